From an optimization exercise on the open Yosys and OpenROAD flow, aimed at small area; shortcuts taken in it are not production practice. Where RTL was checked, it was by simulation tests only, not by an equivalence proof against the original. Runs are listed by start time; runs that overlapped did not see each other's results, and the first one shown may already differ from the original design. Not every run is shown, and edits may drop behaviour that the tests do not exercise. Function not checked in runs 2 to 4: the RTL went through the layout flow alone. No driver is modelled on the clock port, so clock power and skew are understated where the tree is cut down; a real chip needs a root buffer or a tree. Power figures rest on the tool's default switching activity, not on a simulated workload.

<file path="flow/design.v">
module usart (
    input clk,               
    input rst_n,             
    input usart_rxp,
    output[5:0] led
);
    parameter BaudRateDiv = 234;     
    reg[$clog2(BaudRateDiv+1)-1:0] BaudRateCnt;      
    reg rx_r, rx_rr;
    always @(posedge clk) begin
        if(!rst_n) begin
            rx_r <= 1'b1;
            rx_rr <= 1'b1;
        end
        else begin
            rx_r <= usart_rxp;
            rx_rr <= rx_r;
        end
    end
    reg [5:0] led_reg;
    localparam RX_STATE_IDLE = 0;
    localparam RX_STATE_START = 1;
    localparam RX_STATE_READ = 2;
    localparam RX_STATE_STOP = 3;
    reg [1:0] status;
    reg [7:0] rx_data;
    reg [2:0] rx_cur_index;
    reg rx_data_valid;
    always @(posedge clk) begin
        if(!rst_n) begin
            BaudRateCnt <= 0;
            status <= RX_STATE_IDLE;
            rx_data <= 8'b11000000;
            rx_cur_index <= 0;
            rx_data_valid <= 1'b0;
        end
        else
        case (status)
            RX_STATE_IDLE:begin
                if(rx_rr==0) begin
                    status <= RX_STATE_START;
                    BaudRateCnt <= 0;
                    rx_data_valid <= 1'b0;
                end
            end
            RX_STATE_START:begin
                BaudRateCnt <= BaudRateCnt+1'b1;
                if(BaudRateCnt == BaudRateDiv/2 - 1) begin   
                    status <= RX_STATE_READ;
                    BaudRateCnt <= 0;    
                    rx_cur_index <= 0;
                end
            end
            RX_STATE_READ:begin
                BaudRateCnt <= BaudRateCnt+1'b1;
                if(BaudRateCnt == BaudRateDiv - 1) begin
                    rx_data <= {rx_rr, rx_data[7:1]};
                    BaudRateCnt <= 0;
                    rx_cur_index <= rx_cur_index+1'b1;
                    if(rx_cur_index == 7) begin
                        status <= RX_STATE_STOP;    
                    end
                end
            end
            RX_STATE_STOP:begin
                BaudRateCnt <= BaudRateCnt+1'b1;
                if(BaudRateCnt == BaudRateDiv-1) begin
                    status <= RX_STATE_IDLE;
                    if(rx_rr == 1'b1) begin
                        rx_data_valid <= 1'b1;
                    end
                end
            end
        endcase
    end
    always @(posedge clk ) begin
        if(!rst_n)
            led_reg <= 6'b111111;
        else if(rx_data_valid == 1) begin
            led_reg <= rx_data[5:0];
        end
    end
    assign led = ~led_reg;
endmodule
module top (
    input clk,               
    input rst_n,
    input usart_rxp,
    output[5:0] led
);
    usart usart_instance(.clk(clk), .rst_n(rst_n), .usart_rxp(usart_rxp), .led(led));
endmodule
</file>
<file path="flow/run.sh">
#!/bin/bash
# synth_recipe.tcl (not shown) runs the flow's synth.tcl, then flattens the netlist and writes it again
# the make line also repeats each setting of config.mk as NAME=value (left out here)
make -C /OpenROAD-flow-scripts/flow DESIGN_CONFIG=/design/flow/config.mk WORK_HOME=/design/flow/orfs CLKGATE_MAP_FILE= SYNTH_SCRIPT=/design/flow/synth_recipe.tcl finish
</file>
<file path="flow/config.mk">
export PLATFORM = sky130hd
export DESIGN_NAME = top
export DESIGN_NICKNAME = top
export VERILOG_FILES = /design/flow/design.v
export SDC_FILE = /design/flow/constraint.sdc
export NUM_CORES = 4
export LEC_CHECK = 0
export CAP_MARGIN = 20
export CORE_MARGIN = 2
export CORE_UTILIZATION = 40
export SLEW_MARGIN = 20
</file>
<file path="flow/constraint.sdc">
create_clock -name core_clock -period 10.0 [get_ports {clk}]
set_input_delay 2.0000 -clock core_clock [delete_from_list [all_inputs] [get_ports {clk}]]
set_output_delay 2.0000 -clock core_clock [all_outputs]
set_load 0.01 [all_outputs]
</file>
==> impl_metrics.py, run 1 <==
metrics = {
    "layout": {
        "layout_commonest_cell": "dfxtp_1",
        "syn_to_final_growth_pct": 11.0,
        "utilization": 0.463,
        "antenna_cells": 0,
        "design_area_mm2": 0.00170,
        "nets": 187,
        "layout.cells.non_filler": 224,
        "drive_gt1_frac": 0.0682,
        "final_cell_mix": "dfxtp_1 (30), nand2_1 (28), inv_1 (13), o211ai_1 (13)",
    },
    "power": {
        "switchingPower_mw": 0.0900,
        "power_density_mw_per_mm2": 169,
        "p_int_mw": 0.196,
        "combinationalPowerShare": 0.201,
        "power.total_mw": 0.286,
        "peakVddDrop_mv": 0.116,
        "p_leak_nw": 0.674,
        "pwr-share-seq": 0.444,
        "swShare": 0.314,
        "clockPowerShare": 0.355,
    },
    "floorplanning": {
        "dieHeight_um": 65.8,
        "dieWidth_um": 65.8,
        "row_count": 22,
        "core-area_mm2": 0.00366,
        "initial_utilization": 0.418,
        "io_pins": 9,
        "fp.dieArea_mm2": 0.00433,
    },
    "synthesis": {
        "ys_ff_latch": 30,
        "synthSimpleGateAreaFrac": 0.212,
        "syn_inst": 172,
        "synth-compound-area-share": 0.190,
        "synth_area_leaders": "dfxtp_1 (39%), ha_1 (7.4%), nand2_1 (6.9%)",
        "yosysTopAreaCell": "dfxtp_1",
        "synth_nets": 184,
        "ys.flop_type": "dfxtp_1",
        "synth_edf_count": 0,
        "syn_avg_cell_area_um2": 8.89,
        "synth_top_family_by_area": "simple AND/OR/NAND/NOR gates",
        "ys_types": 43,
        "ys.warnings.count": 1,
        "synth_mux_area_frac": 0.0589,
        "async_reset_ff_frac": 0,
        "yosysSeqAreaShare": 0.393,
        "synthAdderAreaFrac": 0.0736,
        "synth_xor_area_frac": 0,
        "synth_top_cell_area_share": 0.393,
        "synth_area_mm2": 0.00153,
    },
    "clocking": {
        "h-tree-depth": 2,
        "cts_hold_buf": 0,
        "clock_sinks": 30,
        "cts_root_buffer": "clkbuf_8",
        "clockBufferDepth": 2,
        "cts_made_buffers": 5,
        "clk_pin_slew_ns": 0.07,
        "clk_latency_ns": 0.28,
        "cts_setup_buffers": 0,
        "tritoncts": "yes",
        "post_cts_resize_count": 0,
    },
    "timing": {
        "rsz0062_at_grt": "no",
        "slew_violations": 0,
        "hold_viol_final": 0,
        "maxSlewHeadroom": 0.469,
        "finClkSkew_ns": 0.00730,
        "max_freq_mhz": 316,
        "worst_pin_slew_ns": 0.796,
        "post-route-period-util": 0.316,
        "setup_viol_count_final": 0,
        "period_minus_slack_ns": 3.16,
        "setup_tns_ns": 0,
    },
    "critical_path": {
        "crit_family": "buffers and inverters",
        "cp.arrival_ns": 1.16,
        "crit_slowest_cell": "clkdlybuf4s50_1",
        "slowest_delay_ns": 0.53,
        "worstPathMaxFanout": 2,
        "worst_ep_required_time_ns": 8.00,
        "worstSetupEndpointType": "primary output",
        "path_class": "reg -> out",
        "critPathLaunchType": "flip-flop",
        "crit_chain": "inv_1, clkdlybuf4s50_1",
        "crit_buf_inv": 2,
    },
    "routing": {
        "remaining_drc_errors": 0,
        "num_vias": 1200,
        "drt-initial-drc-count": 67,
        "routed_wl_um": 2910,
        "ant_nets": 0,
        "via_per_inst": 5.36,
        "first_pass_iters": 4,
        "wl_per_cell_um": 13.0,
    },
    "grt": {
        "grt-busiest-layer": "met2",
        "grt_max_degree": 37,
        "antenna_found_initial": 0,
        "use_met3": 0.0562,
        "use_met1": 0.189,
        "grt_pass1_wl_um": 5250,
        "use_met2": 0.270,
        "grt_pass1_vias": 1205,
        "grt_overflow_total": 0,
        "track_usage": 0.159,
    },
    "place": {
        "portBuffers": 8,
        "placed_cell_area_mm2": 0.00161,
        "globalplace.congestion": 0.814,
        "dp_hpwl_um": 2000,
        "dp.cells": 216,
    },
    "flow_run": {
        "maxCapViolations": 0,
    },
    "hold_path": {
        "hp-class": "reg -> reg",
    },
    "run_status": {
        "outcome": "timing/DRC/antenna clean",
    },
}
-- per-stage QoR --
step	worst slack, ns	hold WS, ns
after CTS	6.30	0.425
final	6.84	0.424
after floorplan	6.98	0.386
after global routing	6.77	0.438
after detailed placement	6.00	0.408
after global placement	6.08	0.395
-- path summary, 6_finish.rpt --
| check | from | endpoint | slack (ns) | depth (start not counted) |
|---|---|---|---|---|
| setup / recovery | usart_instance.led_reg[3] | led[3] | 6.84 | 2 |
| hold / removal | usart_instance.rx_r | usart_instance.rx_rr | 0.42 | 1 |
| setup reg to reg | usart_instance.BaudRateCnt[1] | usart_instance.BaudRateCnt[5] | 7.77 | 6 |
| hold reg to reg | usart_instance.rx_r | usart_instance.rx_rr | 0.42 | 1 |
-- cells by family (layout without fill, tap and decap cells) --
logic type                 Yosys count  after routing
AOI/OAI and AO/OA                   39             39
adders and majority gates            9              9
buffers and inverters               25             29
DFF                                 30             30
muxes                                9              9
and+or+nand+nor                     60             60
-- synth_stat cells, types with 2 or more instances --
master and number:
nor4_1 2, inv_1 13, nand2_1 28, o2111a_1 2
clkbuf_1 7, nand2b_1 4, o22ai_1 2, nor2b_1 7
buf_4 2, nor4bb_1 2, o21bai_1 2, a21boi_0 2
ha_1 9, mux2i_1 9, a21oi_1 2, nor4b_1 2
or3_1 2, o21ai_0 5, o211ai_1 13, dfxtp_1 30
nand3_1 5
-- power groups by stage --
stage	registers [mW]	clock network (mW)	logic [mW]
2_1_floorplan	0.129	0	0.0456
4_1_cts	0.127	0.104	0.0587
3_5_place_dp	0.130	0	0.0587
3_3_place_gp	0.129	0	0.0571
5_1_grt	0.128	0.109	0.0663
6_report	0.127	0.102	0.0576
-- routing by layer --
metal	wire length [um]	part of all wire	vias up
li1	-	-	618
met1	1420	0.49	553
met2	1360	0.47	27
met3	114	0.039	2
met4	17	0.0058	0
met5	0	0	-
-- area by class of cell --
cell class | instances | area [um2]
clock buffers | 6 | 82.6
clock inverters | 2 | 12.5
fillers | 363 | 1960
inverters | 13 | 48.8
multi-input cells | 117 | 817
flip-flops and latches | 30 | 601
well taps | 48 | 60.1
repair buffers | 8 | 75.1
==> inputs of run 2 (changes only) <==
==> flow/design.v (replaced) <==
module usart (
    input clk,
    input rst_n,
    input usart_rxp,
    output [5:0] led
);
    reg rx1;                 
    reg [6:0] t;             
    reg [4:0] ph;            
    reg [5:0] sr;            
    reg pend;                
    reg [5:0] ledq;
    wire tend = (t[6:2] == 5'b01010);    
    wire idle = (ph == 5'd0);
    wire adv  = idle ? ~rx1 : tend;
    wire last = (ph == 5'd19);           
    wire shift = adv & ph[0] & ~ph[4] & ~(ph[3] & ph[2] & ph[1]);
    wire load = pend & (~idle | t[6]);
    always @(posedge clk)
        rx1 <= usart_rxp | ~rst_n;
    always @(posedge clk)
        t <= adv ? 7'd21 : {~t[5:0], t[0] ^ t[6]};
    always @(posedge clk) begin
        if (!rst_n || (adv && last)) ph <= 5'd0;
        else if (adv) ph <= ph + 5'd1;
    end
    always @(posedge clk)
        if (shift) sr <= {~rx1, sr[5:1]};
    always @(posedge clk)
        pend <= rst_n & ((adv & last & rx1) | (pend & ~load));
    always @(posedge clk) begin
        if (!rst_n) ledq <= 6'd0;
        else if (load) ledq <= sr;
    end
    assign led = ledq;
endmodule
module top (
    input clk,
    input rst_n,
    input usart_rxp,
    output [5:0] led
);
    usart usart_instance(.clk(clk), .rst_n(rst_n), .usart_rxp(usart_rxp), .led(led));
endmodule
--- a/flow/config.mk
+++ b/flow/config.mk
@@ -6,6 +6,10 @@
 export NUM_CORES = 4
 export LEC_CHECK = 0
+export ABC_CLOCK_PERIOD_IN_PS = 10000
 export CAP_MARGIN = 20
 export CORE_MARGIN = 2
 export CORE_UTILIZATION = 40
+export CTS_BUF_LIST = sky130_fd_sc_hd__clkbuf_8
+export CTS_CLUSTER_DIAMETER = 100
+export CTS_CLUSTER_SIZE = 30
 export SLEW_MARGIN = 20
==> run 2 against run 1 <==
Via count decreased by 45%. Power decreased by 20%. Core utilization increased by 2.6 points. Critical path depth decreased by 1. Area after synthesis decreased by 33%. Design area decreased by 29%. Non-clock buffer count increased by 1. Clock skew decreased by 0.0057 ns. Worst hold slack got worse by 0.038 ns. Synthesized cell count decreased by 46%. Register-to-register slack improved by 0.11 ns. Highest routed layer unchanged.
==> impl_metrics.py, run 2 <==
metrics = {
    "clocking": {
        "tritoncts": "yes",
        "cts_setup_buffers": 0,
        "clk_pin_slew_ns": 0.09,
        "cts_hold_buf": 0,
        "post_cts_resize_count": 0,
        "clock_sinks": 26,
        "cts_root_buffer": "clkbuf_8",
        "cts_made_buffers": 3,
        "clockBufferDepth": 2,
        "h-tree-depth": 1,
        "clk_latency_ns": 0.26,
    },
    "floorplanning": {
        "dieWidth_um": 54.8,
        "io_pins": 9,
        "initial_utilization": 0.420,
        "dieHeight_um": 54.8,
        "core-area_mm2": 0.00245,
        "fp.dieArea_mm2": 0.00300,
        "row_count": 18,
    },
    "grt": {
        "grt_pass1_wl_um": 2840,
        "grt_pass1_vias": 659,
        "grt_overflow_total": 0,
        "antenna_found_initial": 0,
        "track_usage": 0.136,
        "grt_max_degree": 16,
    },
    "synthesis": {
        "async_reset_ff_frac": 0,
        "synth_area_mm2": 0.00103,
        "ys_types": 29,
        "ys.warnings.count": 1,
        "yosysSeqAreaShare": 0.563,
        "ys_ff_latch": 26,
        "synth_top_cell_area_share": 0.388,
        "synth_edf_count": 6,
        "yosysTopAreaCell": "dfxtp_1",
        "yosysMostFrequentCell": "dfxtp_1",
        "ys.flop_type": "dfxtp_1",
        "synth_nets": 98,
        "syn_inst": 93,
        "yosys-top-cells-count": "dfxtp_1 (20), nor2_1 (8), nor2b_1 (8)",
        "synth_area_leaders": "dfxtp_1 (39%), edfxtp_1 (17%), mux2i_1 (5.8%)",
        "syn_avg_cell_area_um2": 11.1,
    },
    "timing": {
        "maxSlewHeadroom": 0.754,
        "setup_viol_count_final": 0,
        "post-route-period-util": 0.314,
        "finClkSkew_ns": 0.00160,
        "period_minus_slack_ns": 3.14,
        "rsz0062_at_grt": "no",
        "worst_pin_slew_ns": 0.367,
        "hold_viol_final": 0,
        "max_freq_mhz": 319,
        "slew_violations": 0,
        "hold-worst-slack_ns": 0.386,
        "setup_tns_ns": 0,
    },
    "power": {
        "peakVddDrop_mv": 0.112,
        "p_leak_nw": 0.492,
        "power_density_mw_per_mm2": 190,
    },
    "place": {
        "portBuffers": 8,
        "globalplace.congestion": 0.815,
        "dp_hpwl_um": 1240,
    },
    "layout": {
        "nets": 109,
        "antenna_cells": 0,
        "multi_input_area_um2": 409,
        "largest_register_ffs": 7,
        "seqCellArea_um2": 581,
        "drive_gt1_frac": 0.0874,
        "fill_cells": 220,
        "syn_to_final_growth_pct": 16.5,
        "top_register": "usart_instance.t",
        "layout_commonest_cell": "dfxtp_1",
        "final_cell_mix": "dfxtp_1 (20), nor2_1 (8), nor2b_1 (8), clkdlybuf4s50_1 (8)",
    },
    "critical_path": {
        "worstSetupEndpointType": "primary output",
        "worstPathMaxFanout": 2,
        "slowest_delay_ns": 0.53,
        "critPathLaunchType": "flip-flop",
        "crit_family": "buffers and inverters",
        "crit_slowest_cell": "clkdlybuf4s50_1",
        "crit_chain": "clkdlybuf4s50_1",
        "crit_buf_inv": 1,
        "cp.arrival_ns": 1.14,
        "worst_ep_required_time_ns": 8.00,
        "path_class": "reg -> out",
    },
    "run_status": {
        "outcome": "timing/DRC/antenna clean",
    },
    "routing": {
        "via_per_inst": 5.00,
        "ant_nets": 0,
        "wl_per_cell_um": 12.7,
        "first_pass_iters": 4,
        "routed_wl_um": 1690,
        "num_vias": 665,
        "remaining_drc_errors": 0,
        "drt-initial-drc-count": 11,
    },
    "hold_path": {
        "hp-class": "reg -> reg",
    },
    "flow_run": {
        "maxCapViolations": 0,
    },
}
==> run 2: kinds of logic (layout without fill, tap and decap cells) <==
logic type      after synthesis  after routing  share of synthesized area
flops                        26             26                      0.563
fa+ha+maj                     2              2                     0.0243
buf+inv                       7             17                     0.0400
simple gates                 38             38                      0.209
mux                           6              6                     0.0583
compound gates               12             12                     0.0886
xor+xnor                      2              2                     0.0170
==> run 2: layout make-up <==
| class | count | area share |
|---|---|---|
| clock inverters | 1 | 0.0250 |
| flip-flops and latches | 26 | 0.483 |
| inverters | 4 | 0.0125 |
| multi-input cells | 60 | 0.341 |
| clock buffers | 3 | 0.0344 |
| well taps | 30 | 0.0313 |
| repair buffers | 9 | 0.0729 |
==> run 2: layer usage <==
metal,wire length (um),up-vias,part of all wire,track usage
li1,-,340,-,-
met1,813,318,0.48,0.162
met2,824,5,0.49,0.228
met3,45,2,0.027,0.0246
met4,10,0,0.0059,0.0750
met5,0,-,0,0
==> run 2: worst paths after layout <==
kind,from,end,slack (ns),cells after the start
setup / recovery,usart_instance.ledq[4],led[4],6.86,1
hold / removal,usart_instance.t[1],usart_instance.t[2],0.39,1
setup reg to reg,usart_instance.ph[0],usart_instance.sr[1],7.88,7
hold reg to reg,usart_instance.t[1],usart_instance.t[2],0.39,1
==> run 2: through the flow <==
step	power [mW]	instance area, um2	cells	utilization	setup WS, ns
detailed placement	0.145	1130	129	0.460	6.77
global placement	0.144	1130	129	0.460	6.80
CTS	0.230	1200	133	0.489	6.85
floorplan	0.141	1030	93	-	7.54
finish	0.228	1200	133	0.489	6.86
global route	0.237	1200	133	0.489	6.80
==> run 2: report_power, final <==
part | internal (mW) | switching, mW | leakage, nW
Clock | 0.0535 | 0.0321 | 0.0357
Sequential | 0.118 | 0.00816 | 0.218
Combinational | 0.00803 | 0.00785 | 0.239
==> inputs of run 3 (changes only) <==
==> flow/flow/run.sh (new file) <==
#!/bin/bash
# Own layout flow: the standard flow with three changes.
#  - ports are buffered with the smallest buffer (buf_1);
#  - clock tree: one cluster of clkbuf_8, no dummy loads;
#  - after placement every combinational cell is swapped for the smallest
#    cell of the same function (the design has ample slack at 10 ns).
set -euo pipefail
export BUFFER_PORTS_ARGS="-buffer_cell sky130_fd_sc_hd__buf_1"
export CTS_ARGS="-sink_clustering_enable -repair_clock_nets -buf_list sky130_fd_sc_hd__clkbuf_8 -dont_use_dummy_load -sink_clustering_size 50 -sink_clustering_max_diameter 300"
bash standard.sh synth floorplan place > std_place.log 2>&1
R=orfs/results/sky130hd/top/base
ODB_IN=$R/3_place.odb SDC_IN=$R/3_place.sdc openroad -no_init -exit flow/downsize.tcl > downsize.log 2>&1
bash standard.sh > std_finish.log 2>&1
==> flow/flow/downsize.tcl (new file) <==
# Swap every combinational cell of the placed design for the smallest cell of
# the same function (same name but drive suffix), then legalise the placement.
set p $::env(FLOW_HOME)/platforms/sky130hd
read_lef $p/lef/sky130_fd_sc_hd.tlef
read_lef $p/lef/sky130_fd_sc_hd_merged.lef
read_liberty $p/lib/sky130_fd_sc_hd__tt_025C_1v80.lib
read_db $::env(ODB_IN)
read_sdc $::env(SDC_IN)
set db [ord::get_db]
set masters {}
foreach lib [$db getLibs] {
  foreach m [$lib getMasters] { dict set masters [$m getName] $m }
}
set n 0
foreach inst [[ord::get_db_block] getInsts] {
  set m [$inst getMaster]
  set name [$m getName]
  if {![regexp {^(sky130_fd_sc_hd__[a-z0-9]+)_([0-9]+)$} $name -> base drv]} continue
  if {[regexp {df|edf|sdf|dl|tap|fill|decap|conb|clkbuf|clkinv|dly} $base]} continue
  set best $name
  set ba [expr {[$m getWidth]*[$m getHeight]}]
  foreach d {0 1 2} {
    set c ${base}_$d
    if {![dict exists $masters $c]} continue
    set cm [dict get $masters $c]
    set a [expr {[$cm getWidth]*[$cm getHeight]}]
    if {$a < $ba} { set best $c; set ba $a }
  }
  if {$best ne $name} {
    puts "resize [$inst getName] $name -> $best"
    replace_cell [$inst getName] $best
    incr n
  }
}
puts "downsized $n cells"
detailed_placement
check_placement -verbose
write_db $::env(ODB_IN)
==> flow/standard.sh (new file) <==
#!/bin/bash
# synth_recipe.tcl (not shown) runs the flow's synth.tcl, then flattens the netlist and writes it again
# the make line also repeats each setting of config.mk as NAME=value (left out here)
make -C /OpenROAD-flow-scripts/flow DESIGN_CONFIG=/design/flow/config.mk WORK_HOME=/design/flow/orfs CLKGATE_MAP_FILE= SYNTH_SCRIPT=/design/flow/synth_recipe.tcl "${@:-finish}"
--- a/flow/config.mk
+++ b/flow/config.mk
@@ -10,6 +10,3 @@
 export CORE_MARGIN = 2
 export CORE_UTILIZATION = 40
-export CTS_BUF_LIST = sky130_fd_sc_hd__clkbuf_8
-export CTS_CLUSTER_DIAMETER = 100
-export CTS_CLUSTER_SIZE = 30
 export SLEW_MARGIN = 20
removed: flow/run.sh
==> run 3 against run 2 <==
Core utilization down 4.3 points. First-iteration DRC count is 27% higher. Final cell count is 0.75% lower. Highest routed layer unchanged. Non-clock buffer count unchanged. Critical endpoint unchanged. Largest cell class unchanged. Combinational power decreased by 12%. Sequential cell count is the same. Design area down 8.9%. Global-route usage about the same. Still clean.
==> impl_metrics.py, run 3 <==
metrics = {
    "critical_path": {
        "worstSetupEndpointType": "primary output",
        "cp.arrival_ns": 0.76,
        "crit_buf_inv": 1,
        "worstPathMaxFanout": 2,
        "path_class": "reg -> out",
        "crit_slowest_cell": "dfxtp_1",
        "crit_chain": "buf_1",
        "critPathLaunchType": "flip-flop",
        "crit_family": "flip-flops",
        "slowest_delay_ns": 0.34,
        "worst_ep_required_time_ns": 8.00,
    },
    "place": {
        "dp.cells": 129,
        "placed_cell_area_mm2": 0.00108,
        "globalplace.congestion": 0.779,
        "pre_cts_ws_ns": 7.13,
        "dp_hpwl_um": 1220,
        "portBuffers": 8,
    },
    "timing": {
        "period_minus_slack_ns": 2.76,
        "post-route-period-util": 0.276,
        "slew_violations": 0,
        "fin_ws_ns": 7.24,
        "max_freq_mhz": 362,
        "finClkSkew_ns": 0.0164,
        "setup_tns_ns": 0,
        "hold-worst-slack_ns": 0.371,
        "worst_pin_slew_ns": 0.694,
        "maxSlewHeadroom": 0.534,
        "hold_viol_final": 0,
        "setup_viol_count_final": 0,
        "rsz0062_at_grt": "no",
    },
    "synthesis": {
        "ys_types": 29,
        "synth_nets": 98,
        "synth_area_leaders": "dfxtp_1 (39%), edfxtp_1 (17%), mux2i_1 (5.8%)",
        "synth_area_mm2": 0.00103,
        "ys.flop_type": "dfxtp_1",
        "ys.warnings.count": 1,
        "yosysTopAreaCell": "dfxtp_1",
        "synth_edf_count": 6,
        "yosysMostFrequentCell": "dfxtp_1",
        "yosysSeqAreaShare": 0.563,
        "synth_top_cell_area_share": 0.388,
        "async_reset_ff_frac": 0,
        "syn_avg_cell_area_um2": 11.1,
        "syn_inst": 93,
        "yosys-top-cells-count": "dfxtp_1 (20), nor2_1 (8), nor2b_1 (8)",
        "ys_ff_latch": 26,
    },
    "layout": {
        "antenna_cells": 0,
        "top_register": "usart_instance.t",
        "final_cell_mix": "dfxtp_1 (20), nor2_1 (9), buf_1 (9), nor2b_1 (8)",
        "fill_cells": 246,
        "design_area_mm2": 0.00109,
        "syn_to_final_growth_pct": 6.19,
        "drive_gt1_frac": 0.0392,
        "layout.cells.non_filler": 132,
        "utilization": 0.446,
        "multi_input_area_um2": 387,
        "largest_register_ffs": 7,
        "nets": 109,
        "layout_commonest_cell": "dfxtp_1",
        "seqCellArea_um2": 581,
    },
    "clocking": {
        "cts_root_buffer": "clkbuf_8",
        "tritoncts": "yes",
        "cts_setup_buffers": 0,
        "h-tree-depth": 1,
        "post_cts_resize_count": 0,
        "clock_sinks": 26,
        "clk_pin_slew_ns": 0.09,
        "clk_latency_ns": 0.27,
        "cts_hold_buf": 0,
        "clockBufferDepth": 2,
        "cts_made_buffers": 3,
    },
    "routing": {
        "remaining_drc_errors": 0,
        "routed_wl_um": 1640,
        "num_vias": 681,
        "first_pass_iters": 4,
        "ant_nets": 0,
        "via_per_inst": 5.16,
        "drt-initial-drc-count": 14,
        "wl_per_cell_um": 12.4,
    },
    "power": {
        "peakVddDrop_mv": 0.115,
        "power.total_mw": 0.196,
        "power_density_mw_per_mm2": 179,
        "p_leak_nw": 0.454,
    },
    "grt": {
        "grt_overflow_total": 0,
        "antenna_found_initial": 0,
        "grt_pass1_wl_um": 2730,
        "grt_max_degree": 16,
        "track_usage": 0.136,
        "grt_pass1_vias": 613,
    },
    "floorplanning": {
        "initial_utilization": 0.420,
        "row_count": 18,
        "dieHeight_um": 54.8,
        "core-area_mm2": 0.00245,
        "io_pins": 9,
        "dieWidth_um": 54.8,
        "fp.dieArea_mm2": 0.00300,
    },
    "run_status": {
        "outcome": "timing/DRC/antenna clean",
    },
    "hold_path": {
        "hp-class": "reg -> reg",
    },
    "flow_run": {
        "maxCapViolations": 0,
    },
}
run 3: layout make-up:
cell class / instances / share of cell area
clock buffers: 3 / 0.0377
inverters: 4 / 0.0137
multi-input cells: 60 / 0.353
flip-flops and latches: 26 / 0.530
well taps: 30 / 0.0343
repair buffers: 9 / 0.0309
run 3: cells by family after synthesis:
| family | count (synthesis) | synth area share |
|---|---|---|
| AND/OR/NAND/NOR | 38 | 0.209 |
| flip-flops | 26 | 0.563 |
| AO/OA/AOI/OAI | 12 | 0.0886 |
| buffers and inverters | 7 | 0.0400 |
| multiplexers | 6 | 0.0583 |
| XOR/XNOR | 2 | 0.0170 |
| adder cells (fa/ha/maj) | 2 | 0.0243 |
run 3: routing by layer:
layer	track usage	vias to the layer above	part of all wire
met2	0.214	16	0.48
met1	0.164	320	0.46
met5	0	-	0
met3	0.0246	4	0.044
li1	-	341	-
met4	0.100	0	0.021
run 3: worst paths after layout:
kind                          startpoint                    to  slack (ns)  cells after the start
hold / removal       usart_instance.t[1]   usart_instance.t[2]        0.37                      1
setup reg to reg    usart_instance.ph[0]  usart_instance.sr[0]        7.51                      7
hold reg to reg      usart_instance.t[1]   usart_instance.t[2]        0.37                      1
setup / recovery  usart_instance.ledq[4]                led[4]        7.24                      1
run 3: power by group:
group / total (mW) / switching (mW) / internal, mW
sequential: 0.126 / 0.00768 / 0.118
combinational: 0.0140 / 0.00713 / 0.00685
clock: 0.0561 / 0.0292 / 0.0269
==> inputs of run 4 (changes only) <==
==> flow/flow/run.sh (replaced) <==
#!/bin/bash
# Own layout flow: the standard flow (standard.sh) with these changes.
#  - ports are buffered with the smallest buffer (buf_1);
#  - after placement every combinational cell is swapped for the smallest
#    cell of the same function (the design has ample slack at 10 ns);
#  - the clock tree is collapsed to one clkbuf_16 that drives every register.
set -euo pipefail
export BUFFER_PORTS_ARGS="-buffer_cell sky130_fd_sc_hd__buf_1"
export CTS_ARGS="-sink_clustering_enable -repair_clock_nets -buf_list sky130_fd_sc_hd__clkbuf_8 -dont_use_dummy_load"
R=orfs/results/sky130hd/top/base
bash standard.sh synth floorplan place > std_place.log 2>&1
ODB_IN=$R/3_place.odb SDC_IN=$R/3_place.sdc openroad -no_init -exit flow/downsize.tcl > downsize.log 2>&1
bash standard.sh cts > std_cts.log 2>&1
ODB_IN=$R/4_cts.odb SDC_IN=$R/4_cts.sdc openroad -no_init -exit flow/clock.tcl > clock.log 2>&1
bash standard.sh > std_finish.log 2>&1
==> flow/flow/clock.tcl (new file) <==
# Collapse the clock tree that CTS built to its root buffer, sized up to
# clkbuf_16: every leaf buffer is removed and its sinks move to the root's
# net, so all registers get the clock from one buffer (no skew between them).
set p $::env(FLOW_HOME)/platforms/sky130hd
read_lef $p/lef/sky130_fd_sc_hd.tlef
read_lef $p/lef/sky130_fd_sc_hd_merged.lef
read_liberty $p/lib/sky130_fd_sc_hd__tt_025C_1v80.lib
read_db $::env(ODB_IN)
read_sdc $::env(SDC_IN)
source $p/setRC.tcl
set block [ord::get_db_block]
set root [$block findInst clkbuf_0_clk]
set rootnet [[$root findITerm X] getNet]
foreach inst [$block getInsts] {
  set n [$inst getName]
  if {$n eq "clkbuf_0_clk" || ![string match clkbuf_* $n]} continue
  set onet [[$inst findITerm X] getNet]
  foreach it [$onet getITerms] {
    if {[$it isOutputSignal]} continue
    $it disconnect
    $it connect $rootnet
  }
  [$inst findITerm A] disconnect
  [$inst findITerm X] disconnect
  odb::dbInst_destroy $inst
  odb::dbNet_destroy $onet
}
replace_cell clkbuf_0_clk sky130_fd_sc_hd__clkbuf_16
detailed_placement
check_placement -verbose
estimate_parasitics -placement
report_clock_skew
report_worst_slack -max
report_worst_slack -min
write_db $::env(ODB_IN)
==> run 4 against run 3 <==
Clock power fell by 24%. Non-clock buffer count stayed put. Worst hold slack better by 0.0018 ns. First-iteration DRC count unchanged. Still clean. Critical endpoint is now usart_instance.ph[0]. Global-route usage up 2.0 points. Area after synthesis is the same. Clock skew is 0.0094 ns lower. Wire length shrank 1.0%. Sequential cell count is the same. Core utilization is 0.66 points lower. Critical path type is now in -> reg.
==> impl_metrics.py, run 4 <==
metrics = {
    "power": {
        "power.total_mw": 0.182,
        "clockPowerShare": 0.233,
        "switchingPower_mw": 0.0388,
        "p_int_mw": 0.144,
        "pwr-share-seq": 0.690,
        "p_leak_nw": 0.445,
        "peakVddDrop_mv": 0.110,
        "power_density_mw_per_mm2": 169,
        "swShare": 0.213,
        "combinationalPowerShare": 0.077,
    },
    "synthesis": {
        "syn_inst": 93,
        "synth_area_mm2": 0.00103,
        "yosysMostFrequentCell": "dfxtp_1",
        "synth_edf_count": 6,
        "yosys-top-cells-count": "dfxtp_1 (20), nor2_1 (8), nor2b_1 (8)",
        "syn_avg_cell_area_um2": 11.1,
        "ys.warnings.count": 1,
        "ys_types": 29,
        "ys_ff_latch": 26,
        "async_reset_ff_frac": 0,
        "synth_nets": 98,
        "synth_top_cell_area_share": 0.388,
        "yosysSeqAreaShare": 0.563,
        "synth_area_leaders": "dfxtp_1 (39%), edfxtp_1 (17%), mux2i_1 (5.8%)",
        "ys.flop_type": "dfxtp_1",
        "yosysTopAreaCell": "dfxtp_1",
    },
    "timing": {
        "post-route-period-util": 0.268,
        "setup_viol_count_final": 0,
        "hold-worst-slack_ns": 0.373,
        "hold_viol_final": 0,
        "period_minus_slack_ns": 2.68,
        "worst_pin_slew_ns": 0.693,
        "finClkSkew_ns": 0.00698,
        "slew_violations": 0,
        "rsz0062_at_grt": "no",
        "setup_tns_ns": 0,
        "maxSlewHeadroom": 0.535,
        "max_freq_mhz": 373,
    },
    "critical_path": {
        "r2r_start": "usart_instance.ph[0]",
        "worstPathMaxFanout": 12,
        "cp.arrival_ns": 2.77,
        "path_class": "in -> reg",
        "critPathLaunchType": "input pin",
        "r2r-end": "usart_instance.sr[2]",
        "ff2ff_path_depth": 7,
        "worstSetupEndpointType": "flip-flop",
        "reg2reg_slack_ns": 7.50,
        "worst_ep_required_time_ns": 10.09,
    },
    "routing": {
        "drt-initial-drc-count": 14,
        "ant_nets": 0,
        "num_vias": 678,
        "routed_wl_um": 1620,
        "remaining_drc_errors": 0,
        "first_pass_iters": 4,
        "wl_per_cell_um": 12.5,
        "via_per_inst": 5.22,
    },
    "layout": {
        "design_area_mm2": 0.00108,
        "drive_gt1_frac": 0.0200,
        "layout.cells.non_filler": 130,
        "syn_to_final_growth_pct": 4.61,
        "largest_register_ffs": 7,
        "antenna_cells": 0,
        "layout_commonest_cell": "dfxtp_1",
        "top_register": "usart_instance.t",
        "nets": 107,
        "final_cell_mix": "dfxtp_1 (20), nor2_1 (9), buf_1 (9), nor2b_1 (8)",
    },
    "grt": {
        "grt_max_degree": 27,
        "antenna_found_initial": 0,
        "grt_pass1_wl_um": 2710,
        "grt_pass1_vias": 592,
        "grt_overflow_total": 0,
        "grt-busiest-layer": "met2",
        "use_met3": 0.0246,
        "track_usage": 0.156,
        "use_met1": 0.211,
        "use_met2": 0.258,
    },
    "hold_path": {
        "min_from": "usart_instance.t[1]",
        "min_to": "usart_instance.t[2]",
        "min_delay_path_depth": 1,
        "hp-class": "reg -> reg",
    },
    "floorplanning": {
        "row_count": 18,
        "fp.dieArea_mm2": 0.00300,
        "io_pins": 9,
        "core-area_mm2": 0.00245,
        "dieHeight_um": 54.8,
        "initial_utilization": 0.420,
        "dieWidth_um": 54.8,
    },
    "clocking": {
        "post_cts_resize_count": 0,
        "clk_latency_ns": 0.16,
        "clock_sinks": 26,
        "cts_hold_buf": 0,
        "cts_setup_buffers": 0,
        "clk_pin_slew_ns": 0.09,
    },
    "place": {
        "placed_cell_area_mm2": 0.00108,
        "dp.cells": 129,
        "dp_hpwl_um": 1220,
        "globalplace.congestion": 0.779,
        "portBuffers": 8,
    },
    "flow_run": {
        "maxCapViolations": 0,
    },
    "run_status": {
        "outcome": "timing/DRC/antenna clean",
    },
}
==> run 4: cell count changes in the layout (fill, tap and decap cells not counted), sizes merged <==
cell    change
clkbuf      -2
==> run 4: worst max-delay path, stage by stage <==
cell     delay (ns)
buf_1          0.32
a21bo_2        0.29
nor3_1         0.16
==> run 4: metal layers <==
| layer | vias to the layer above | wire length, um |
|---|---|---|
| li1 | 338 | - |
| met1 | 322 | 726 |
| met2 | 16 | 815 |
| met3 | 2 | 59 |
| met4 | 0 | 19 |
| met5 | - | 0 |
==> run 4: power groups by stage <==
stage / Clock (mW) / Sequential (mW) / Combinational (mW)
CTS: 0.0588 / 0.126 / 0.0143
detailed placement: 0 / 0.129 / 0.0152
floorplan: 0 / 0.127 / 0.0134
global placement: 0 / 0.129 / 0.0147
finish: 0.0425 / 0.126 / 0.0140
global route: 0.0474 / 0.128 / 0.0163
==> run 4: final cells by class <==
type | instances | area, um2
clock buffers | 1 | 25.0
repair buffers | 9 | 33.8
fillers | 247 | 1380
well taps | 30 | 37.5
multi-input cells | 60 | 387
flip-flops and latches | 26 | 581
inverters | 4 | 15.0
==> run 4: cells by family after synthesis <==
kind of cell | after synthesis | share of synthesized area
xor gates and xnor gates | 2 | 0.0170
DFF | 26 | 0.563
buffers and inverters | 7 | 0.0400
muxes | 6 | 0.0583
adders and majority gates | 2 | 0.0243
AOI/OAI and AO/OA | 12 | 0.0886
and+or+nand+nor | 38 | 0.209
==> run 4: worst max-delay path by stage <==
stage / start / end / slack (ns) / cells after the start
after floorplan: rst_n / usart_instance.ph[4] / 7.54 / 3
final: rst_n / usart_instance.ph[0] / 7.32 / 3
after CTS: usart_instance.ledq[4] / led[4] / 7.22 / 1
after global placement: rst_n / usart_instance.ph[0] / 7.16 / 3
after global routing: rst_n / usart_instance.ph[0] / 7.22 / 3
after detailed placement: rst_n / usart_instance.ph[0] / 7.13 / 3
==> run 4: per-stage QoR <==
step                      worst slack (ns)   util
after global routing                  7.22  0.439
after floorplan                       7.54      -
after CTS                             7.22  0.446
final                                 7.32  0.439
after detailed placement              7.13  0.440
after global placement                7.16  0.440
==> inputs of run 5 (changes only) <==
==> flow/design.v (replaced) <==
module usart (
    input clk,
    input rst_n,
    input usart_rxp,
    output [5:0] led
);
    reg rx1;                 
    reg [6:0] t;             
    reg h;                   
    reg [4:0] j;             
    reg [5:0] sr;            
    reg pend;                
    reg [5:0] ledq;
    wire tend = (t[6:2] == 5'b01010);    
    wire idle = ~h & ~j[4] & ~j[0];
    wire adv  = idle ? ~rx1 : tend;
    wire last = j[4] & ~j[3];            
    wire shift = adv & h & (~j[4] | j[1]);
    wire load = pend & (~idle | t[6]);
    always @(posedge clk)
        rx1 <= usart_rxp | ~rst_n;
    always @(posedge clk)
        t <= adv ? 7'd21 : {~t[5:0], t[0] ^ t[6]};
    always @(posedge clk)
        h <= rst_n & (h ^ adv);
    always @(posedge clk) begin
        if (!rst_n) j <= 5'd0;
        else if (adv & h) j <= {j[3:0], ~j[4]};
    end
    always @(posedge clk)
        if (shift) sr <= {~rx1, sr[5:1]};
    always @(posedge clk)
        pend <= rst_n & ((adv & h & last & rx1) | (pend & ~load));
    always @(posedge clk) begin
        if (!rst_n) ledq <= 6'd0;
        else if (load) ledq <= sr;
    end
    assign led = ledq;
endmodule
module top (
    input clk,
    input rst_n,
    input usart_rxp,
    output [5:0] led
);
    usart usart_instance(.clk(clk), .rst_n(rst_n), .usart_rxp(usart_rxp), .led(led));
endmodule
==> flow/flow/run.sh (replaced) <==
#!/bin/bash
# Own layout flow: the standard flow (standard.sh) with these changes.
#  - synthesis is the standard synthesis (synth_recipe.tcl, same registers)
#    except that ABC maps the logic with an area-oriented script
#    (flow/abc_area.script, used through ABC_AREA=1 and a copy of ORFS's
#    scripts folder that differs only in that file);
#  - ports are buffered with the smallest buffer (buf_1);
#  - after placement every combinational cell is swapped for the smallest
#    cell of the same function (the design has ample slack at 10 ns);
#  - the clock tree is collapsed to one clock buffer that drives every
#    register, the smallest clkbuf that keeps their clock slew low.
set -euo pipefail
export BUFFER_PORTS_ARGS="-buffer_cell sky130_fd_sc_hd__buf_1"
export CTS_ARGS="-sink_clustering_enable -repair_clock_nets -buf_list sky130_fd_sc_hd__clkbuf_8 -dont_use_dummy_load"
R=orfs/results/sky130hd/top/base
rm -rf scripts_abc
cp -r "$FLOW_HOME/scripts" scripts_abc
cp flow/abc_area.script scripts_abc/abc_area.script
sed "s|\"\${@:-finish}\"|SCRIPTS_DIR=$PWD/scripts_abc ABC_AREA=1 \"\${@:-finish}\"|" standard.sh > synth.sh
bash synth.sh synth > synth.log 2>&1
bash standard.sh floorplan place > std_place.log 2>&1
ODB_IN=$R/3_place.odb SDC_IN=$R/3_place.sdc openroad -no_init -exit flow/downsize.tcl > downsize.log 2>&1
bash standard.sh cts > std_cts.log 2>&1
ODB_IN=$R/4_cts.odb SDC_IN=$R/4_cts.sdc CLK_SLEW_TARGET=${CLK_SLEW_TARGET:-0.105} openroad -no_init -exit flow/clock.tcl > clock.log 2>&1
bash standard.sh > std_finish.log 2>&1
==> flow/flow/abc_area.script (new file) <==
strash
dc2
dch -f
amap
--- a/flow/flow/clock.tcl
+++ b/flow/flow/clock.tcl
@@ -1,4 +1,5 @@
-# Collapse the clock tree that CTS built to its root buffer, sized up to
-# clkbuf_16: every leaf buffer is removed and its sinks move to the root's
+# Collapse the clock tree that CTS built to its root buffer, sized to the
+# smallest clkbuf that gives the registers a clock slew below
+# CLK_SLEW_TARGET (ns): every leaf buffer is removed and its sinks move to the root's
 # net, so all registers get the clock from one buffer (no skew between them).
 set p $::env(FLOW_HOME)/platforms/sky130hd
@@ -26,6 +27,31 @@
   odb::dbNet_destroy $onet
 }
-replace_cell clkbuf_0_clk sky130_fd_sc_hd__clkbuf_16
-detailed_placement
+# move the root buffer to the middle of the registers it drives
+set sx 0; set sy 0; set sn 0
+foreach it [$rootnet getITerms] {
+  if {[$it isOutputSignal]} continue
+  set bb [[$it getInst] getBBox]
+  set sx [expr {$sx + ([$bb xMin] + [$bb xMax]) / 2}]
+  set sy [expr {$sy + ([$bb yMin] + [$bb yMax]) / 2}]
+  incr sn
+}
+$root setLocation [expr {$sx / $sn}] [expr {$sy / $sn}]
+
+proc clk_slew {} {
+  estimate_parasitics -placement
+  set mx 0
+  foreach pin [get_pins -hierarchical */CLK] {
+    set s [get_property $pin slew_max]
+    if {$s > $mx} { set mx $s }
+  }
+  return $mx
+}
+foreach size {4 8 16} {
+  replace_cell clkbuf_0_clk sky130_fd_sc_hd__clkbuf_$size
+  detailed_placement
+  set s [clk_slew]
+  puts "clock root clkbuf_$size: worst register clock slew $s"
+  if {$s < $::env(CLK_SLEW_TARGET)} break
+}
 check_placement -verbose
 estimate_parasitics -placement
==> run 5 against run 4 <==
Highest routed layer unchanged. Design area decreased by 12%. Sequential power up 3%. Sequential cell count is 1 higher. Maximum frequency fell by 1.6%. Combinational power is 7% lower.
==> impl_metrics.py, run 5 <==
metrics = {
    "grt": {
        "grt_overflow_total": 0,
        "grt_pass1_wl_um": 2200,
        "grt_max_degree": 28,
        "grt_pass1_vias": 467,
        "track_usage": 0.148,
        "antenna_found_initial": 0,
    },
    "synthesis": {
        "synth_area_leaders": "dfxtp_1 (49%), edfxtp_1 (21%), o221a_1 (9.1%)",
        "synth_nets": 76,
        "synth_edf_count": 6,
        "yosys-top-cells-count": "dfxtp_1 (21), nor2_1 (12), clkinv_1 (8), o221a_1 (7), edfxtp_1 (6)",
        "ys_types": 18,
        "synth_area_um2": 865,
        "yosysMostFrequentCell": "dfxtp_1",
        "yosysTopAreaCell": "dfxtp_1",
        "async_reset_ff_frac": 0,
        "ys.warnings.count": 1,
        "synth_top_cell_area_share": 0.486,
        "ys.flop_type": "dfxtp_1",
        "syn_avg_cell_area_um2": 12.0,
        "syn_inst": 72,
        "yosysSeqAreaShare": 0.695,
        "ys_ff_latch": 27,
    },
    "routing": {
        "routed_wl_um": 1340,
        "ant_nets": 0,
        "top_layer": "met4",
        "met2_length_um": 588,
        "wl_per_cell_um": 12.4,
        "drt-initial-drc-count": 50,
        "via_per_inst": 5.21,
        "first_pass_iters": 5,
        "remaining_drc_errors": 0,
        "wl_met3_um": 96,
        "wl_met1_um": 636,
        "num_vias": 563,
    },
    "floorplanning": {
        "io_pins": 9,
        "initial_utilization": 0.432,
        "dieWidth_um": 50.5,
        "dieHeight_um": 50.5,
        "fp.dieArea_mm2": 0.00255,
        "core-area_mm2": 0.00200,
        "row_count": 16,
    },
    "timing": {
        "slew_violations": 0,
        "worst_pin_slew_ns": 0.760,
        "post-route-period-util": 0.273,
        "finClkSkew_ns": 0.00407,
        "setup_tns_ns": 0,
        "fin_ws_ns": 7.27,
        "setup_viol_count_final": 0,
        "period_minus_slack_ns": 2.73,
        "max_freq_mhz": 367,
        "rsz0062_at_grt": "no",
        "maxSlewHeadroom": 0.488,
        "hold_viol_final": 0,
    },
    "layout": {
        "antenna_cells": 0,
        "syn_to_final_growth_pct": 10.3,
        "nets": 87,
        "top_register": "usart_instance.t",
        "drive_gt1_frac": 0.0123,
        "utilization": 0.476,
        "fill_cells": 198,
        "layout_commonest_cell": "dfxtp_1",
        "final_cell_mix": "dfxtp_1 (21), nor2_1 (12), clkinv_1 (8), buf_1 (8), o221a_1 (7)",
        "layout.cells.non_filler": 108,
        "largest_register_ffs": 7,
    },
    "clocking": {
        "clk_latency_ns": 0.16,
        "clk_pin_slew_ns": 0.10,
        "cts_setup_buffers": 0,
        "clock_sinks": 27,
        "cts_hold_buf": 0,
        "post_cts_resize_count": 0,
    },
    "critical_path": {
        "crit_end": "usart_instance.rx1",
        "reg2reg_slack_ns": 7.47,
        "crit_family": "buffers and inverters",
        "cp.arrival_ns": 2.79,
        "r2r-end": "usart_instance.sr[1]",
        "ff2ff_path_depth": 7,
        "r2r_start": "usart_instance.j[4]",
        "crit_buf_inv": 2,
        "worstPathMaxFanout": 9,
        "path_class": "in -> reg",
        "crit_slowest_cell": "buf_1",
        "worst_ep_required_time_ns": 10.06,
        "slowest_delay_ns": 0.29,
        "crit_start": "rst_n",
        "worstSetupEndpointType": "flip-flop",
        "critPathLaunchType": "input pin",
        "crit_chain": "buf_1, clkinv_1, or2_0",
        "crit_cells": 3,
    },
    "power": {
        "power_density_mw_per_mm2": 196,
        "switchingPower_mw": 0.0397,
        "peakVddDrop_mv": 0.126,
        "clockPowerShare": 0.235,
        "swShare": 0.212,
        "p_leak_nw": 0.337,
        "p_int_mw": 0.148,
        "combinationalPowerShare": 0.070,
        "pwr-share-seq": 0.695,
    },
    "run_status": {
        "outcome": "timing/DRC/antenna clean",
    },
    "flow_run": {
        "maxCapViolations": 0,
    },
    "place": {
        "dp_hpwl_um": 956,
        "portBuffers": 8,
        "dp.cells": 107,
        "pre_cts_ws_ns": 7.08,
        "globalplace.congestion": 0.695,
    },
    "hold_path": {
        "hp-class": "reg -> reg",
    },
}
[run 5: power by group through the flow]
stage | clock [mW] | combinational (mW) | sequential (mW)
2_1_floorplan | 0 | 0.0106 | 0.131
3_3_place_gp | 0 | 0.0129 | 0.132
3_5_place_dp | 0 | 0.0133 | 0.133
4_1_cts | 0.0563 | 0.0134 | 0.130
5_1_grt | 0.0502 | 0.0151 | 0.132
6_report | 0.0440 | 0.0130 | 0.130
[run 5: worst min path at each step]
stage	startpoint	to	cells past startpoint
2_1_floorplan	usart_instance.t[1]	usart_instance.t[2]	1
3_3_place_gp	usart_instance.t[1]	usart_instance.t[2]	1
3_5_place_dp	usart_instance.t[1]	usart_instance.t[2]	1
4_1_cts	usart_instance.t[1]	usart_instance.t[2]	1
5_1_grt	usart_instance.t[1]	usart_instance.t[2]	1
6_report	usart_instance.t[1]	usart_instance.t[2]	1
[run 5: kinds of logic (layout without fill, tap and decap cells)]
| kind of cell | Yosys count | in the layout | share of synthesized area |
|---|---|---|---|
| AOI/OAI and AO/OA | 16 | 16 | 0.158 |
| adders and majority gates | 1 | 1 | 0.0145 |
| buffers and inverters | 8 | 17 | 0.0347 |
| DFF | 27 | 27 | 0.695 |
| and+or+nand+nor | 20 | 20 | 0.0984 |
[run 5: area by class of cell]
class	instances	area (um2)	share of cell area
well taps	27	33.8	0.0354
inverters	8	30.0	0.0315
flip-flops and latches	27	601	0.630
multi-input cells	37	234	0.245
clock buffers	1	25.0	0.0262
repair buffers	8	30.0	0.0315
[run 5: per-layer routing]
layer	GRT usage	up-vias
met2	0.226	23
met4	0.0135	0
met5	0	-
met1	0.222	257
li1	-	279
met3	0.0357	4
[run 5: through the flow]
step	area [um2]	power (mW)	hold slack (ns)
after floorplan	865	0.142	0.343
after global placement	928	0.145	0.348
after detailed placement	928	0.146	0.351
after CTS	970	0.200	0.367
after global routing	953	0.197	0.396
final	953	0.187	0.374
==> inputs of run 6 (changes only) <==
--- a/flow/config.mk
+++ b/flow/config.mk
@@ -9,4 +9,5 @@
 export CAP_MARGIN = 20
 export CORE_MARGIN = 2
-export CORE_UTILIZATION = 40
+export CORE_UTILIZATION = 20
+export PLACE_DENSITY = 0.7
 export SLEW_MARGIN = 20
==> run 6 against run 5 <==
Non-clock buffer count is the same. Critical path depth unchanged. Final cell count increased by 21%. Setup slack worse by 0.040 ns. Sequential share of layout area down 1.8 points. Die area up 91%. Design area increased by 3.0%. Maximum frequency decreased by 1.4%. Sequential cell count unchanged. Area after synthesis stayed put. Critical endpoint unchanged.
==> impl_metrics.py, run 6 <==
metrics = {
    "run_status": {
        "outcome": "timing/DRC/antenna clean",
    },
    "floorplanning": {
        "fp.dieArea_mm2": 0.00487,
        "dieWidth_um": 69.8,
        "initial_utilization": 0.212,
        "dieHeight_um": 69.8,
        "row_count": 23,
        "io_pins": 9,
        "core-area_mm2": 0.00409,
    },
    "clocking": {
        "cts_setup_buffers": 0,
        "cts_hold_buf": 0,
        "clk_latency_ns": 0.16,
        "clock_sinks": 27,
        "post_cts_resize_count": 0,
        "clk_pin_slew_ns": 0.09,
    },
    "power": {
        "power_density_mw_per_mm2": 190,
        "power.total_mw": 0.187,
        "peakVddDrop_mv": 0.0727,
        "p_leak_nw": 0.337,
    },
    "critical_path": {
        "crit_cells": 3,
        "worstPathMaxFanout": 9,
        "cp.arrival_ns": 2.82,
        "ff2ff_path_depth": 7,
        "worst_ep_required_time_ns": 10.05,
        "crit_family": "buffers and inverters",
        "worstSetupEndpointType": "flip-flop",
        "crit_slowest_cell": "buf_1",
        "slowest_delay_ns": 0.30,
        "crit_chain": "buf_1, clkinv_1, or2_0",
        "crit_buf_inv": 2,
        "critPathLaunchType": "input pin",
        "path_class": "in -> reg",
    },
    "layout": {
        "drive_gt1_frac": 0.0123,
        "largest_register_ffs": 7,
        "nets": 87,
        "utilization": 0.240,
        "multi_input_area_um2": 234,
        "fill_cells": 436,
        "top_register": "usart_instance.t",
        "syn_to_final_growth_pct": 13.6,
        "layout_commonest_cell": "dfxtp_1",
        "seqCellArea_um2": 601,
        "antenna_cells": 0,
        "final_cell_mix": "dfxtp_1 (21), nor2_1 (12), clkinv_1 (8), buf_1 (8), o221a_1 (7)",
    },
    "timing": {
        "period_minus_slack_ns": 2.77,
        "hold_viol_final": 0,
        "post-route-period-util": 0.277,
        "maxSlewHeadroom": 0.511,
        "fin_ws_ns": 7.23,
        "finClkSkew_ns": 0.00221,
        "setup_tns_ns": 0,
        "worst_pin_slew_ns": 0.726,
        "slew_violations": 0,
        "setup_viol_count_final": 0,
        "rsz0062_at_grt": "no",
        "max_freq_mhz": 361,
    },
    "routing": {
        "via_per_inst": 4.24,
        "routed_wl_um": 1370,
        "drt-initial-drc-count": 85,
        "first_pass_iters": 6,
        "num_vias": 556,
        "remaining_drc_errors": 0,
        "ant_nets": 0,
        "wl_per_cell_um": 10.4,
    },
    "synthesis": {
        "synth_xor_area_frac": 0,
        "ys.flop_type": "dfxtp_1",
        "synth_edf_count": 6,
        "synth_top_family_by_area": "compound AO/OA/AOI/OAI gates",
        "async_reset_ff_frac": 0,
        "synth-compound-area-share": 0.158,
        "synth_area_um2": 865,
        "yosys-top-cells-count": "dfxtp_1 (21), nor2_1 (12), clkinv_1 (8), o221a_1 (7), edfxtp_1 (6)",
        "yosysTopAreaCell": "dfxtp_1",
        "synthAdderAreaFrac": 0.0145,
        "yosysMostFrequentCell": "dfxtp_1",
        "yosysSeqAreaShare": 0.695,
        "ys_types": 18,
        "ys_ff_latch": 27,
        "synth_area_leaders": "dfxtp_1 (49%), edfxtp_1 (21%), o221a_1 (9.1%)",
        "synth_nets": 76,
        "ys.warnings.count": 1,
        "syn_inst": 72,
        "synthSimpleGateAreaFrac": 0.0984,
        "synth_top_cell_area_share": 0.486,
        "synth_mux_area_frac": 0,
        "syn_avg_cell_area_um2": 12.0,
    },
    "grt": {
        "grt_overflow_total": 0,
        "antenna_found_initial": 0,
        "grt_max_degree": 28,
        "grt_pass1_vias": 514,
        "track_usage": 0.0687,
        "grt_pass1_wl_um": 2220,
    },
    "place": {
        "pre_cts_ws_ns": 7.07,
        "dp_hpwl_um": 1020,
        "globalplace.congestion": 0.679,
        "portBuffers": 8,
    },
    "flow_run": {
        "maxCapViolations": 0,
    },
    "hold_path": {
        "min_delay_path_depth": 1,
        "hp-class": "reg -> reg",
    },
}
## run 6: where the power goes
group          internal [mW]  switching [mW]
Sequential             0.123         0.00707
Clock                 0.0184          0.0247
Combinational        0.00590         0.00747
## run 6: final cells by class
| cell class | count | area share |
|---|---|---|
| clock buffers | 1 | 0.0255 |
| inverters | 8 | 0.0306 |
| multi-input cells | 37 | 0.238 |
| flip-flops and latches | 27 | 0.611 |
| well taps | 50 | 0.0637 |
| repair buffers | 8 | 0.0306 |
## run 6: kinds of logic after synthesis
family / count (synthesis)
flip-flops: 27
AND/OR/NAND/NOR: 20
AO/OA/AOI/OAI: 16
buffers and inverters: 8
adder cells (fa/ha/maj): 1
## run 6: path summary, 6_finish.rpt
check / startpoint / endpoint / slack [ns]
max: rst_n / usart_instance.rx1 / 7.23
min: usart_instance.t[1] / usart_instance.t[2] / 0.37
max reg2reg: usart_instance.j[4] / usart_instance.sr[5] / 7.48
min reg2reg: usart_instance.t[1] / usart_instance.t[2] / 0.37
## run 6: per-stage QoR
stage	hold WS (ns)	cell area, um2	cells
2_1_floorplan	0.343	865	72
3_3_place_gp	0.347	957	130
3_5_place_dp	0.358	957	130
4_1_cts	0.371	998	133
5_1_grt	0.395	982	131
6_report	0.370	982	131
## run 6: metal layers
layer	vias up	track usage	wire (um)
met5	-	0	0
met4	0	0.0128	17
met3	2	0.0203	125
met2	22	0.115	636
met1	256	0.0882	589
li1	276	-	-
==> inputs of run 7 (changes only) <==
--- a/flow/config.mk
+++ b/flow/config.mk
@@ -10,4 +10,3 @@
 export CORE_MARGIN = 2
 export CORE_UTILIZATION = 20
-export PLACE_DENSITY = 0.7
 export SLEW_MARGIN = 20
==> run 7 against run 6 <==
Via count shrank 0.18%. Core utilization is the same. Combinational power is essentially flat. Maximum frequency grew 0.23%. Critical path type unchanged. Sequential share of layout area is the same. Clock skew grew 0.0062 ns. Sequential cell count is the same. Still clean on timing, DRC and antenna. First-iteration DRC count shrank 7.1%. Final cell count is the same. Register-to-register slack lost 0.04 ns.
==> impl_metrics.py, run 7 <==
metrics = {
    "critical_path": {
        "crit_buf_inv": 2,
        "critPathLaunchType": "input pin",
        "crit_slowest_cell": "buf_1",
        "slowest_delay_ns": 0.30,
        "worstPathMaxFanout": 9,
        "worst_ep_required_time_ns": 10.06,
        "crit_family": "buffers and inverters",
        "worstSetupEndpointType": "flip-flop",
        "crit_chain": "buf_1, clkinv_1, or2_0",
        "cp.arrival_ns": 2.82,
        "path_class": "in -> reg",
    },
    "layout": {
        "antenna_cells": 0,
        "final_cell_mix": "dfxtp_1 (21), nor2_1 (12), clkinv_1 (8), buf_1 (8), o221a_1 (7)",
        "syn_to_final_growth_pct": 13.6,
        "drive_gt1_frac": 0.0123,
        "largest_register_ffs": 7,
        "layout_commonest_cell": "dfxtp_1",
        "top_register": "usart_instance.t",
        "nets": 87,
    },
    "grt": {
        "grt_max_degree": 28,
        "grt_pass1_vias": 543,
        "track_usage": 0.0774,
        "antenna_found_initial": 0,
        "grt_pass1_wl_um": 2500,
        "grt_overflow_total": 0,
    },
    "routing": {
        "first_pass_iters": 4,
        "routed_wl_um": 1460,
        "remaining_drc_errors": 0,
        "wl_per_cell_um": 11.2,
        "drt-initial-drc-count": 79,
        "ant_nets": 0,
        "via_per_inst": 4.24,
        "num_vias": 555,
    },
    "synthesis": {
        "synth_area_um2": 865,
        "yosysSeqAreaShare": 0.695,
        "synth_edf_count": 6,
        "ys_types": 18,
        "synth_nets": 76,
        "syn_avg_cell_area_um2": 12.0,
        "syn_inst": 72,
        "yosysTopAreaCell": "dfxtp_1",
        "yosys-top-cells-count": "dfxtp_1 (21), nor2_1 (12), clkinv_1 (8), o221a_1 (7), edfxtp_1 (6)",
        "yosysMostFrequentCell": "dfxtp_1",
        "ys_ff_latch": 27,
        "async_reset_ff_frac": 0,
        "synth_area_leaders": "dfxtp_1 (49%), edfxtp_1 (21%), o221a_1 (9.1%)",
        "synth_top_cell_area_share": 0.486,
        "ys.flop_type": "dfxtp_1",
        "ys.warnings.count": 1,
    },
    "floorplanning": {
        "io_pins": 9,
        "initial_utilization": 0.212,
        "row_count": 23,
        "dieHeight_um": 69.8,
        "core-area_mm2": 0.00409,
        "fp.dieArea_mm2": 0.00487,
        "dieWidth_um": 69.8,
    },
    "clocking": {
        "cts_hold_buf": 0,
        "cts_setup_buffers": 0,
        "clock_sinks": 27,
        "post_cts_resize_count": 0,
        "clk_pin_slew_ns": 0.10,
        "clk_latency_ns": 0.16,
    },
    "timing": {
        "rsz0062_at_grt": "no",
        "setup_tns_ns": 0,
        "finClkSkew_ns": 0.00842,
        "slew_violations": 0,
        "post-route-period-util": 0.276,
        "max_freq_mhz": 362,
        "maxSlewHeadroom": 0.392,
        "period_minus_slack_ns": 2.76,
        "fin_ws_ns": 7.24,
        "worst_pin_slew_ns": 0.903,
        "hold_viol_final": 0,
        "setup_viol_count_final": 0,
    },
    "place": {
        "portBuffers": 8,
        "pre_cts_ws_ns": 7.05,
        "globalplace.congestion": 0.780,
    },
    "power": {
        "p_leak_nw": 0.337,
        "power_density_mw_per_mm2": 191,
        "peakVddDrop_mv": 0.0792,
    },
    "hold_path": {
        "hp-class": "reg -> reg",
    },
    "run_status": {
        "outcome": "timing/DRC/antenna clean",
    },
    "flow_run": {
        "maxCapViolations": 0,
    },
}
[run 7: layer usage]
metal	vias up	track usage	wire, um
li1	278	-	-
met4	0	0.0128	13
met5	-	0	0
met3	2	0.0218	94
met2	19	0.121	668
met1	256	0.108	686
[run 7: path summary, 6_finish.rpt]
check                         endpoint                start  depth (start not counted)  slack (ns)
setup / recovery    usart_instance.rx1                rst_n                          3        7.24
hold / removal     usart_instance.t[2]  usart_instance.t[1]                          1        0.38
setup reg to reg  usart_instance.sr[0]  usart_instance.j[4]                          7        7.44
hold reg to reg    usart_instance.t[2]  usart_instance.t[1]                          1        0.38
[run 7: worst reg2reg max path, stage by stage (launching register included)]
cell	delay [ns]
dfxtp_1	0.36
or3_1	0.43
nor2_1	0.14
a31oi_1	0.11
clkinv_1	0.13
ha_1	0.22
clkinv_1	0.21
o22ai_1	0.59
[run 7: kinds of logic (layout without fill, tap and decap cells)]
| logic type | after synthesis | count (layout) | synth area share |
|---|---|---|---|
| AOI/OAI and AO/OA | 16 | 16 | 0.158 |
| adders and majority gates | 1 | 1 | 0.0145 |
| and+or+nand+nor | 20 | 20 | 0.0984 |
| buffers and inverters | 8 | 17 | 0.0347 |
| DFF | 27 | 27 | 0.695 |
[run 7: per-stage QoR]
stage	util	hold WS [ns]	std cells	cell area (um2)	power (mW)
finish	0.240	0.378	131	982	0.187
global route	0.240	0.398	131	982	0.198
CTS	0.244	0.373	133	998	0.203
detailed placement	0.234	0.352	130	957	0.147
global placement	0.234	0.346	130	957	0.145
floorplan	-	0.343	72	865	0.142
[run 7: cell type report]
class | count | area, um2
Fill cell | 443 | 3100
Sequential cell | 27 | 601
Multi-Input combinational cell | 37 | 234
Tap cell | 50 | 62.6
Timing Repair Buffer | 8 | 30.0
Inverter | 8 | 30.0
Clock buffer | 1 | 25.0
[run 7: where the power goes]
| part | internal (mW) | switching [mW] |
|---|---|---|
| logic | 0.00582 | 0.00754 |
| registers | 0.123 | 0.00696 |
| clock network | 0.0184 | 0.0252 |
==> inputs of run 8 (changes only) <==
--- a/flow/design.v
+++ b/flow/design.v
@@ -5,5 +5,5 @@
     output [5:0] led
 );
-    reg rx1;                 
+    reg rx1n;                
     reg [6:0] t;             
     reg h;                   
@@ -12,14 +12,14 @@
     reg pend;                
     reg [5:0] ledq;
-    wire tend = (t[6:2] == 5'b01010);    
+    wire tend = ~t[0] & ~t[2] & t[3] & ~t[4] & ~t[6];    
     wire idle = ~h & ~j[4] & ~j[0];
-    wire adv  = idle ? ~rx1 : tend;
+    wire adv  = idle ? rx1n : tend;
     wire last = j[4] & ~j[3];            
     wire shift = adv & h & (~j[4] | j[1]);
-    wire load = pend & (~idle | t[6]);
+    wire load = pend & (~idle | t[0]);
     always @(posedge clk)
-        rx1 <= usart_rxp | ~rst_n;
+        rx1n <= ~usart_rxp & rst_n;
     always @(posedge clk)
-        t <= adv ? 7'd21 : {~t[5:0], t[0] ^ t[6]};
+        t <= adv ? 7'd14 : {~t[5:0], t[2] ^ t[6]};
     always @(posedge clk)
         h <= rst_n & (h ^ adv);
@@ -29,7 +29,7 @@
     end
     always @(posedge clk)
-        if (shift) sr <= {~rx1, sr[5:1]};
+        if (shift) sr <= {rx1n, sr[5:1]};
     always @(posedge clk)
-        pend <= rst_n & ((adv & h & last & rx1) | (pend & ~load));
+        pend <= rst_n & ((adv & h & last & ~rx1n) | (pend & ~load));
     always @(posedge clk) begin
         if (!rst_n) ledq <= 6'd0;
==> run 8 against run 7 <==
Sequential share of layout area up 0.55 points. First-iteration DRC count is 56% lower. Power increased by 9.1%. Synthesized cell count decreased by 4.2%. Count of clock-buffer cells in the layout stayed put. Area after synthesis shrank 1.0%. Register-to-register slack got worse by 0.26 ns.
==> impl_metrics.py, run 8 <==
metrics = {
    "synthesis": {
        "syn_inst": 69,
        "synth_nets": 73,
        "syn_avg_cell_area_um2": 12.4,
        "ys.warnings.count": 1,
        "synth_top_cell_area_share": 0.491,
        "yosysTopAreaCell": "dfxtp_1",
        "yosys-top-cells-count": "dfxtp_1 (21), nor2_1 (13), o221a_1 (7), edfxtp_1 (6), clkinv_1 (5)",
        "synth_area_um2": 856,
        "ys.flop_type": "dfxtp_1",
        "async_reset_ff_frac": 0,
        "synth_area_leaders": "dfxtp_1 (49%), edfxtp_1 (21%), o221a_1 (9.2%)",
        "synth_edf_count": 6,
        "yosysMostFrequentCell": "dfxtp_1",
        "yosysSeqAreaShare": 0.702,
        "ys_types": 17,
        "ys_ff_latch": 27,
    },
    "grt": {
        "grt_pass1_vias": 530,
        "track_usage": 0.0755,
        "grt_max_degree": 28,
        "grt_overflow_total": 0,
        "antenna_found_initial": 0,
        "grt_pass1_wl_um": 2370,
    },
    "place": {
        "dp.cells": 127,
        "pre_cts_ws_ns": 7.12,
        "dp_hpwl_um": 1060,
        "globalplace.congestion": 0.755,
        "portBuffers": 8,
    },
    "clocking": {
        "clk_latency_ns": 0.16,
        "post_cts_resize_count": 0,
        "clock_sinks": 27,
        "cts_hold_buf": 0,
        "clk_pin_slew_ns": 0.10,
        "cts_setup_buffers": 0,
    },
    "critical_path": {
        "cp.arrival_ns": 2.62,
        "path_class": "reg -> reg",
        "worstPathMaxFanout": 9,
        "r2r_start": "usart_instance.j[0]",
        "critPathLaunchType": "flip-flop",
        "reg2reg_slack_ns": 7.18,
        "slowest_delay_ns": 0.57,
        "crit_slowest_cell": "o22ai_1",
        "ff2ff_path_depth": 5,
        "crit_family": "compound AO/OA/AOI/OAI gates",
        "crit_end": "usart_instance.sr[1]",
        "crit_start": "usart_instance.j[0]",
        "r2r-end": "usart_instance.sr[1]",
        "crit_buf_inv": 1,
        "crit_cells": 5,
        "crit_chain": "or3_1, o21ai_0, ha_1, clkinv_1, o22ai_1",
        "worst_ep_required_time_ns": 9.80,
        "worstSetupEndpointType": "flip-flop",
    },
    "routing": {
        "remaining_drc_errors": 0,
        "via_per_inst": 4.25,
        "wl_per_cell_um": 11.1,
        "first_pass_iters": 5,
        "num_vias": 544,
        "ant_nets": 0,
        "routed_wl_um": 1420,
        "drt-initial-drc-count": 35,
    },
    "timing": {
        "post-route-period-util": 0.282,
        "period_minus_slack_ns": 2.82,
        "worst_pin_slew_ns": 0.848,
        "rsz0062_at_grt": "no",
        "maxSlewHeadroom": 0.429,
        "slew_violations": 0,
        "hold-worst-slack_ns": 0.391,
        "fin_ws_ns": 7.18,
        "max_freq_mhz": 355,
        "finClkSkew_ns": 0.00232,
        "hold_viol_final": 0,
        "setup_viol_count_final": 0,
        "setup_tns_ns": 0,
    },
    "power": {
        "p_leak_nw": 0.332,
        "power_density_mw_per_mm2": 210,
        "power.total_mw": 0.204,
        "peakVddDrop_mv": 0.0730,
    },
    "layout": {
        "antenna_cells": 0,
        "drive_gt1_frac": 0.0128,
        "layout.cells.non_filler": 128,
        "syn_to_final_growth_pct": 13.7,
        "layout_commonest_cell": "dfxtp_1",
        "top_register": "usart_instance.t",
        "largest_register_ffs": 7,
        "final_cell_mix": "dfxtp_1 (21), nor2_1 (13), buf_1 (8), o221a_1 (7), edfxtp_1 (6)",
        "nets": 84,
    },
    "flow_run": {
        "maxCapViolations": 0,
    },
    "floorplanning": {
        "initial_utilization": 0.211,
        "core-area_mm2": 0.00406,
        "row_count": 23,
        "dieWidth_um": 69.4,
        "fp.dieArea_mm2": 0.00482,
        "dieHeight_um": 69.4,
        "io_pins": 9,
    },
    "hold_path": {
        "hp-class": "reg -> reg",
    },
    "run_status": {
        "outcome": "timing/DRC/antenna clean",
    },
}
-- run 8: cell count changes after synthesis, moves of 2 or more --
cell / delta
clkinv_1: -3
nand2_1: -3
nand2b_1: +2
o21ai_0: +2
-- run 8: final cells by class --
class / instances / area [um2]
fillers: 420 / 3080
multi-input cells: 37 / 236
repair buffers: 8 / 30.0
flip-flops and latches: 27 / 601
clock buffers: 1 / 25.0
inverters: 5 / 18.8
well taps: 50 / 62.6
-- run 8: how the worst min path moves through the flow --
stage                                    from                   to  slack, ns  cells after the start
after global routing      usart_instance.t[5]  usart_instance.t[6]       0.40                      1
after floorplan           usart_instance.t[1]  usart_instance.t[2]       0.36                      1
after global placement    usart_instance.t[1]  usart_instance.t[2]       0.36                      1
final                     usart_instance.t[5]  usart_instance.t[6]       0.39                      1
after detailed placement  usart_instance.t[1]  usart_instance.t[2]       0.37                      1
after CTS                 usart_instance.t[5]  usart_instance.t[6]       0.39                      1
-- run 8: logic make-up (layout without fill, tap and decap cells) --
logic type,after synthesis,count (layout),synth area share
AOI/OAI and AO/OA,17,17,0.162
and+or+nand+nor,19,19,0.0994
DFF,27,27,0.702
buffers and inverters,5,14,0.0219
adders and majority gates,1,1,0.0146
-- run 8: stage by stage --
stage / area (um2) / util
3_5_place_dp: 948 / 0.234
5_1_grt: 973 / 0.240
2_1_floorplan: 856 / -
6_report: 973 / 0.240
3_3_place_gp: 948 / 0.234
4_1_cts: 990 / 0.244
-- run 8: power by group --
part           switching, mW  total, mW  internal, mW  leakage, nW
sequential           0.00981      0.139         0.129        0.227
combinational         0.0123     0.0217       0.00940       0.0926
clock                 0.0253     0.0437        0.0184       0.0123
total                 0.0474      0.204         0.157        0.332
-- run 8: worst reg2reg max path: cells and delay by family, from the launching register on --
kind                       cells  cell delay (ns)
AOI/OAI and AO/OA              2             1.11
adders and majority gates      1             0.35
buffers and inverters          1             0.23
DFF                            1             0.33
and+or+nand+nor                1             0.43
-- run 8: routing by layer --
layer | track usage | part of all wire | up-vias | wire length (um)
met3 | 0.0189 | 0.067 | 2 | 95
met4 | 0.0196 | 0.011 | 0 | 16
met5 | 0 | 0 | - | 0
met1 | 0.0934 | 0.45 | 257 | 642
li1 | - | - | 269 | -
met2 | 0.130 | 0.47 | 16 | 663
==> inputs of run 9 (changes only) <==
==> flow/flow/abc_area.script (replaced) <==
strash
dc2
dch -f
amap
mfs2 -a
strash
dch -f
amap
==> run 9 against run 8 <==
Area after synthesis is 1.6% lower. Largest power group unchanged. Clock skew grew 0.0029 ns. Still clean. Sequential share of layout area rose by 0.40 points. Setup slack improved by 0.087 ns. Worst hold slack better by 0.0060 ns. Highest routed layer unchanged. Sequential power barely moved. Largest cell class unchanged. Register-to-register slack improved by 0.09 ns. Sequential cell count is the same.
==> impl_metrics.py, run 9 <==
metrics = {
    "synthesis": {
        "ys_types": 16,
        "synth_area_leaders": "dfxtp_1 (50%), edfxtp_1 (21%), nor2_1 (7.1%)",
        "synth_nets": 78,
        "yosysTopAreaCell": "dfxtp_1",
        "synth_area_um2": 842,
        "yosys-top-cells-count": "dfxtp_1 (21), nor2_1 (16), o22ai_1 (8), edfxtp_1 (6)",
        "async_reset_ff_frac": 0,
        "yosysSeqAreaShare": 0.713,
        "synth_edf_count": 6,
        "ys_ff_latch": 27,
        "yosysMostFrequentCell": "dfxtp_1",
        "synth_top_cell_area_share": 0.499,
        "syn_avg_cell_area_um2": 11.4,
        "syn_inst": 74,
        "ys.flop_type": "dfxtp_1",
        "ys.warnings.count": 1,
    },
    "layout": {
        "nets": 89,
        "final_cell_mix": "dfxtp_1 (21), nor2_1 (16), o22ai_1 (8), buf_1 (8), edfxtp_1 (6)",
        "drive_gt1_frac": 0.0241,
        "syn_to_final_growth_pct": 14.9,
        "fill_cells": 431,
        "utilization": 0.240,
        "largest_register_ffs": 7,
        "antenna_cells": 0,
        "seqCellArea_um2": 601,
        "multi_input_area_um2": 230,
        "top_register": "usart_instance.t",
        "layout_commonest_cell": "dfxtp_1",
    },
    "clocking": {
        "post_cts_resize_count": 0,
        "clk_pin_slew_ns": 0.10,
        "clk_latency_ns": 0.16,
        "clock_sinks": 27,
        "cts_hold_buf": 0,
        "cts_setup_buffers": 0,
    },
    "timing": {
        "max_freq_mhz": 366,
        "setup_viol_count_final": 0,
        "maxSlewHeadroom": 0.420,
        "hold_viol_final": 0,
        "finClkSkew_ns": 0.00519,
        "post-route-period-util": 0.273,
        "fin_ws_ns": 7.27,
        "rsz0062_at_grt": "no",
        "worst_pin_slew_ns": 0.861,
        "slew_violations": 0,
        "period_minus_slack_ns": 2.73,
        "setup_tns_ns": 0,
    },
    "power": {
        "pwr-share-seq": 0.678,
        "swShare": 0.238,
        "power_density_mw_per_mm2": 212,
        "p_int_mw": 0.157,
        "p_leak_nw": 0.338,
        "combinationalPowerShare": 0.112,
        "power.total_mw": 0.206,
        "clockPowerShare": 0.211,
        "peakVddDrop_mv": 0.135,
        "switchingPower_mw": 0.0489,
    },
    "routing": {
        "wl_per_cell_um": 10.9,
        "via_per_inst": 4.30,
        "ant_nets": 0,
        "routed_wl_um": 1450,
        "num_vias": 572,
        "drt-initial-drc-count": 63,
        "first_pass_iters": 4,
        "remaining_drc_errors": 0,
    },
    "critical_path": {
        "path_class": "reg -> reg",
        "crit_start": "usart_instance.t[2]",
        "r2r_start": "usart_instance.t[2]",
        "reg2reg_slack_ns": 7.27,
        "worstPathMaxFanout": 7,
        "worstSetupEndpointType": "flip-flop",
        "r2r-end": "usart_instance.sr[1]",
        "ff2ff_path_depth": 6,
        "worst_ep_required_time_ns": 9.80,
        "cp.arrival_ns": 2.53,
        "critPathLaunchType": "flip-flop",
    },
    "grt": {
        "grt_pass1_wl_um": 2460,
        "grt_overflow_total": 0,
        "grt_max_degree": 28,
        "track_usage": 0.0866,
        "grt_pass1_vias": 563,
        "antenna_found_initial": 0,
    },
    "floorplanning": {
        "dieHeight_um": 68.9,
        "fp.dieArea_mm2": 0.00475,
        "core-area_mm2": 0.00403,
        "row_count": 23,
        "io_pins": 9,
        "dieWidth_um": 68.9,
        "initial_utilization": 0.209,
    },
    "hold_path": {
        "min_to": "usart_instance.t[6]",
        "hp-class": "reg -> reg",
        "min_from": "usart_instance.t[5]",
        "min_delay_path_depth": 1,
    },
    "flow_run": {
        "maxCapViolations": 0,
    },
    "place": {
        "globalplace.congestion": 0.736,
        "portBuffers": 8,
        "pre_cts_ws_ns": 6.97,
        "dp_hpwl_um": 1060,
    },
    "run_status": {
        "outcome": "timing/DRC/antenna clean",
    },
}
-- run 9: changes by cell type after synthesis --
cell / change
a21oi_1: -1
a211oi_1: +1
nand2_1: +5
o41ai_1: +1
nand4_1: -1
o22ai_1: +7
a32oi_1: -1
nor2_1: +3
or3_1: -1
o221a_1: -6
o21ai_0: -2
-- run 9: kinds of logic (layout without fill, tap and decap cells) --
kind of cell | after synthesis | after routing | synth area share
compound gates | 16 | 16 | 0.128
flops | 27 | 27 | 0.713
fa+ha+maj | 1 | 1 | 0.0149
buf+inv | 5 | 14 | 0.0223
simple gates | 25 | 25 | 0.122
-- run 9: routing by layer --
layer  up-vias  global-route usage  wire (um)
met3         3              0.0195         95
met4         0             0.00735         18
met5         -                   0          0
met2        21               0.142        690
met1       268               0.121        646
li1        280                   -          -
-- run 9: area by class of cell --
cell class	instances	share of cell area
timing repair buffer	8	0.0310
sequential	27	0.621
tap	50	0.0647
clock buffer	1	0.0259
multi-input combinational	42	0.238
inverter	5	0.0194
-- run 9: stage by stage --
step                cell area, um2  std cells  hold slack, ns
floorplan                      842         74           0.356
global placement               935        132           0.375
detailed placement             935        132           0.382
CTS                            976        135           0.399
global route                   967        133           0.425
finish                         967        133           0.397
-- run 9: power by group through the flow --
stage	Combinational (mW)	Clock (mW)	Sequential, mW
floorplan	0.0166	0	0.138
global placement	0.0200	0	0.140
detailed placement	0.0218	0	0.141
CTS	0.0217	0.0576	0.138
global route	0.0263	0.0493	0.142
finish	0.0230	0.0433	0.139
-- run 9: worst max path at each step --
stage / slack (ns) / cells after the start / to
after floorplan: 7.42 / 6 / usart_instance.sr[0]
after global placement: 7.20 / 6 / usart_instance.sr[0]
after detailed placement: 6.97 / 6 / usart_instance.sr[1]
after CTS: 6.95 / 6 / usart_instance.sr[0]
after global routing: 6.92 / 6 / usart_instance.sr[3]
final: 7.27 / 6 / usart_instance.sr[1]
-- run 9: worst max-delay path: stages (launching register included) --
cell      delay (ns)
dfxtp_1         0.34
nor2_1          0.18
nand2_1         0.10
o41ai_2         0.55
ha_1            0.34
clkinv_1        0.20
o21ai_0         0.66
==> inputs of run 10 (changes only) <==
--- a/flow/config.mk
+++ b/flow/config.mk
@@ -7,6 +7,6 @@
 export LEC_CHECK = 0
 export ABC_CLOCK_PERIOD_IN_PS = 10000
-export CAP_MARGIN = 20
+export CAP_MARGIN = 0
 export CORE_MARGIN = 2
 export CORE_UTILIZATION = 20
-export SLEW_MARGIN = 20
+export SLEW_MARGIN = 0
==> run 10 against run 9 <==
Still clean. Register-to-register slack lost 0.29 ns. First-iteration DRC count shrank 22%. Final cell count is the same. Clock skew shrank 0.0022 ns. Critical endpoint is now usart_instance.sr[4].
==> impl_metrics.py, run 10 <==
metrics = {
    "hold_path": {
        "min_to": "usart_instance.t[6]",
        "hp-class": "reg -> reg",
        "min_from": "usart_instance.t[5]",
        "min_delay_path_depth": 1,
    },
    "clocking": {
        "clock_sinks": 27,
        "post_cts_resize_count": 0,
        "clk_latency_ns": 0.15,
        "cts_hold_buf": 0,
        "clk_pin_slew_ns": 0.09,
        "cts_setup_buffers": 0,
    },
    "layout": {
        "top_register": "usart_instance.t",
        "design_area_um2": 960,
        "final_cell_mix": "dfxtp_1 (21), nor2_1 (16), o22ai_1 (8), buf_1 (8), edfxtp_1 (6)",
        "antenna_cells": 0,
        "layout_commonest_cell": "dfxtp_1",
        "largest_register_ffs": 7,
        "syn_to_final_growth_pct": 14.0,
        "nets": 89,
        "drive_gt1_frac": 0.0120,
    },
    "timing": {
        "slew_violations": 0,
        "setup_tns_ns": 0,
        "rsz0062_at_grt": "no",
        "hold_viol_final": 0,
        "maxSlewHeadroom": 0.354,
        "setup_viol_count_final": 0,
        "max_freq_mhz": 331,
        "worst_pin_slew_ns": 0.957,
        "finClkSkew_ns": 0.00298,
        "post-route-period-util": 0.302,
        "period_minus_slack_ns": 3.02,
    },
    "synthesis": {
        "yosysSeqAreaShare": 0.713,
        "yosysTopAreaCell": "dfxtp_1",
        "synth_nets": 78,
        "synth_top_cell_area_share": 0.499,
        "async_reset_ff_frac": 0,
        "ys.warnings.count": 1,
        "ys.flop_type": "dfxtp_1",
        "ys_types": 16,
        "syn_inst": 74,
        "syn_avg_cell_area_um2": 11.4,
        "ys_ff_latch": 27,
        "synth_area_leaders": "dfxtp_1 (50%), edfxtp_1 (21%), nor2_1 (7.1%)",
        "yosys-top-cells-count": "dfxtp_1 (21), nor2_1 (16), o22ai_1 (8), edfxtp_1 (6)",
        "synth_edf_count": 6,
        "yosysMostFrequentCell": "dfxtp_1",
        "synth_area_um2": 842,
    },
    "power": {
        "power_density_mw_per_mm2": 210,
        "peakVddDrop_mv": 0.133,
        "p_leak_nw": 0.333,
    },
    "critical_path": {
        "critPathLaunchType": "flip-flop",
        "cp.arrival_ns": 2.82,
        "worst_ep_required_time_ns": 9.79,
        "ff2ff_path_depth": 6,
        "r2r_start": "usart_instance.t[2]",
        "reg2reg_slack_ns": 6.98,
        "r2r-end": "usart_instance.sr[4]",
        "path_class": "reg -> reg",
        "worstPathMaxFanout": 7,
        "worstSetupEndpointType": "flip-flop",
    },
    "grt": {
        "grt_max_degree": 28,
        "track_usage": 0.0866,
        "grt_overflow_total": 0,
        "grt_pass1_wl_um": 2460,
        "antenna_found_initial": 0,
        "grt_pass1_vias": 563,
    },
    "floorplanning": {
        "row_count": 23,
        "io_pins": 9,
        "core-area_mm2": 0.00403,
        "initial_utilization": 0.209,
        "dieWidth_um": 68.9,
        "dieHeight_um": 68.9,
        "fp.dieArea_mm2": 0.00475,
    },
    "routing": {
        "wl_per_cell_um": 10.5,
        "first_pass_iters": 4,
        "via_per_inst": 4.29,
        "drt-initial-drc-count": 49,
        "ant_nets": 0,
        "remaining_drc_errors": 0,
        "routed_wl_um": 1400,
        "num_vias": 571,
    },
    "place": {
        "placed_cell_area_um2": 935,
        "dp_hpwl_um": 1060,
        "portBuffers": 8,
        "globalplace.congestion": 0.736,
    },
    "flow_run": {
        "maxCapViolations": 0,
    },
    "run_status": {
        "outcome": "timing/DRC/antenna clean",
    },
}
-- run 10: changes by cell type in the layout (fill, tap and decap cells not counted) --
cell     before  now
o41ai_2       1    0
o41ai_1       0    1
-- run 10: area by class of cell --
cell class / count / area (um2)
fillers: 432 / 3070
flip-flops and latches: 27 / 601
multi-input cells: 42 / 223
well taps: 50 / 62.6
repair buffers: 8 / 30.0
clock buffers: 1 / 25.0
inverters: 5 / 18.8
-- run 10: critical path: stages, from the launching register on --
cell      delay [ns]
dfxtp_1         0.34
nor2_1          0.16
nand2_1         0.08
o41ai_1         0.82
ha_1            0.39
clkinv_1        0.21
o21ai_0         0.67
-- run 10: power by group --
part / total, mW / switching, mW / internal [mW]
sequential: 0.138 / 0.00927 / 0.129
combinational: 0.0213 / 0.0125 / 0.00884
clock: 0.0423 / 0.0239 / 0.0184
total: 0.202 / 0.0457 / 0.156
-- run 10: per-layer routing --
metal | global-route usage | wire, um | vias to the layer above
met3 | 0.0195 | 114 | 0
met4 | 0.00735 | 0 | 0
met1 | 0.121 | 633 | 265
li1 | - | - | 278
met2 | 0.142 | 649 | 28
met5 | 0 | 0 | -
-- run 10: worst max path at each step --
stage / from / endpoint / slack [ns] / cells past startpoint
2_1_floorplan: usart_instance.t[2] / usart_instance.sr[0] / 7.42 / 6
3_3_place_gp: usart_instance.t[2] / usart_instance.sr[0] / 7.20 / 6
3_5_place_dp: usart_instance.t[2] / usart_instance.sr[1] / 6.97 / 6
4_1_cts: usart_instance.t[2] / usart_instance.sr[0] / 6.95 / 6
5_1_grt: usart_instance.t[2] / usart_instance.sr[3] / 6.54 / 6
6_report: usart_instance.t[2] / usart_instance.sr[4] / 6.98 / 6
-- run 10: logic make-up (layout without fill, tap and decap cells) --
family | Yosys count | count (layout) | synth area share
and+or+nand+nor | 25 | 25 | 0.122
adders and majority gates | 1 | 1 | 0.0149
AOI/OAI and AO/OA | 16 | 16 | 0.128
buffers and inverters | 5 | 14 | 0.0223
DFF | 27 | 27 | 0.713
-- run 10: per-stage QoR --
| step | util | instances | power [mW] | worst slack, ns | hold WS [ns] |
|---|---|---|---|---|---|
| after detailed placement | 0.232 | 132 | 0.162 | 6.97 | 0.382 |
| after global placement | 0.232 | 132 | 0.160 | 7.20 | 0.375 |
| after CTS | 0.242 | 135 | 0.217 | 6.95 | 0.399 |
| after floorplan | - | 74 | 0.155 | 7.42 | 0.356 |
| after global routing | 0.238 | 133 | 0.215 | 6.54 | 0.425 |
| final | 0.238 | 133 | 0.202 | 6.98 | 0.396 |

==> separate check: timing with driven ports <==
How much do the figures lean on ideal ports? The routed layouts below were timed once more, with nothing changed but the port constraints. Step 1 (the two cells are an assumption about what drives the block):
set clk [get_ports {clk}]
set_driving_cell -lib_cell sky130_fd_sc_hd__clkbuf_16 $clk
set_driving_cell -lib_cell sky130_fd_sc_hd__buf_2 [delete_from_list [all_inputs] $clk]
Step 2 also shifts input and output timing later by t, the mid clock arrival at the registers, as if the neighbouring blocks saw the same clock. Three values: ideal ports, drivers, drivers and shift; two values: the first two.
run | t, ns | setup WS [ns] | worst register clock-pin slew, ns | pins driven straight from the clock port
run 1 | 0.303 | 6.835 / 6.810 / 6.836 | 0.07 / 0.07 | 1
run 2 | 0.285 | 6.861 / 6.840 / 6.766 | 0.09 / 0.09 | 1
run 3 | 0.285 | 7.236 / 7.213 / 7.124 | 0.09 / 0.09 | 1
run 4 | 0.181 | 7.318 / 7.320 / 7.140 | 0.09 / 0.09 | 1
run 5 | 0.185 | 7.273 / 7.277 / 7.092 | 0.10 / 0.10 | 1
run 6 | 0.183 | 7.233 / 7.236 / 7.053 | 0.09 / 0.09 | 1
run 7 | 0.185 | 7.240 / 7.246 / 7.060 | 0.10 / 0.10 | 1
run 8 | 0.186 | 7.182 / 7.182 / 7.121 | 0.10 / 0.10 | 1
run 9 | 0.182 | 7.268 / 7.268 / 7.169 | 0.10 / 0.10 | 1
run 10 | 0.179 | 6.975 / 6.975 / 6.975 | 0.09 / 0.09 | 1
After both steps every run listed still meets setup and hold. The setup slack of run 5, which loses most, moves by +0.004 ns with the drivers and by -0.181 ns with both steps.
